This design comes from an exercise in tuning for small area, a short achievable clock period and few clock cycles per item on the open sky130 flow, not from production work.
In this exercise RTL edits were held to simulation tests only and were not proved equivalent to the original.
Order is by start time. A run may have started before the one above it ended, and the first run may already hold edits.
Some runs may be left out. An edit can pass the tests and still lose a function that they never use.

--- design/flow/run.sh ---
#!/bin/bash
# synth_recipe.tcl (not shown) runs the flow's synth.tcl, then flattens the netlist and writes it again
# the make line also repeats each setting of config.mk as NAME=value (left out here)
make -C /OpenROAD-flow-scripts/flow DESIGN_CONFIG=/design/flow/config.mk WORK_HOME=/design/flow/orfs CLKGATE_MAP_FILE= SYNTH_SCRIPT=/design/flow/synth_recipe.tcl finish
--- design/flow/config.mk ---
export PLATFORM = sky130hd
export DESIGN_NAME = Crossbar_switching_fabric
export DESIGN_NICKNAME = Crossbar_switching_fabric
export VERILOG_FILES = /design/flow/design.v
export SDC_FILE = /design/flow/constraint.sdc
export NUM_CORES = 4
export LEC_CHECK = 0
export CAP_MARGIN = 20
export CORE_MARGIN = 2
export CORE_UTILIZATION = 40
export SLEW_MARGIN = 20
--- design/flow/constraint.sdc ---
create_clock -name core_clock -period 5.0 [get_ports {i_clk}]
set_input_delay 1.0000 -clock core_clock [delete_from_list [all_inputs] [get_ports {i_clk}]]
set_output_delay 1.0000 -clock core_clock [all_outputs]
set_load 0.01 [all_outputs]
--- design/flow/design.v ---
`timescale 1ns / 1ps
module cross_node_buffer (
    input             clk,
    input             rst_n,
    input      [31:0] din,
    input             wr_en,
    input             rd_en,       
    output     [31:0] head_dout,
    output            head_valid
);
reg  [31:0] d [0:15];
reg  [15:0] v;
wire [15:0] a;
assign a[0] = v[0];
genvar k;
generate
    for (k = 1; k < 16; k = k + 1) begin : g_all
        assign a[k] = a[k-1] & v[k];
    end
endgenerate
wire [14:0] mv;
generate
    for (k = 0; k < 15; k = k + 1) begin : g_mv
        assign mv[k] = v[k+1] & (rd_en | ~a[k]);
    end
endgenerate
wire [15:0] v_nx;
assign v_nx[0]  = (v[0] & ~rd_en) | mv[0];
assign v_nx[15] = (v[15] & ~mv[14]) | wr_en;
generate
    for (k = 1; k < 15; k = k + 1) begin : g_v
        assign v_nx[k] = (v[k] & ~mv[k-1]) | mv[k];
    end
endgenerate
always @(posedge clk or negedge rst_n) begin
    if (!rst_n) v <= 16'd0;
    else        v <= v_nx;
end
generate
    for (k = 0; k < 15; k = k + 1) begin : g_d
        always @(posedge clk) begin
            if (mv[k]) d[k] <= d[k+1];
        end
    end
endgenerate
always @(posedge clk) begin
    if (wr_en) d[15] <= din;
end
assign head_dout  = d[0];
assign head_valid = v[0];
endmodule
`timescale 1ns / 1ps
 `timescale 1ns / 1ps
module Crossbar_switching_fabric(
    input                                      i_clk,
    input                                      i_rst_n,
    input           [32-1:0]      i_cb_l1_din,
    input           [1:0]                      i_cb_l1_sel,
    input                                      i_cb_l1_wr_en,
    input           [32-1:0]      i_cb_l2_din,
    input           [1:0]                      i_cb_l2_sel,
    input                                      i_cb_l2_wr_en,
    input           [32-1:0]      i_cb_l3_din,
    input           [1:0]                      i_cb_l3_sel,
    input                                      i_cb_l3_wr_en,
    input           [32-1:0]      i_cb_l4_din,
    input           [1:0]                      i_cb_l4_sel,
    input                                      i_cb_l4_wr_en,
    output          [4:0]                      o_cb_c1_queue_sel,
    output          [32-1:0]      o_cb_c1_dout,
    output                                     o_cb_c1_dat_valid,
    output          [4:0]                      o_cb_c2_queue_sel,
    output          [32-1:0]      o_cb_c2_dout,
    output                                     o_cb_c2_dat_valid,
    output          [4:0]                      o_cb_c3_queue_sel,
    output          [32-1:0]      o_cb_c3_dout,
    output                                     o_cb_c3_dat_valid,
    output          [4:0]                      o_cb_c4_queue_sel,
    output          [32-1:0]      o_cb_c4_dout,
    output                                     o_cb_c4_dat_valid
    );
wire [32-1:0] lane_din [0:3];
wire [1:0]                 lane_sel [0:3];
wire [3:0]                 lane_wr;
assign lane_din[0] = i_cb_l1_din; assign lane_sel[0] = i_cb_l1_sel; assign lane_wr[0] = i_cb_l1_wr_en;
assign lane_din[1] = i_cb_l2_din; assign lane_sel[1] = i_cb_l2_sel; assign lane_wr[1] = i_cb_l2_wr_en;
assign lane_din[2] = i_cb_l3_din; assign lane_sel[2] = i_cb_l3_sel; assign lane_wr[2] = i_cb_l3_wr_en;
assign lane_din[3] = i_cb_l4_din; assign lane_sel[3] = i_cb_l4_sel; assign lane_wr[3] = i_cb_l4_wr_en;
wire [32-1:0] head_dout [0:15];
wire [15:0]                head_valid;
wire [15:0]                node_rd;
genvar l, c;
generate
    for (l = 0; l < 4; l = l + 1) begin : g_lane
        for (c = 0; c < 4; c = c + 1) begin : g_col
            cross_node_buffer u_node (
                .clk        (i_clk),
                .rst_n      (i_rst_n),
                .din        (lane_din[l]),
                .wr_en      (lane_wr[l] & (lane_sel[l] == c)),
                .rd_en      (node_rd[4*l+c]),
                .head_dout  (head_dout[4*l+c]),
                .head_valid (head_valid[4*l+c])
            );
        end
    end
endgenerate
reg [32-1:0] col_dout  [0:3];
reg [3:0]                 col_valid;
generate
    for (c = 0; c < 4; c = c + 1) begin : g_arb
        wire [3:0] req = {head_valid[12+c], head_valid[8+c], head_valid[4+c], head_valid[c]};
        reg  [3:0] last;    
        reg  [3:0] gnt;
        always @(*) begin
            case (last)
                4'b0001: gnt = req[1] ? 4'b0010 : req[2] ? 4'b0100 : req[3] ? 4'b1000 : req[0] ? 4'b0001 : 4'b0000;
                4'b0010: gnt = req[2] ? 4'b0100 : req[3] ? 4'b1000 : req[0] ? 4'b0001 : req[1] ? 4'b0010 : 4'b0000;
                4'b0100: gnt = req[3] ? 4'b1000 : req[0] ? 4'b0001 : req[1] ? 4'b0010 : req[2] ? 4'b0100 : 4'b0000;
                default: gnt = req[0] ? 4'b0001 : req[1] ? 4'b0010 : req[2] ? 4'b0100 : req[3] ? 4'b1000 : 4'b0000;
            endcase
        end
        assign node_rd[c]    = gnt[0];
        assign node_rd[4+c]  = gnt[1];
        assign node_rd[8+c]  = gnt[2];
        assign node_rd[12+c] = gnt[3];
        always @(posedge i_clk or negedge i_rst_n) begin
            if (!i_rst_n) begin
                last         <= 4'b1000;
                col_valid[c] <= 1'b0;
            end
            else begin
                if (|req) last <= gnt;
                col_valid[c] <= |req;
            end
        end
        always @(posedge i_clk) begin
            col_dout[c] <= ({32{gnt[0]}} & head_dout[c])
                         | ({32{gnt[1]}} & head_dout[4+c])
                         | ({32{gnt[2]}} & head_dout[8+c])
                         | ({32{gnt[3]}} & head_dout[12+c]);
        end
    end
endgenerate
assign o_cb_c1_dout = col_dout[0];
assign o_cb_c2_dout = col_dout[1];
assign o_cb_c3_dout = col_dout[2];
assign o_cb_c4_dout = col_dout[3];
assign o_cb_c1_queue_sel = {col_dout[0][6:4], col_dout[0][1:0]};
assign o_cb_c2_queue_sel = {col_dout[1][6:4], col_dout[1][1:0]};
assign o_cb_c3_queue_sel = {col_dout[2][6:4], col_dout[2][1:0]};
assign o_cb_c4_queue_sel = {col_dout[3][6:4], col_dout[3][1:0]};
assign o_cb_c1_dat_valid = col_valid[0];
assign o_cb_c2_dat_valid = col_valid[1];
assign o_cb_c3_dat_valid = col_valid[2];
assign o_cb_c4_dat_valid = col_valid[3];
endmodule
==> results of run 1 <==
==> per-layer routing <==
metal	vias to the layer above	track usage	wire length [um]
met5	-	0	51
met4	8	0.0470	18300
met3	848	0.0220	34300
met2	3520	0.229	233000
met1	49300	0.209	211000
li1	43600	-	-
==> worst max path at each step <==
stage / from / end / slack (ps)
5_1_grt: g_arb[2].last[0]$_DFFE_PN0P_ / g_lane[2].g_col[2].u_node.d[13][31]$_DFFE_PP_ / 1120
4_1_cts: g_arb[2].last[1]$_DFFE_PN0P_ / g_lane[2].g_col[2].u_node.d[13][30]$_DFFE_PP_ / 1370
2_1_floorplan: g_arb[3].last[2]$_DFFE_PN0P_ / g_lane[2].g_col[3].u_node.d[10][0]$_DFFE_PP_ / 460
3_5_place_dp: g_arb[2].last[0]$_DFFE_PN0P_ / g_lane[2].g_col[2].u_node.d[13][5]$_DFFE_PP_ / 1380
3_3_place_gp: g_arb[3].last[1]$_DFFE_PN0P_ / g_lane[3].g_col[3].u_node.d[9][25]$_DFFE_PP_ / 1390
6_report: g_arb[2].last[0]$_DFFE_PN0P_ / g_lane[2].g_col[2].u_node.d[13][30]$_DFFE_PP_ / 1330
==> repair_timing <==
action	in CTS	in global routing
endpoints found under the hold margin	54	0
endpoints found under the setup margin	0	0
setup buffers	0	0
hold buffers	1	0
==> registers in the layout, indices dropped and copies added, names as in the netlist <==
signal,cells
g_lane.g_col.u_node.v,256
g_arb.last,16
g_lane.g_col.u_node.d,8192
col_valid,4
col_dout,128
==> Yosys cell counts (15+ instances only) <==
| cell | n | area, um2 |
|---|---|---|
| a222oi_1 | 32 | 320 |
| edfxtp_1 | 8192 | 246000 |
| buf_4 | 21 | 158 |
| a31oi_1 | 42 | 263 |
| a41o_1 | 17 | 170 |
| a22o_1 | 34 | 298 |
| inv_1 | 132 | 495 |
| a21oi_1 | 15 | 75.1 |
| and3_1 | 70 | 438 |
| nor3_1 | 21 | 105 |
| a221o_1 | 33 | 330 |
| nor2_1 | 58 | 218 |
| dfxtp_1 | 128 | 2560 |
| and2_1 | 65 | 407 |
| o21bai_1 | 47 | 353 |
| o211ai_1 | 37 | 278 |
| a211o_1 | 32 | 280 |
| buf_2 | 36 | 180 |
| clkbuf_1 | 69 | 259 |
| o21ai_0 | 64 | 320 |
| a22oi_1 | 32 | 240 |
| a21o_1 | 80 | 601 |
| nand2_1 | 141 | 529 |
| or2_2 | 40 | 250 |
| o21a_1 | 48 | 360 |
| a31o_2 | 26 | 228 |
| a21boi_0 | 57 | 428 |
| nand3_1 | 54 | 270 |
| nand4_1 | 30 | 188 |
| nand2b_1 | 23 | 144 |
| a32o_1 | 32 | 320 |
| dfrtp_1 | 272 | 6810 |
| nor2b_1 | 48 | 300 |
==> stage by stage <==
stage	hold WS, ps	worst slack [ps]	util
floorplan	400	461	-
global placement	400	1390	0.426
detailed placement	405	1380	0.426
CTS	345	1370	0.465
global route	358	1120	0.466
finish	363	1330	0.466
==> kinds of logic after synthesis <==
| kind of cell | count (synthesis) | share of synthesized area |
|---|---|---|
| AND/OR/NAND/NOR | 621 | 0.0131 |
| flip-flops | 8596 | 0.962 |
| AO/OA/AOI/OAI | 680 | 0.0202 |
| buffers and inverters | 267 | 0.00441 |
| XOR/XNOR | 4 | 0.000132 |
| multiplexers | 2 | 0.0000754 |
==> area by class of cell <==
| class | instances | area (um2) |
|---|---|---|
| Fill cell | 53000 | 354000 |
| Clock inverter | 395 | 4540 |
| Sequential cell | 8596 | 255000 |
| Clock buffer | 1066 | 21300 |
| Antenna cell | 75 | 188 |
| Multi-Input combinational cell | 1307 | 10300 |
| Inverter | 132 | 495 |
| Tap cell | 8729 | 10900 |
| Timing Repair Buffer | 558 | 5400 |
==> flow_summary.toml, run 1 <==
[routing]
drc_errors = 0
wl_per_cell_um = 23.8
dr.pass1.iters = 19
drtAntennaViolNets = 0
totalWireLength_mm = 497
drt_iter0_markers = 11900
avgViaCountPerCell = 4.66
vias = 97200

[synthesis]
yosys_register_bits = 8596
netlist_area_um2 = 266000
ys_async_sr_fraction = 0.0321
ys.flop_type = "edfxtp_1"
synth_edf_count = 8192
syn_nets = 10300
ys_warn_count = 5
postSynthCellCount = 10200
avgSynthCellArea_um2 = 26.1
synth.distinct_cells = 87
yosysSeqAreaShare = 0.962

[die]
io_pins = 294
fp.dieH_um = 819
coreArea_um2 = 662000
dieArea_um2 = 670000
die_w_um = 819
start_util = 0.401
rows = 299

[clock_tree]
cts_tree = "built"
post_cts_resized = 0
clock-root-buffer = "clkbuf_16"
cts_buffer_depth = 4
cts-buffers-inserted = 786
clkTransAtPathRegs_ps = 60
cts.sinks = 8596
clk_latency_ps = 1110
ctsHtreeMaxLevel = 6

[setup_path]
worstPathMaxFanout = 32
cp_top_family = "compound AO/OA/AOI/OAI gates"
critical_path_cell_count = 6
cp.required_ps = 5620
worstReg2RegStart = "g_arb[2].last[0]$_DFFE_PN0P_"
cp_data_arrival_time_ps = 4290
critPathKind = "reg -> reg"
reg2reg_to = "g_lane[2].g_col[2].u_node.d[13][30]$_DFFE_PP_"
worstPathCellList = "nor4b_2, a221oi_1, nand4_1, buf_4, nor2_2, a41oi_4"
cpPeakStageDelay_ps = 730
critPathCaptureType = "register"
cp_slowest_cell = "a221oi_1"
ff2ff_path_depth = 6
path_buf_inv = 1
rrSetupSlack_ps = 1330
startpoint_type = "register"

[global_routing]
grt_max_degree = 67
grt_pass1_wl_mm = 695
grt_overflow = 0
antenna_found_initial = 121
grt_usage = 0.145
grt_pass1_vias = 94300

[timing]
post-route-period-util = 0.734
fmax_mhz = 272
maxSlewHeadroom = 0.236
worst_pin_slew_ps = 1140
min_period_ps = 3670
slew_viol_final = 0
finalClockSkew_ps = 102
hold_viol_final = 0
rsz0062_at_grt = "false"
setup_viol = 0
setup-tns-final_ps = 0

[job]
cap_violations = 0

[finish]
drive_gt1_frac = 0.138
mostFrequentLayoutCells = "edfxtp_1, clkbuf_16, clkdlybuf4s50_1"
area_growth_pct = 16.2
final_common_cell = "edfxtp_1"
stdcell_area_um2 = 309000
stdcell_count = 20900
nets = 11500

[place]
portBuffers = 293
placed_area_um2 = 282000
dp_cells = 19300
routabilityCongestion = 0.862
dp_hpwl_mm = 336

[min_path]
min_path_type = "reg -> reg"
hp-start = "g_lane[1].g_col[3].u_node.d[4][26]$_DFFE_PP_"
hold_depth = 0
hold_end = "g_lane[1].g_col[3].u_node.d[3][26]$_DFFE_PP_"

[run_status]
status = "finished clean"
Testbench counts, summed over its fixed seeds: cycles 4,458, items 16,384.
Power of run 1 is not shown: the default activity estimate is doubtful for this run.
==> inputs of run 2 (changes only) <==
--- a/design/flow/config.mk
+++ b/design/flow/config.mk
@@ -7,5 +7,7 @@
 export LEC_CHECK = 0
+export ABC_CLOCK_PERIOD_IN_PS = 2500
 export CAP_MARGIN = 20
 export CORE_MARGIN = 2
-export CORE_UTILIZATION = 40
+export CORE_UTILIZATION = 60
+export SETUP_SLACK_MARGIN = 2.5
 export SLEW_MARGIN = 20
==> run 2 against run 1 <==
  * Still clean on timing, DRC and antenna
  * Global-route usage up 9.2 points
  * Core utilization up 25 points
  * Critical path depth up 3
  * Final area up 2.9%
  * Final cell count down 10%
==> flow_summary.toml, run 2 <==
[die]
die_w_um = 669
coreArea_um2 = 441000
io_pins = 294
rows = 244
dieArea_um2 = 448000
fp.dieH_um = 669
start_util = 0.602

[routing]
drtAntennaViolNets = 0
drt_iter0_markers = 12800
wl_per_cell_um = 28.8
avgViaCountPerCell = 5.57
met1Wirelength_mm = 217
top_layer = "met5"
totalWireLength_mm = 538
wl_met3_mm = 39.6
vias = 104000
dr.pass1.iters = 10
routed-wl-met2_mm = 260
drc_errors = 0

[synthesis]
yosys-top-cells-count = "edfxtp_1, dfrtp_1, nand2_1"
synth_edf_count = 8192
synth.most_common_cell = "edfxtp_1"
avgSynthCellArea_um2 = 26.1
syn_nets = 10300
yosysTopAreaCellShare = 0.926
synth_top_area_cell = "edfxtp_1"
synth.distinct_cells = 87
ys_async_sr_fraction = 0.0321
synth.area.top_cells = "edfxtp_1, dfrtp_1, dfxtp_1"
ys_warn_count = 5
yosys_register_bits = 8596
netlist_area_um2 = 266000
ys.flop_type = "edfxtp_1"
yosysSeqAreaShare = 0.962
postSynthCellCount = 10200

[finish]
num-fill-cells = 24700
drive_gt1_frac = 0.225
mostFrequentLayoutCells = "edfxtp_1, clkbuf_16, buf_4"
nets = 12200
largest_reg_flops = 8192
area_growth_pct = 19.6
regMostFlops = "g_lane.g_col.u_node.d"
multi_input_area_um2 = 15500
final_common_cell = "edfxtp_1"
top_regs = "g_lane.g_col.u_node.d: 8192 flops, g_lane.g_col.u_node.v: 256 flops, col_dout: 128 flops"
final-seq-area_um2 = 256000

[clock_tree]
clk_latency_ps = 1060
cts_buffer_depth = 4
cts-buffers-inserted = 795
ctsHtreeMaxLevel = 6
cts.sinks = 8596
clkTransAtPathRegs_ps = 70
clock-root-buffer = "clkbuf_16"
cts_tree = "built"

[setup_path]
path_buf_inv = 4
critPathKind = "reg -> reg"
startpoint_type = "register"
worstPathMaxFanout = 8
cp_top_family = "compound AO/OA/AOI/OAI gates"
cp.required_ps = 5770
crit_path_frequent_cell = "buf_16"
critPathCaptureType = "register"
cp_slowest_cell = "or4b_4"
cp_data_arrival_time_ps = 3510
worstPathCellList = "or4b_4, a21o_1, a21oi_2, nor3b_4, buf_6, buf_16, buf_12, a31oi_4, buf_16"
cpPeakStageDelay_ps = 560

[timing]
rsz0062_at_grt = "true"
post-route-period-util = 0.549
setup-tns-final_ps = 0
maxSlewHeadroom = 0.215
min_period_ps = 2750
slew_viol_final = 0
setup_viol = 0
finalClockSkew_ps = 27.2
fmax_mhz = 364
worst_pin_slew_ps = 1170
hold_viol_final = 0

[min_path]
min_path_type = "reg -> reg"

[global_routing]
antenna_found_initial = 88
grt_pass1_wl_mm = 745
grt_max_degree = 68
grt_pass1_vias = 103000
grt_usage = 0.237
grt_overflow = 0

[place]
routabilityCongestion = 0.915
portBuffers = 293
dp_hpwl_mm = 324

[job]
cap_violations = 0

[run_status]
status = "finished clean"
==> run 2: cell count changes in the layout (fill, tap and decap cells not counted), moves of 42 or more <==
| cell | delta |
|---|---|
| clkdlybuf4s50_1 | -152 |
| buf_4 | +62 |
| clkbuf_16 | +52 |
| diode_2 | -49 |
| clkinv_2 | +43 |
| buf_12 | +233 |
| a21boi_4 | +82 |
| nor2b_4 | +56 |
| dfxtp_2 | +96 |
| buf_6 | +280 |
| a31oi_4 | +42 |
| o21a_4 | +74 |
| dfxtp_1 | -116 |
==> run 2: final cells by class <==
| type | instances | share of cell area |
|---|---|---|
| repair buffers | 1031 | 0.0405 |
| multi-input cells | 1522 | 0.0489 |
| inverters | 132 | 0.00157 |
| diodes | 26 | 0.000205 |
| clock buffers | 1072 | 0.0694 |
| flip-flops and latches | 8596 | 0.805 |
| well taps | 5904 | 0.0233 |
| clock inverters | 400 | 0.0112 |
==> run 2: timing repair <==
item,CTS,global route
gates resized for setup,1368,304
hold endpoints to repair,31,0
gates cloned,200,65
hold buffers,1,0
pin swaps,261,105
setup buffers,425,165
setup endpoints to repair,7296,5726
==> run 2: final timing paths <==
kind / startpoint / end / slack, ps / depth (start not counted)
worst max-delay path: g_arb[0].last[2]$_DFFE_PN0P_ / g_lane[3].g_col[0].u_node.d[6][16]$_DFFE_PP_ / 2250 / 9
worst min-delay path: g_lane[1].g_col[1].u_node.d[15][28]$_DFFE_PP_ / g_lane[1].g_col[1].u_node.d[14][28]$_DFFE_PP_ / 400 / 0
worst max register to register: g_arb[0].last[2]$_DFFE_PN0P_ / g_lane[3].g_col[0].u_node.d[6][16]$_DFFE_PP_ / 2250 / 9
worst min register to register: g_lane[1].g_col[1].u_node.d[15][28]$_DFFE_PP_ / g_lane[1].g_col[1].u_node.d[14][28]$_DFFE_PP_ / 400 / 0
max in group asynchronous: i_rst_n / g_lane[1].g_col[0].u_node.v[6]$_DFF_PN0_ / 3170 / 3
min in group asynchronous: i_rst_n / g_lane[0].g_col[2].u_node.v[11]$_DFF_PN0_ / 530 / 2
==> run 2: logic make-up (layout without fill, tap and decap cells) <==
| kind of cell | after synthesis | after routing | synth area share |
|---|---|---|---|
| AO/OA/AOI/OAI | 680 | 832 | 0.0202 |
| XOR/XNOR | 4 | 4 | 0.000132 |
| buffers and inverters | 267 | 2635 | 0.00441 |
| flip-flops | 8596 | 8596 | 0.962 |
| multiplexers | 2 | 2 | 0.0000754 |
| other | 0 | 26 | 0 |
| AND/OR/NAND/NOR | 621 | 684 | 0.0131 |
==> run 2: per-layer routing <==
layer  up-vias  track usage
met5         -            0
met4        18       0.0882
met3       986       0.0437
met2      4187        0.374
met1     53500        0.338
li1      45400            -
==> run 2: stage by stage <==
stage	instances	hold slack (ps)	instance area (um2)	util	worst slack, ps
floorplan	10200	400	268000	-	1860
global placement	16300	400	278000	0.630	1250
detailed placement	16300	405	278000	0.630	1190
CTS	18400	403	314000	0.711	2200
global route	18700	407	318000	0.720	2230
finish	18700	400	318000	0.720	2250
Power of run 2 is not shown: the default activity estimate is doubtful for this run.
==> inputs of run 3 (changes only) <==
--- a/design/flow/design.v
+++ b/design/flow/design.v
@@ -23,3 +23,3 @@
     for (k = 0; k < 15; k = k + 1) begin : g_mv
-        assign mv[k] = v[k+1] & (rd_en | ~a[k]);
+        assign mv[k] = rd_en ? v[k+1] : (v[k+1] & ~a[k]);
     end
@@ -34,5 +34,4 @@
 endgenerate
-always @(posedge clk or negedge rst_n) begin
-    if (!rst_n) v <= 16'd0;
-    else        v <= v_nx;
+always @(posedge clk) begin
+    v <= v_nx & {16{rst_n}};
 end
@@ -126,11 +125,9 @@
         assign node_rd[12+c] = gnt[3];
+        always @(posedge i_clk) begin
+            if (!i_rst_n)  last <= 4'b1000;
+            else if (|req) last <= gnt;
+        end
         always @(posedge i_clk or negedge i_rst_n) begin
-            if (!i_rst_n) begin
-                last         <= 4'b1000;
-                col_valid[c] <= 1'b0;
-            end
-            else begin
-                if (|req) last <= gnt;
-                col_valid[c] <= |req;
-            end
+            if (!i_rst_n) col_valid[c] <= 1'b0;
+            else          col_valid[c] <= |req;
         end
--- a/design/flow/config.mk
+++ b/design/flow/config.mk
@@ -7,3 +7,2 @@
 export LEC_CHECK = 0
-export ABC_CLOCK_PERIOD_IN_PS = 2500
 export CAP_MARGIN = 20
@@ -11,2 +10,4 @@
 export CORE_UTILIZATION = 60
+export CTS_CLUSTER_DIAMETER = 100
+export CTS_CLUSTER_SIZE = 30
 export SETUP_SLACK_MARGIN = 2.5
==> run 3 against run 2 <==
  * Final cell count is 4.5% lower
  * Die area down 0.27%
  * Hold slack improved by 6.8 ps
  * Clock-buffer cell count decreased by 512
  * Fmax rose by 0.31%
  * Sequential cell count unchanged
  * Worst setup slack better by 8.5 ps
  * Register-to-register slack about the same
  * Critical path depth grew 2
  * Non-clock buffer count down 156
==> flow_summary.toml, run 3 <==
[run_status]
status = "finished clean"

[place]
routabilityCongestion = 0.891
dp_hpwl_mm = 336
placed_area_um2 = 277000
portBuffers = 293
dp_cells = 16500

[die]
coreArea_um2 = 439000
dieArea_um2 = 447000
die_w_um = 668
rows = 243
fp.dieH_um = 668
start_util = 0.604
io_pins = 294

[clock_tree]
cts_tree = "built"
clock-root-buffer = "clkbuf_16"
ctsHtreeMaxLevel = 5
cts-buffers-inserted = 325
cts_buffer_depth = 4
clkTransAtPathRegs_ps = 110
clk_latency_ps = 980
cts.sinks = 8596

[synthesis]
yosys.area_share.xor_xnor = 0.000132
ys.flop_type = "edfxtp_1"
synth-simple-area-share = 0.0167
yosysSeqAreaShare = 0.960
ys_warn_count = 5
yosys-top-cells-count = "edfxtp_1, dfxtp_1, nand2_1"
avgSynthCellArea_um2 = 25.4
synth_edf_count = 8192
netlist_area_um2 = 265000
synth.most_common_cell = "edfxtp_1"
synth.distinct_cells = 82
synth.area.top_cells = "edfxtp_1, dfxtp_1, nand2_1"
synth_compound_area_frac = 0.0188
yosysTopAreaCellShare = 0.929
synth-adder-area-share = 0
syn_nets = 10600
synth_top_family_by_area = "compound AO/OA/AOI/OAI gates"
synth_top_area_cell = "edfxtp_1"
ys_async_sr_fraction = 0.000465
muxShareOfSynthArea = 0.0000803
postSynthCellCount = 10400
yosys_register_bits = 8596

[timing]
maxSlewHeadroom = 0.201
finalClockSkew_ps = 45.0
rsz0062_at_grt = "true"
worst_pin_slew_ps = 1200
hold_viol_final = 0
setup_viol = 0
setup-tns-final_ps = 0
slew_viol_final = 0
fmax_mhz = 365
post-route-period-util = 0.547
min_period_ps = 2740

[routing]
vias = 99600
totalWireLength_mm = 521
avgViaCountPerCell = 5.58
drtAntennaViolNets = 0
drt_iter0_markers = 12200
drc_errors = 0
wl_per_cell_um = 29.2
dr.pass1.iters = 9

[finish]
regMostFlops = "g_lane.g_col.u_node.d"
drive_gt1_frac = 0.158
stdcell_count = 17800
largest_reg_flops = 8192
final_util = 0.682
top_regs = "g_lane.g_col.u_node.d: 8192 flops, g_lane.g_col.u_node.v: 256 flops, col_dout: 128 flops"
final_common_cell = "edfxtp_1"
area_growth_pct = 13.0
nets = 11800
stdcell_area_um2 = 299000
mostFrequentLayoutCells = "edfxtp_1, clkbuf_16, nand2_1"
num-fill-cells = 26300

[setup_path]
worstPathMaxFanout = 8
cpPeakStageDelay_ps = 570
crit_path_frequent_cell = "buf_12"
cp.required_ps = 5710
startpoint_type = "register"
cp_slowest_cell = "or4b_4"
cp_data_arrival_time_ps = 3440
worstPathCellList = "or4b_4, o211a_4, o31ai_4, buf_12, buf_6, a21oi_4, buf_12, buf_12, buf_6, a31oi_4, clkbuf_16"
critPathKind = "reg -> reg"
critPathCaptureType = "register"

[global_routing]
grt_max_degree = 76
antenna_found_initial = 112
grt_pass1_vias = 97200
grt_usage = 0.233
grt_pass1_wl_mm = 723
grt_overflow = 0

[min_path]
min_path_type = "reg -> reg"

[job]
cap_violations = 0
-- run 3: layer usage --
metal	vias up	track usage	share of wire
met4	0	0.0888	0.044
li1	44100	-	-
met2	3434	0.386	0.50
met3	685	0.0291	0.065
met5	-	0	0
met1	51400	0.325	0.39
-- run 3: logic make-up after synthesis --
| logic type | after synthesis |
|---|---|
| muxes | 2 |
| buffers and inverters | 286 |
| AOI/OAI and AO/OA | 680 |
| xor gates and xnor gates | 4 |
| and+or+nand+nor | 874 |
| DFF | 8596 |
-- run 3: through the flow --
stage          hold WS (ps)  setup WS [ps]
6_report                407           2260
5_1_grt                 416           2230
4_1_cts                 406           2220
3_5_place_dp            405           1220
3_3_place_gp            400           1350
2_1_floorplan           400           2070
-- run 3: path summary, 6_finish.rpt --
| check | start | endpoint | slack [ps] | cells past startpoint |
|---|---|---|---|---|
| max in group asynchronous | i_rst_n | col_valid[1]$_DFF_PN0_ | 3470 | 3 |
| worst min-delay path | g_lane[2].g_col[0].u_node.d[15][7]$_DFFE_PP_ | g_lane[2].g_col[0].u_node.d[14][7]$_DFFE_PP_ | 410 | 0 |
| worst min register to register | g_lane[2].g_col[0].u_node.d[15][7]$_DFFE_PP_ | g_lane[2].g_col[0].u_node.d[14][7]$_DFFE_PP_ | 410 | 0 |
| min in group asynchronous | i_rst_n | col_valid[2]$_DFF_PN0_ | 620 | 2 |
| worst max register to register | g_arb[1].last[1]$_SDFFE_PN0P_ | g_lane[3].g_col[1].u_node.d[9][28]$_DFFE_PP_ | 2260 | 11 |
| worst max-delay path | g_arb[1].last[1]$_SDFFE_PN0P_ | g_lane[3].g_col[1].u_node.d[9][28]$_DFFE_PP_ | 2260 | 11 |
-- run 3: layout make-up --
cell class	instances	area (um2)	area share
well taps	5880	7360	0.0246
inverters	136	518	0.00173
flip-flops and latches	8596	255000	0.850
repair buffers	875	11400	0.0380
diodes	37	92.6	0.000309
clock buffers	560	9370	0.0313
multi-input cells	1754	15900	0.0531
clock inverters	11	129	0.000431
-- run 3: timing repair --
item                       4_1_cts  5_1_grt
setup endpoints to repair     7756     6009
pin swaps                      178       93
hold endpoints to repair         2        0
hold buffers                     1        0
gates cloned                   187       19
buffers inserted               322      163
gates resized for setup       1344      150
-- run 3: worst max-delay path, delay by kind of cell (launching register included) --
kind / cells / cell delay [ps]
buffers and inverters: 6 / 850
AO/OA/AOI/OAI: 4 / 660
AND/OR/NAND/NOR: 1 / 570
flip-flops: 1 / 380
Testbench counts for the RTL of run 3, summed over its fixed seeds: cycles 4,458, items 16,384.
Power of run 3 is not shown: the default activity estimate is doubtful for this run.
==> inputs of run 4 (changes only) <==
--- a/design/flow/design.v
+++ b/design/flow/design.v
@@ -8,3 +8,4 @@
     output     [31:0] head_dout,
-    output            head_valid
+    output            head_valid,
+    output            head_valid_nx    
 );
@@ -48,3 +49,4 @@
 assign head_dout  = d[0];
-assign head_valid = v[0];
+assign head_valid    = v[0];
+assign head_valid_nx = v_nx[0] & rst_n;
 endmodule
@@ -89,2 +91,3 @@
 wire [15:0]                head_valid;
+wire [15:0]                head_valid_nx;
 wire [15:0]                node_rd;
@@ -95,9 +98,10 @@
             cross_node_buffer u_node (
-                .clk        (i_clk),
-                .rst_n      (i_rst_n),
-                .din        (lane_din[l]),
-                .wr_en      (lane_wr[l] & (lane_sel[l] == c)),
-                .rd_en      (node_rd[4*l+c]),
-                .head_dout  (head_dout[4*l+c]),
-                .head_valid (head_valid[4*l+c])
+                .clk           (i_clk),
+                .rst_n         (i_rst_n),
+                .din           (lane_din[l]),
+                .wr_en         (lane_wr[l] & (lane_sel[l] == c)),
+                .rd_en         (node_rd[4*l+c]),
+                .head_dout     (head_dout[4*l+c]),
+                .head_valid    (head_valid[4*l+c]),
+                .head_valid_nx (head_valid_nx[4*l+c])
             );
@@ -110,5 +114,6 @@
     for (c = 0; c < 4; c = c + 1) begin : g_arb
-        wire [3:0] req = {head_valid[12+c], head_valid[8+c], head_valid[4+c], head_valid[c]};
+        wire [3:0] req = {head_valid_nx[12+c], head_valid_nx[8+c], head_valid_nx[4+c], head_valid_nx[c]};
         reg  [3:0] last;    
         reg  [3:0] gnt;
+        reg  [3:0] gnt_q;   
         always @(*) begin
@@ -121,9 +126,15 @@
         end
-        assign node_rd[c]    = gnt[0];
-        assign node_rd[4+c]  = gnt[1];
-        assign node_rd[8+c]  = gnt[2];
-        assign node_rd[12+c] = gnt[3];
+        assign node_rd[c]    = gnt_q[0];
+        assign node_rd[4+c]  = gnt_q[1];
+        assign node_rd[8+c]  = gnt_q[2];
+        assign node_rd[12+c] = gnt_q[3];
         always @(posedge i_clk) begin
-            if (!i_rst_n)  last <= 4'b1000;
-            else if (|req) last <= gnt;
+            if (!i_rst_n) begin
+                last  <= 4'b1000;
+                gnt_q <= 4'b0000;
+            end
+            else begin
+                if (|req) last <= gnt;
+                gnt_q <= gnt;
+            end
         end
@@ -131,9 +142,9 @@
             if (!i_rst_n) col_valid[c] <= 1'b0;
-            else          col_valid[c] <= |req;
+            else          col_valid[c] <= |gnt_q;
         end
         always @(posedge i_clk) begin
-            col_dout[c] <= ({32{gnt[0]}} & head_dout[c])
-                         | ({32{gnt[1]}} & head_dout[4+c])
-                         | ({32{gnt[2]}} & head_dout[8+c])
-                         | ({32{gnt[3]}} & head_dout[12+c]);
+            col_dout[c] <= ({32{gnt_q[0]}} & head_dout[c])
+                         | ({32{gnt_q[1]}} & head_dout[4+c])
+                         | ({32{gnt_q[2]}} & head_dout[8+c])
+                         | ({32{gnt_q[3]}} & head_dout[12+c]);
         end
==> run 4 against run 3 <==
  * Still clean
  * Critical path depth fell by 10
  * Die area is 0.32% lower
  * Synthesized cell count fell by 1.7%
  * Via count shrank 5.8%
  * Critical path type is now reg -> out
  * Critical endpoint is now o_cb_c1_dat_valid
  * Highest routed layer unchanged
==> flow_summary.toml, run 4 <==
[timing]
hold_viol_final = 0
worst_pin_slew_ps = 1130
finalClockSkew_ps = 42.1
slew_viol_final = 0
setup-tns-final_ps = 0
whs_ps = 399
min_period_ps = 2640
setup_viol = 0
fmax_mhz = 379
rsz0062_at_grt = "true"
maxSlewHeadroom = 0.249
post-route-period-util = 0.528

[die]
coreArea_um2 = 438000
start_util = 0.602
die_w_um = 667
fp.dieH_um = 667
dieArea_um2 = 445000
io_pins = 294
rows = 243

[synthesis]
postSynthCellCount = 10300
synth_edf_count = 8192
synth.most_common_cell = "edfxtp_1"
netlist_area_um2 = 264000
synth_top_area_cell = "edfxtp_1"
synth_top_family_by_area = "simple AND/OR/NAND/NOR gates"
ys_warn_count = 5
synth.area.top_cells = "edfxtp_1, dfxtp_1, a22oi_1"
avgSynthCellArea_um2 = 25.7
synth_compound_area_frac = 0.0162
yosysSeqAreaShare = 0.964
yosys-top-cells-count = "edfxtp_1, dfxtp_1, nor2_1"
ys_async_sr_fraction = 0.000464
muxShareOfSynthArea = 0
yosys_register_bits = 8612
synth-adder-area-share = 0
yosysTopAreaCellShare = 0.932
yosys.area_share.xor_xnor = 0
synth-simple-area-share = 0.0168
syn_nets = 10400
synth.distinct_cells = 74
ys.flop_type = "edfxtp_1"

[clock_tree]
clock-root-buffer = "clkbuf_16"
clkTransAtPathRegs_ps = 110
ctsHtreeMaxLevel = 5
cts_buffer_depth = 4
cts-buffers-inserted = 325
cts.sinks = 8612
cts_tree = "built"
clk_latency_ps = 990

[routing]
drtAntennaViolNets = 0
wl_per_cell_um = 26.7
dr.pass1.iters = 6
drt_iter0_markers = 11400
drc_errors = 0
avgViaCountPerCell = 5.44
totalWireLength_mm = 460
vias = 93800

[setup_path]
cp_data_arrival_time_ps = 1640
cp.required_ps = 4000
cp_top_family = "flip-flops"
cp_slowest_cell = "dfrtp_2"
cpPeakStageDelay_ps = 490
critPathKind = "reg -> out"
worstPathCellList = "buf_6"
startpoint_type = "register"
rrSetupSlack_ps = 2560
critPathCaptureType = "primary output"
path_buf_inv = 1
worstPathMaxFanout = 1

[global_routing]
grt_overflow = 0
grt_usage = 0.207
grt_pass1_vias = 91400
antenna_found_initial = 13
grt_max_degree = 84
grt_pass1_wl_mm = 654

[job]
cap_violations = 0

[run_status]
status = "finished clean"

[finish]
regMostFlops = "g_lane.g_col.u_node.d"
nets = 11200
final_util = 0.656
drive_gt1_frac = 0.107
top_regs = "g_lane.g_col.u_node.d: 8192 flops, g_lane.g_col.u_node.v: 256 flops, col_dout: 128 flops"
largest_reg_flops = 8192
area_growth_pct = 8.97
mostFrequentLayoutCells = "edfxtp_1, clkbuf_16, dfxtp_1"
final_common_cell = "edfxtp_1"

[place]
portBuffers = 293
dp_hpwl_mm = 310
routabilityCongestion = 0.893

[min_path]
min_path_type = "reg -> reg"
[run 4: changes by cell type in the layout (fill, tap and decap cells not counted), moves of 88 or more]
cell,before,now
a22oi_1,96,256
buf_12,269,26
nor2_1,40,263
nand2_1,296,208
inv_1,134,40
nand3_1,127,35
nor2b_4,175,19
[run 4: path summary, 6_finish.rpt]
check                                                                    from                                       endpoint  cells past startpoint
min in group asynchronous                                             i_rst_n                         col_valid[0]$_DFF_PN0_                      2
worst min-delay path            g_lane[1].g_col[3].u_node.d[15][28]$_DFFE_PP_  g_lane[1].g_col[3].u_node.d[14][28]$_DFFE_PP_                      0
worst max-delay path                                   col_valid[0]$_DFF_PN0_                              o_cb_c1_dat_valid                      1
worst max register to register                   g_arb[3].gnt_q[2]$_SDFF_PN0_  g_lane[2].g_col[3].u_node.d[11][15]$_DFFE_PP_                      9
worst min register to register  g_lane[1].g_col[3].u_node.d[15][28]$_DFFE_PP_  g_lane[1].g_col[3].u_node.d[14][28]$_DFFE_PP_                      0
max in group asynchronous                                             i_rst_n                         col_valid[2]$_DFF_PN0_                      2
[run 4: layout make-up]
cell class                      instances  area [um2]
Sequential cell                      8612      255000
Fill cell                           27300      150000
Multi-Input combinational cell       1505       10300
Clock buffer                          581        9430
Tap cell                             5880        7360
Timing Repair Buffer                  594        5590
Inverter                               42         165
Clock inverter                         12         130
Antenna cell                           10        25.0
[run 4: cells by family after synthesis]
kind of cell | count (synthesis)
buf+inv | 176
compound gates | 599
flops | 8612
simple gates | 881
[run 4: metal layers]
| layer | track usage | vias to the layer above | wire length [um] |
|---|---|---|---|
| met5 | 0 | - | 0 |
| met4 | 0.0593 | 0 | 14700 |
| met3 | 0.0245 | 600 | 25400 |
| met2 | 0.325 | 2778 | 219000 |
| met1 | 0.314 | 48200 | 201000 |
| li1 | - | 42300 | - |
[run 4: per-stage QoR]
step	area [um2]	setup WS, ps	std cells
2_1_floorplan	265000	1680	10300
3_3_place_gp	276000	1760	16500
3_5_place_dp	276000	1710	16500
4_1_cts	287000	2220	17200
5_1_grt	288000	2280	17200
6_report	288000	2360	17200
[run 4: what timing repair did]
item                                    in CTS  in global routing
buffers inserted                            36                 18
endpoints found under the setup margin    2704               2054
gates cloned                                23                  3
pin swaps                                   28                 15
resized for setup                          883                 81
hold buffers                                 1                  0
hold endpoints to repair                     2                  0
Testbench counts for the RTL of run 4, summed over its fixed seeds: cycles 4,458, items 16,384.
Power of run 4 is not shown: the default activity estimate is doubtful for this run.
==> inputs of run 5 (changes only) <==
--- a/design/flow/design.v
+++ b/design/flow/design.v
@@ -1,3 +1,5 @@
 `timescale 1ns / 1ps
-module cross_node_buffer (
+module cross_node_buffer #(
+    parameter ENTRY = 3
+) (
     input             clk,
@@ -6,3 +8,3 @@
     input             wr_en,
-    input             rd_en,       
+    input             rd_en,           
     output     [31:0] head_dout,
@@ -27,8 +29,15 @@
 endgenerate
+wire wr_lo = wr_en & ~(|v[15:ENTRY+1]) & (~v[ENTRY] | mv[ENTRY-1]);
+wire wr_hi = wr_en & ~wr_lo;
 wire [15:0] v_nx;
 assign v_nx[0]  = (v[0] & ~rd_en) | mv[0];
-assign v_nx[15] = (v[15] & ~mv[14]) | wr_en;
+assign v_nx[15] = (v[15] & ~mv[14]) | wr_hi;
 generate
     for (k = 1; k < 15; k = k + 1) begin : g_v
-        assign v_nx[k] = (v[k] & ~mv[k-1]) | mv[k];
+        if (k == ENTRY) begin : g_e
+            assign v_nx[k] = (v[k] & ~mv[k-1]) | mv[k] | wr_lo;
+        end
+        else begin : g_n
+            assign v_nx[k] = (v[k] & ~mv[k-1]) | mv[k];
+        end
     end
@@ -40,4 +49,12 @@
     for (k = 0; k < 15; k = k + 1) begin : g_d
-        always @(posedge clk) begin
-            if (mv[k]) d[k] <= d[k+1];
+        if (k == ENTRY) begin : g_e
+            always @(posedge clk) begin
+                if (wr_lo)      d[k] <= din;
+                else if (mv[k]) d[k] <= d[k+1];
+            end
+        end
+        else begin : g_n
+            always @(posedge clk) begin
+                if (mv[k]) d[k] <= d[k+1];
+            end
         end
@@ -46,5 +63,5 @@
 always @(posedge clk) begin
-    if (wr_en) d[15] <= din;
+    if (wr_hi) d[15] <= din;
 end
-assign head_dout  = d[0];
+assign head_dout     = d[0];
 assign head_valid    = v[0];
==> run 5 against run 4 <==
  * Sequential share of layout area shrank 2.7 points
  * Die area is 2.7% higher
  * Critical path type unchanged
  * Still clean on timing, DRC and antenna
  * Register-to-register slack worse by 60 ps
  * Sequential cell count is the same
  * Global-route usage is 3.9 points higher
  * Non-clock buffer count up 145
==> flow_summary.toml, run 5 <==
[clock_tree]
clkTransAtPathRegs_ps = 110
cts_tree = "built"
cts.sinks = 8612
ctsHtreeMaxLevel = 5
cts-buffers-inserted = 325
clock-root-buffer = "clkbuf_16"
clk_latency_ps = 1000
cts_buffer_depth = 4

[synthesis]
synth_top_area_cell = "edfxtp_1"
avgSynthCellArea_um2 = 24.7
synth.distinct_cells = 80
synth.area.top_cells = "edfxtp_1, dfxtp_1, mux2_2"
yosys.area_share.xor_xnor = 0.000129
synth_edf_count = 8192
synth_top_family_by_area = "multiplexers"
muxShareOfSynthArea = 0.0221
syn_nets = 11100
yosysSeqAreaShare = 0.939
netlist_area_um2 = 271000
synth-adder-area-share = 0
ys_warn_count = 5
yosys-top-cells-count = "edfxtp_1, mux2_2, dfxtp_1"
yosysTopAreaCellShare = 0.907
postSynthCellCount = 11000
ys_async_sr_fraction = 0.000464
yosys_register_bits = 8612
ys.flop_type = "edfxtp_1"
synth_compound_area_frac = 0.0153
synth-simple-area-share = 0.0191
synth.most_common_cell = "edfxtp_1"

[timing]
fmax_mhz = 373
slew_viol_final = 0
setup-tns-final_ps = 0
min_period_ps = 2680
maxSlewHeadroom = 0.125
finalClockSkew_ps = 45.4
rsz0062_at_grt = "true"
post-route-period-util = 0.537
worst_pin_slew_ps = 1310
setup_viol = 0
hold_viol_final = 0

[setup_path]
critical_path_cell_count = 1
worstReg2RegStart = "g_arb[3].gnt_q[3]$_SDFF_PN0_"
critPathKind = "reg -> out"
cp_slowest_cell = "dfrtp_2"
cp_top_family = "flip-flops"
worstPathCellList = "buf_6"
startpoint_type = "register"
cp_data_arrival_time_ps = 1680
cp.required_ps = 4000
path_buf_inv = 1
worstPathMaxFanout = 1
ff2ff_path_depth = 6
cpPeakStageDelay_ps = 510
reg2reg_to = "g_arb[3].last[2]$_SDFFE_PN0P_"
critPathCaptureType = "primary output"
rrSetupSlack_ps = 2500

[die]
io_pins = 294
fp.dieH_um = 676
start_util = 0.603
dieArea_um2 = 457000
rows = 246
die_w_um = 676
coreArea_um2 = 449000

[routing]
vias = 103000
drt_iter0_markers = 13700
drc_errors = 0
avgViaCountPerCell = 5.68
totalWireLength_mm = 563
drtAntennaViolNets = 0
wl_per_cell_um = 30.9
dr.pass1.iters = 6

[global_routing]
grt_pass1_wl_mm = 762
grt_overflow = 0
antenna_found_initial = 108
grt_max_degree = 60
grt_pass1_vias = 98000
grt_usage = 0.246

[finish]
mostFrequentLayoutCells = "edfxtp_1, mux2_2, buf_4"
nets = 12000
top_regs = "g_lane.g_col.u_node.d: 8192 flops, g_lane.g_col.u_node.v: 256 flops, col_dout: 128 flops"
regMostFlops = "g_lane.g_col.u_node.d"
num-fill-cells = 28400
final_common_cell = "edfxtp_1"
largest_reg_flops = 8192
area_growth_pct = 9.46
drive_gt1_frac = 0.161

[place]
routabilityCongestion = 0.968
portBuffers = 293
dp_hpwl_mm = 376

[min_path]
hp-start = "g_lane[3].g_col[2].u_node.d[6][23]$_DFFE_PP_"
min_path_type = "reg -> reg"
hold_depth = 0
hold_end = "g_lane[3].g_col[2].u_node.d[5][23]$_DFFE_PP_"

[job]
cap_violations = 0

[run_status]
status = "finished clean"
run 5: timing repair:
action / 4_1_cts / 5_1_grt
cloned: 26 / 11
hold endpoints to repair: 1 / 0
hold buffers: 1 / 0
gates resized for setup: 929 / 86
pin swaps: 28 / 16
setup endpoints to repair: 4351 / 2099
buffers inserted: 44 / 23
run 5: routing by layer:
layer  GRT usage  wire length [um]  vias up
met3      0.0438             45500      886
met5           0                73        -
met4      0.0972             25300       12
met2       0.401            276000     4173
met1       0.336            216000    53000
li1            -                 -    45400
run 5: worst max-delay path by stage:
stage / from / endpoint / slack, ps
4_1_cts: col_valid[1]$_DFF_PN0_ / o_cb_c2_dat_valid / 2240
3_5_place_dp: i_cb_l2_sel[1] / g_lane[1].g_col[2].u_node.d[3][24]$_DFFE_PP_ / 870
5_1_grt: col_valid[1]$_DFF_PN0_ / o_cb_c2_dat_valid / 2280
2_1_floorplan: i_cb_l3_wr_en / g_lane[2].g_col[0].u_node.d[15][0]$_DFFE_PP_ / 2230
6_report: col_valid[1]$_DFF_PN0_ / o_cb_c2_dat_valid / 2320
3_3_place_gp: i_cb_l2_sel[1] / g_lane[1].g_col[2].u_node.d[3][25]$_DFFE_PP_ / 840
run 5: final cells by class:
cell class / instances / area (um2) / share of cell area
inverter: 58 / 234 / 0.000788
clock buffer: 593 / 9530 / 0.0321
tap: 5952 / 7450 / 0.0251
sequential: 8612 / 255000 / 0.858
multi-input combinational: 2136 / 17800 / 0.0599
antenna: 115 / 288 / 0.000970
timing repair buffer: 739 / 6790 / 0.0229
clock inverter: 9 / 92.6 / 0.000312
run 5: logic make-up (layout without fill, tap and decap cells):
family                    Yosys count  after routing
and+or+nand+nor                   988           1010
AOI/OAI and AO/OA                 596            610
xor gates and xnor gates            4              4
muxes                             512            512
buffers and inverters             245           1399
other                               0            115
DFF                              8612           8612
run 5: stage by stage:
stage / setup WS (ps) / hold slack (ps) / std cells / instance area [um2] / utilization
floorplan: 2230 / 400 / 11000 / 272000 / -
global placement: 836 / 400 / 17300 / 284000 / 0.632
detailed placement: 870 / 405 / 17400 / 284000 / 0.633
CTS: 2240 / 403 / 18000 / 295000 / 0.657
global route: 2280 / 406 / 18100 / 297000 / 0.660
finish: 2320 / 399 / 18200 / 297000 / 0.660
Testbench counts for the RTL of run 5, summed over its fixed seeds: cycles 4,369, items 16,384.
Power of run 5 is not shown: the default activity estimate is doubtful for this run.
==> inputs of run 6 (changes only) <==
--- a/design/flow/design.v
+++ b/design/flow/design.v
@@ -1,5 +1,40 @@
 `timescale 1ns / 1ps
-module cross_node_buffer #(
-    parameter ENTRY = 3
-) (
+module cross_node_buffer (
+    input             clk,
+    input             rst_n,
+    input      [31:0] din,
+    input             wr_en,
+    input             rd_en,           
+    output     [31:0] head0_dout,      
+    output     [31:0] head1_dout,      
+    output            head_valid_nx,   
+    output            sel_nx           
+);
+reg wsel;    
+reg rsel;    
+wire [1:0] hv_nx;
+fall_chain u_chain0 (
+    .clk (clk), .rst_n (rst_n),
+    .din (din), .wr_en (wr_en & ~wsel), .rd_en (rd_en & ~rsel),
+    .head_dout (head0_dout), .head_valid_nx (hv_nx[0])
+);
+fall_chain u_chain1 (
+    .clk (clk), .rst_n (rst_n),
+    .din (din), .wr_en (wr_en & wsel), .rd_en (rd_en & rsel),
+    .head_dout (head1_dout), .head_valid_nx (hv_nx[1])
+);
+assign sel_nx        = rsel ^ rd_en;
+assign head_valid_nx = sel_nx ? hv_nx[1] : hv_nx[0];
+always @(posedge clk) begin
+    if (!rst_n) begin
+        wsel <= 1'b0;
+        rsel <= 1'b0;
+    end
+    else begin
+        wsel <= wsel ^ wr_en;
+        rsel <= rsel ^ rd_en;
+    end
+end
+endmodule
+module fall_chain (
     input             clk,
@@ -10,8 +45,7 @@
     output     [31:0] head_dout,
-    output            head_valid,
-    output            head_valid_nx    
-);
-reg  [31:0] d [0:15];
-reg  [15:0] v;
-wire [15:0] a;
+    output            head_valid_nx
+);
+reg  [31:0] d [0:7];
+reg  [7:0]  v;
+wire [7:0] a;
 assign a[0] = v[0];
@@ -19,3 +53,3 @@
 generate
-    for (k = 1; k < 16; k = k + 1) begin : g_all
+    for (k = 1; k < 8; k = k + 1) begin : g_all
         assign a[k] = a[k-1] & v[k];
@@ -23,5 +57,5 @@
 endgenerate
-wire [14:0] mv;
-generate
-    for (k = 0; k < 15; k = k + 1) begin : g_mv
+wire [6:0] mv;
+generate
+    for (k = 0; k < 7; k = k + 1) begin : g_mv
         assign mv[k] = rd_en ? v[k+1] : (v[k+1] & ~a[k]);
@@ -29,15 +63,8 @@
 endgenerate
-wire wr_lo = wr_en & ~(|v[15:ENTRY+1]) & (~v[ENTRY] | mv[ENTRY-1]);
-wire wr_hi = wr_en & ~wr_lo;
-wire [15:0] v_nx;
-assign v_nx[0]  = (v[0] & ~rd_en) | mv[0];
-assign v_nx[15] = (v[15] & ~mv[14]) | wr_hi;
-generate
-    for (k = 1; k < 15; k = k + 1) begin : g_v
-        if (k == ENTRY) begin : g_e
-            assign v_nx[k] = (v[k] & ~mv[k-1]) | mv[k] | wr_lo;
-        end
-        else begin : g_n
-            assign v_nx[k] = (v[k] & ~mv[k-1]) | mv[k];
-        end
+wire [7:0] v_nx;
+assign v_nx[0] = (v[0] & ~rd_en) | mv[0];
+assign v_nx[7] = (v[7] & ~mv[6]) | wr_en;
+generate
+    for (k = 1; k < 7; k = k + 1) begin : g_v
+        assign v_nx[k] = (v[k] & ~mv[k-1]) | mv[k];
     end
@@ -45,16 +72,8 @@
 always @(posedge clk) begin
-    v <= v_nx & {16{rst_n}};
+    v <= v_nx & {8{rst_n}};
 end
 generate
-    for (k = 0; k < 15; k = k + 1) begin : g_d
-        if (k == ENTRY) begin : g_e
-            always @(posedge clk) begin
-                if (wr_lo)      d[k] <= din;
-                else if (mv[k]) d[k] <= d[k+1];
-            end
-        end
-        else begin : g_n
-            always @(posedge clk) begin
-                if (mv[k]) d[k] <= d[k+1];
-            end
+    for (k = 0; k < 7; k = k + 1) begin : g_d
+        always @(posedge clk) begin
+            if (mv[k]) d[k] <= d[k+1];
         end
@@ -63,6 +82,5 @@
 always @(posedge clk) begin
-    if (wr_hi) d[15] <= din;
+    if (wr_en) d[7] <= din;
 end
 assign head_dout     = d[0];
-assign head_valid    = v[0];
 assign head_valid_nx = v_nx[0] & rst_n;
@@ -106,5 +124,6 @@
 assign lane_din[3] = i_cb_l4_din; assign lane_sel[3] = i_cb_l4_sel; assign lane_wr[3] = i_cb_l4_wr_en;
-wire [32-1:0] head_dout [0:15];
-wire [15:0]                head_valid;
+wire [32-1:0] head0_dout [0:15];
+wire [32-1:0] head1_dout [0:15];
 wire [15:0]                head_valid_nx;
+wire [15:0]                head_sel_nx;
 wire [15:0]                node_rd;
@@ -120,5 +139,6 @@
                 .rd_en         (node_rd[4*l+c]),
-                .head_dout     (head_dout[4*l+c]),
-                .head_valid    (head_valid[4*l+c]),
-                .head_valid_nx (head_valid_nx[4*l+c])
+                .head0_dout    (head0_dout[4*l+c]),
+                .head1_dout    (head1_dout[4*l+c]),
+                .head_valid_nx (head_valid_nx[4*l+c]),
+                .sel_nx        (head_sel_nx[4*l+c])
             );
@@ -135,2 +155,4 @@
         reg  [3:0] gnt_q;   
+        reg  [7:0] src_q;   
+        wire [3:0] hsel = {head_sel_nx[12+c], head_sel_nx[8+c], head_sel_nx[4+c], head_sel_nx[c]};
         always @(*) begin
@@ -151,2 +173,3 @@
                 gnt_q <= 4'b0000;
+                src_q <= 8'd0;
             end
@@ -155,2 +178,3 @@
                 gnt_q <= gnt;
+                src_q <= {gnt & hsel, gnt & ~hsel};
             end
@@ -162,6 +186,10 @@
         always @(posedge i_clk) begin
-            col_dout[c] <= ({32{gnt_q[0]}} & head_dout[c])
-                         | ({32{gnt_q[1]}} & head_dout[4+c])
-                         | ({32{gnt_q[2]}} & head_dout[8+c])
-                         | ({32{gnt_q[3]}} & head_dout[12+c]);
+            col_dout[c] <= ({32{src_q[0]}} & head0_dout[c])
+                         | ({32{src_q[1]}} & head0_dout[4+c])
+                         | ({32{src_q[2]}} & head0_dout[8+c])
+                         | ({32{src_q[3]}} & head0_dout[12+c])
+                         | ({32{src_q[4]}} & head1_dout[c])
+                         | ({32{src_q[5]}} & head1_dout[4+c])
+                         | ({32{src_q[6]}} & head1_dout[8+c])
+                         | ({32{src_q[7]}} & head1_dout[12+c]);
         end
==> run 6 against run 5 <==
  * Critical endpoint is now o_cb_c4_dat_valid
  * The layout now fails its checks (antenna violations)
  * Global-route usage increased by 2.9 points
  * First-iteration DRC count increased by 26%
  * Non-clock buffer count decreased by 132
  * Sequential share of layout area increased by 1.8 points
==> flow_summary.toml, run 6 <==
[run_status]
status = "finished with violations"
so.violations = "antenna violations"

[global_routing]
antenna_found_initial = 156
grt_usage = 0.274
grt_pass1_vias = 98600
grt_max_degree = 73
grt_pass1_wl_mm = 827
grt_overflow = 0

[timing]
fmax_mhz = 382
slew_viol_final = 0
post-route-period-util = 0.524
worst_pin_slew_ps = 1200
setup_viol = 0
rsz0062_at_grt = "true"
maxSlewHeadroom = 0.201
finalClockSkew_ps = 48.1
hold_viol_final = 0
setup-tns-final_ps = 0
min_period_ps = 2620

[synthesis]
synth.distinct_cells = 67
avgSynthCellArea_um2 = 25.0
yosysTopAreaCellShare = 0.917
synth.most_common_cell = "edfxtp_1"
yosys-top-cells-count = "edfxtp_1, a22oi_1, dfxtp_1"
postSynthCellCount = 10700
syn_nets = 11000
ys.flop_type = "edfxtp_1"
synth_top_area_cell = "edfxtp_1"
ys_warn_count = 6
synth.area.top_cells = "edfxtp_1, dfxtp_1, a22oi_1"
yosys_register_bits = 8676
yosysSeqAreaShare = 0.953
ys_async_sr_fraction = 0.000461
synth_edf_count = 8192
netlist_area_um2 = 268000

[finish]
area_growth_pct = 8.82
nets = 11700
multi_input_area_um2 = 13100
top_regs = "g_lane.g_col.u_node.u_chain0.d: 4096 flops, g_lane.g_col.u_node.u_chain1.d: 4096 flops"
final-seq-area_um2 = 256000
mostFrequentLayoutCells = "edfxtp_1, a22oi_1, nor2_1"
final_common_cell = "edfxtp_1"
num-fill-cells = 28500
drive_gt1_frac = 0.109

[job]
cap_violations = 0

[setup_path]
cp_data_arrival_time_ps = 1620
path_buf_inv = 1
worstPathMaxFanout = 1
cpPeakStageDelay_ps = 480
critPathKind = "reg -> out"
critPathCaptureType = "primary output"
cp.required_ps = 4000
startpoint_type = "register"
cp_slowest_cell = "dfrtp_2"
cp_top_family = "flip-flops"
worstReg2RegStart = "g_arb[3].gnt_q[0]$_SDFF_PN0_"
worstPathCellList = "buf_6"
crit_start = "col_valid[3]$_DFF_PN0_"

[min_path]
min_path_type = "in -> async"

[place]
dp_hpwl_mm = 404
portBuffers = 293
routabilityCongestion = 0.958

[routing]
drtAntennaViolNets = 6
wl_per_cell_um = 34.2
avgViaCountPerCell = 5.89
drt_iter0_markers = 17300
totalWireLength_mm = 619
vias = 106000
drc_errors = 0
dr.pass1.iters = 14

[clock_tree]
clkTransAtPathRegs_ps = 110
cts_tree = "built"
cts_buffer_depth = 4
clock-root-buffer = "clkbuf_16"
cts-buffers-inserted = 328
ctsHtreeMaxLevel = 5
clk_latency_ps = 1000
cts.sinks = 8676

[die]
fp.dieH_um = 673
dieArea_um2 = 453000
die_w_um = 673
coreArea_um2 = 445000
io_pins = 294
start_util = 0.602
rows = 245
[run 6: cell types whose count changed in the layout (fill, tap and decap cells not counted), sizes merged, moves of 43 or more]
cell           change
a22oi            +254
buf               -68
clkdlybuf4s50     -54
dfxtp             +64
diode            +242
ha                +64
mux2             -512
nand2            -178
nand4            +110
nor2             +182
nor4              -43
o21a              -50
[run 6: what timing repair did]
item / CTS / global route
pin swaps: 2 / 6
hold buffers: 1 / 0
endpoints found under the setup margin: 635 / 551
hold endpoints to repair: 1 / 0
gates cloned: 3 / 4
gates resized for setup: 783 / 33
setup buffers: 3 / 15
[run 6: final timing paths]
check | endpoint | slack, ps | depth (start not counted)
hold reg to reg | g_lane[3].g_col[1].u_node.u_chain1.d[0][5]$_DFFE_PP_ | 390 | 0
setup / recovery | o_cb_c4_dat_valid | 2380 | 1
setup reg to reg | g_lane[0].g_col[3].u_node.u_chain1.d[6][9]$_DFFE_PP_ | 2540 | 5
hold / removal | col_valid[1]$_DFF_PN0_ | 140 | 1
max in group asynchronous | col_valid[0]$_DFF_PN0_ | 3940 | 2
min in group core_clock | g_lane[0].g_col[3].u_node.u_chain1.d[7][26]$_DFFE_PP_ | 370 | 1
[run 6: metrics by stage]
stage	std cells	setup WS [ps]	hold WS (ps)	utilization	cell area [um2]
final	18100	2380	142	0.656	292000
after global routing	17800	2320	51.3	0.654	291000
after CTS	17700	2270	30.8	0.653	291000
after detailed placement	17100	1180	405	0.631	281000
after global placement	17100	815	400	0.630	281000
after floorplan	10700	2050	400	-	269000
[run 6: layer usage]
layer | GRT usage | part of all wire
met5 | 0.00223 | 0.00029
met4 | 0.129 | 0.051
met3 | 0.0515 | 0.10
met2 | 0.416 | 0.46
met1 | 0.394 | 0.38
[run 6: cell type report]
class,instances,share of cell area
sequential,8676,0.876
multi-input combinational,1872,0.0448
clock buffer,578,0.0322
tap,5928,0.0254
timing repair buffer,607,0.0172
antenna,357,0.00306
inverter,53,0.000707
clock inverter,15,0.000630
[run 6: logic make-up after synthesis]
kind of cell	after synthesis	synth area share
compound gates	774	0.0209
xor+xnor	7	0.000228
fa+ha+maj	64	0.00298
buf+inv	206	0.00319
flops	8676	0.953
simple gates	1020	0.0199
Testbench counts for the RTL of run 6, summed over its fixed seeds: cycles 4,382, items 16,384.
Power of run 6 is not shown: the default activity estimate is doubtful for this run.
==> inputs of run 7 (changes only) <==
==> design/flow/design.v: back to that of run 4 <==
--- a/design/flow/config.mk
+++ b/design/flow/config.mk
@@ -12,3 +12,3 @@
 export CTS_CLUSTER_SIZE = 30
-export SETUP_SLACK_MARGIN = 2.5
+export SETUP_SLACK_MARGIN = 2.3
 export SLEW_MARGIN = 20
==> run 7 against run 6 <==
  * Critical path type unchanged
  * Die area down 1.6%
  * Non-clock buffer count shrank 27
  * Hold slack improved by 77 ps
  * Core utilization shrank 0.14 points
  * Now clean on timing, DRC and antenna
  * Final area fell by 1.8%
==> flow_summary.toml, run 7 <==
[die]
die_w_um = 667
dieArea_um2 = 445000
fp.dieH_um = 667
start_util = 0.602
rows = 243
coreArea_um2 = 438000
io_pins = 294

[setup_path]
path_buf_inv = 1
cp_top_family = "flip-flops"
cp.required_ps = 4000
worstReg2RegStart = "g_arb[2].gnt_q[3]$_SDFF_PN0_"
ff2ff_path_depth = 6
critPathCaptureType = "primary output"
cp_slowest_cell = "dfrtp_2"
startpoint_type = "register"
rrSetupSlack_ps = 2400
critPathKind = "reg -> out"
cpPeakStageDelay_ps = 470
worstPathMaxFanout = 1
worstPathCellList = "buf_6"
reg2reg_to = "g_lane[3].g_col[2].u_node.d[14][5]$_DFFE_PP_"
cp_data_arrival_time_ps = 1600

[timing]
setup-tns-final_ps = 0
slew_viol_final = 0
hold_viol_final = 0
maxSlewHeadroom = 0.279
finalClockSkew_ps = 39.2
rsz0062_at_grt = "true"
worst_pin_slew_ps = 1080
fmax_mhz = 384
min_period_ps = 2600
setup_slack_ps = 2400
setup_viol = 0
post-route-period-util = 0.521

[synthesis]
synth_top_area_cell = "edfxtp_1"
netlist_area_um2 = 264000
yosys-top-cells-count = "edfxtp_1, dfxtp_1, nor2_1"
ys_warn_count = 5
avgSynthCellArea_um2 = 25.7
synth.distinct_cells = 74
yosys_register_bits = 8612
synth_edf_count = 8192
synth.most_common_cell = "edfxtp_1"
postSynthCellCount = 10300
syn_nets = 10400
yosysSeqAreaShare = 0.964
ys_async_sr_fraction = 0.000464
ys.flop_type = "edfxtp_1"
synth.area.top_cells = "edfxtp_1, dfxtp_1, a22oi_1"
yosysTopAreaCellShare = 0.932

[clock_tree]
clock-root-buffer = "clkbuf_16"
cts_tree = "built"
ctsHtreeMaxLevel = 5
cts_buffer_depth = 4
cts-buffers-inserted = 326
cts.sinks = 8612
clkTransAtPathRegs_ps = 110
clk_latency_ps = 980

[finish]
regMostFlops = "g_lane.g_col.u_node.d"
top_regs = "g_lane.g_col.u_node.d: 8192 flops, g_lane.g_col.u_node.v: 256 flops, col_dout: 128 flops"
mostFrequentLayoutCells = "edfxtp_1, dfxtp_1, clkbuf_16"
area_growth_pct = 8.60
drive_gt1_frac = 0.0825
largest_reg_flops = 8192
final_common_cell = "edfxtp_1"
nets = 11200

[run_status]
status = "finished clean"

[place]
routabilityCongestion = 0.915
dp_hpwl_mm = 312
pre_cts_ws_ps = 1540
portBuffers = 293

[global_routing]
antenna_found_initial = 47
grt_usage = 0.206
grt_pass1_vias = 91200
grt_pass1_wl_mm = 648
grt_max_degree = 66
grt_overflow = 0

[routing]
wl_per_cell_um = 26.7
totalWireLength_mm = 459
dr.pass1.iters = 7
drt_iter0_markers = 11500
avgViaCountPerCell = 5.48
drc_errors = 0
drtAntennaViolNets = 0
vias = 94200

[job]
cap_violations = 0

[min_path]
min_path_type = "in -> async"
==> run 7: cell count changes after synthesis, moves of 64 or more <==
cell     before  now
ha_1         64    0
nor2_1      463  278
nor2b_1     189  123
nand2_1      22  208
dfxtp_1     480  416
nand4_1     135   23
a22oi_1     512  256
==> run 7: worst max path at each step <==
| stage | from | end | slack (ps) | cells past startpoint |
|---|---|---|---|---|
| CTS | col_valid[3]$_DFF_PN0_ | o_cb_c4_dat_valid | 2240 | 1 |
| global placement | g_arb[1].gnt_q[0]$_SDFF_PN0_ | g_lane[0].g_col[1].u_node.d[13][4]$_DFFE_PP_ | 1190 | 5 |
| floorplan | g_arb[1].gnt_q[0]$_SDFF_PN0_ | g_lane[0].g_col[1].u_node.d[3][0]$_DFFE_PP_ | 1470 | 3 |
| detailed placement | g_arb[1].gnt_q[0]$_SDFF_PN0_ | g_lane[0].g_col[1].u_node.d[10][27]$_DFFE_PP_ | 1540 | 5 |
| finish | col_valid[3]$_DFF_PN0_ | o_cb_c4_dat_valid | 2400 | 1 |
| global route | col_valid[3]$_DFF_PN0_ | o_cb_c4_dat_valid | 2300 | 1 |
==> run 7: area by class of cell <==
class	count	area, um2
diodes	12	30.0
clock buffers	583	9550
clock inverters	12	134
fillers	27600	151000
inverters	42	165
multi-input cells	1491	9870
flip-flops and latches	8612	254000
well taps	5880	7360
repair buffers	580	5110
==> run 7: per-stage QoR <==
stage	utilization	hold WS (ps)	instances	cell area (um2)
after floorplan	-	400	10300	264000
after global placement	0.631	400	16600	276000
after detailed placement	0.631	405	16600	276000
after CTS	0.654	11.4	17200	286000
after global routing	0.654	138	17200	287000
final	0.654	219	17200	287000
==> run 7: per-layer routing <==
| metal | track usage | vias to the layer above | wire length, um |
|---|---|---|---|
| met3 | 0.0275 | 569 | 28900 |
| met2 | 0.334 | 2899 | 225000 |
| li1 | - | 42200 | - |
| met5 | 0 | - | 217 |
| met1 | 0.304 | 48600 | 193000 |
| met4 | 0.0527 | 2 | 12500 |
==> run 7: cell families (layout without fill, tap and decap cells) <==
group / Yosys count / count (layout) / share of synthesized area
AO/OA/AOI/OAI: 599 / 610 / 0.0162
buffers and inverters: 176 / 1217 / 0.00307
flip-flops: 8612 / 8612 / 0.964
other: 0 / 12 / 0
AND/OR/NAND/NOR: 881 / 881 / 0.0168
==> run 7: timing repair <==
item                                    CTS  global route
setup buffers                            14            11
pin swaps                                17             7
hold buffers                              0             1
setup endpoints to repair              2375          1226
gates resized for setup                 235            25
gates cloned                             10             1
endpoints found under the hold margin     0             1
Testbench counts for the RTL of run 7, summed over its fixed seeds: cycles 4,458, items 16,384.
Power of run 7 is not shown: the default activity estimate is doubtful for this run.
==> inputs of run 8 (changes only) <==
--- a/design/flow/config.mk
+++ b/design/flow/config.mk
@@ -7,2 +7,3 @@
 export LEC_CHECK = 0
+export ABC_AREA = 1
 export CAP_MARGIN = 20
@@ -12,3 +13,3 @@
 export CTS_CLUSTER_SIZE = 30
-export SETUP_SLACK_MARGIN = 2.3
+export SETUP_SLACK_MARGIN = 2.4
 export SLEW_MARGIN = 20
==> run 8 against run 7 <==
  * Core utilization increased by 0.48 points
  * Clock-buffer cell count down 14
  * Synthesized area is essentially flat
  * Largest cell class unchanged
  * Hold slack improved by 160 ps
  * Die area barely moved
  * Worst setup slack better by 27 ps
  * Critical path depth did not move
==> flow_summary.toml, run 8 <==
[timing]
rsz0062_at_grt = "true"
hold_viol_final = 0
post-route-period-util = 0.515
setup_viol = 0
fmax_mhz = 388
setup-tns-final_ps = 0
min_period_ps = 2580
slew_viol_final = 0
worst_pin_slew_ps = 1060
maxSlewHeadroom = 0.296
finalClockSkew_ps = 43.7

[setup_path]
rrSetupSlack_ps = 2430
worstReg2RegStart = "g_arb[3].gnt_q[1]$_SDFF_PN0_"
cp_slowest_cell = "dfrtp_1"
path_buf_inv = 1
reg2reg_to = "g_lane[1].g_col[3].u_node.d[12][13]$_DFFE_PP_"
critPathKind = "reg -> out"
worstPathCellList = "buf_2"
worstPathMaxFanout = 1
cp_data_arrival_time_ps = 1580
cp.required_ps = 4000
cp_top_family = "flip-flops"
crit_start = "col_valid[2]$_DFF_PN0_"
cpPeakStageDelay_ps = 450
ff2ff_path_depth = 13
critPathCaptureType = "primary output"
startpoint_type = "register"

[synthesis]
synth.most_common_cell = "edfxtp_1"
yosys_register_bits = 8612
synth.distinct_cells = 35
yosys-top-cells-count = "edfxtp_1, nand2_1, inv_1"
yosysSeqAreaShare = 0.963
avgSynthCellArea_um2 = 24.5
synth.area.top_cells = "edfxtp_1, dfxtp_1, nand2_1"
netlist_area_um2 = 264000
ys_warn_count = 5
postSynthCellCount = 10800
synth_edf_count = 8192
syn_nets = 10900
yosysTopAreaCellShare = 0.931
synth_top_area_cell = "edfxtp_1"
ys.flop_type = "edfxtp_1"
ys_async_sr_fraction = 0.000464

[finish]
multi_input_area_um2 = 8580
top_regs = "g_lane.g_col.u_node.d: 8192 flops, g_lane.g_col.u_node.v: 256 flops, col_dout: 128 flops"
stdcell_area_um2 = 289000
final_common_cell = "edfxtp_1"
largest_reg_flops = 8192
num-fill-cells = 27500
nets = 11900
final_util = 0.659
final-seq-area_um2 = 255000
mostFrequentLayoutCells = "edfxtp_1, nand2_1, clkbuf_16"
area_growth_pct = 9.29
regMostFlops = "g_lane.g_col.u_node.d"
drive_gt1_frac = 0.121

[global_routing]
grt_pass1_vias = 93700
grt_usage = 0.219
antenna_found_initial = 69
grt_max_degree = 80
grt_overflow = 0
grt_pass1_wl_mm = 686

[die]
io_pins = 294
die_w_um = 668
fp.dieH_um = 668
rows = 243
coreArea_um2 = 438000
dieArea_um2 = 446000
start_util = 0.603

[routing]
totalWireLength_mm = 489
met1Wirelength_mm = 208
drtAntennaViolNets = 0
drt_iter0_markers = 12100
drc_errors = 0
dr.pass1.iters = 6
top_layer = "met5"
avgViaCountPerCell = 5.42
wl_met3_mm = 33.4
vias = 96900
routed-wl-met2_mm = 235
wl_per_cell_um = 27.3

[clock_tree]
clock-root-buffer = "clkbuf_16"
ctsHtreeMaxLevel = 5
cts.sinks = 8612
cts-buffers-inserted = 326
clkTransAtPathRegs_ps = 110
cts_buffer_depth = 4
cts_tree = "built"
clk_latency_ps = 980

[run_status]
status = "finished clean"

[job]
cap_violations = 0

[place]
routabilityCongestion = 0.949
dp_hpwl_mm = 338
portBuffers = 293
placed_area_um2 = 276000

[min_path]
min_path_type = "in -> async"
## run 8: changes by cell type after synthesis, sizes merged, moves of 47 or more
cell    before  now
and2        64    0
a21oi       87  269
nand4       23  194
and3        47    0
inv         42  455
nand2      210  756
a21boi      78    1
nor2b      127    0
a22oi      256    0
## run 8: layout make-up
type,instances,area share
inverter,458,0.00686
timing repair inverter,52,0.00135
sequential,8612,0.882
clock inverter,12,0.000537
timing repair buffer,697,0.0219
tap,5880,0.0255
multi-input combinational,1585,0.0297
antenna,15,0.000130
clock buffer,569,0.0324
## run 8: routing by layer
| metal | GRT usage | vias up |
|---|---|---|
| met5 | 0 | - |
| met2 | 0.348 | 3258 |
| li1 | - | 43200 |
| met3 | 0.0290 | 549 |
| met4 | 0.0525 | 4 |
| met1 | 0.333 | 49900 |
## run 8: how the worst max path moves through the flow
stage	to	slack (ps)	cells past startpoint
after floorplan	g_lane[3].g_col[1].u_node.d[13][0]$_DFFE_PP_	1960	11
after global placement	g_lane[1].g_col[3].u_node.d[14][5]$_DFFE_PP_	1440	10
final	o_cb_c3_dat_valid	2420	1
after CTS	g_lane[3].g_col[3].u_node.d[13][5]$_DFFE_PP_	2210	11
after detailed placement	g_lane[1].g_col[2].u_node.d[14][21]$_DFFE_PP_	1350	10
after global routing	g_lane[2].g_col[0].u_node.d[13][0]$_DFFE_PP_	2350	15
## run 8: metrics by stage
step / cells / hold slack (ps) / setup WS [ps]
2_1_floorplan: 10800 / 400 / 1960
3_3_place_gp: 17000 / 400 / 1440
3_5_place_dp: 17000 / 405 / 1350
4_1_cts: 17800 / 286 / 2210
5_1_grt: 17900 / 314 / 2350
6_report: 17900 / 384 / 2420
## run 8: repair_timing
| action | 4_1_cts | 5_1_grt |
|---|---|---|
| pin swaps | 39 | 51 |
| endpoints found under the setup margin | 4185 | 2278 |
| hold buffers | 1 | 0 |
| resized for setup | 899 | 71 |
| cloned | 50 | 7 |
| hold endpoints to repair | 2 | 0 |
| setup buffers | 186 | 44 |
## run 8: logic make-up (layout without fill, tap and decap cells)
kind of cell / after synthesis / count (layout) / synth area share
compound gates: 320 / 322 / 0.00642
flops: 8612 / 8612 / 0.963
other cells: 0 / 15 / 0
buf+inv: 572 / 1788 / 0.00856
simple gates: 1263 / 1263 / 0.0220
Power of run 8 is not shown: the default activity estimate is doubtful for this run.
==> inputs of run 9 (changes only) <==
--- a/design/flow/config.mk
+++ b/design/flow/config.mk
@@ -7,9 +7,8 @@
 export LEC_CHECK = 0
-export ABC_AREA = 1
 export CAP_MARGIN = 20
 export CORE_MARGIN = 2
-export CORE_UTILIZATION = 60
+export CORE_UTILIZATION = 50
 export CTS_CLUSTER_DIAMETER = 100
 export CTS_CLUSTER_SIZE = 30
-export SETUP_SLACK_MARGIN = 2.4
+export SETUP_SLACK_MARGIN = 2.5
 export SLEW_MARGIN = 20
==> run 9 against run 8 <==
  * Clock skew rose by 21 ps
  * Die area rose by 20%
  * First-iteration DRC count is 7.2% lower
  * Final cell count grew 2.4%
==> flow_summary.toml, run 9 <==
[run_status]
status = "finished clean"

[setup_path]
cp_top_family = "flip-flops"
cpPeakStageDelay_ps = 460
critPathKind = "reg -> out"
worstReg2RegStart = "g_arb[0].gnt_q[3]$_SDFF_PN0_"
reg2reg_to = "g_lane[3].g_col[0].u_node.d[12][26]$_DFFE_PP_"
worstPathCellList = "buf_6"
path_buf_inv = 1
cp_slowest_cell = "dfrtp_2"
ff2ff_path_depth = 7
critPathCaptureType = "primary output"
cp_data_arrival_time_ps = 1580
worstPathMaxFanout = 1
cp.required_ps = 4000
rrSetupSlack_ps = 2560
startpoint_type = "register"
crit_start = "col_valid[3]$_DFF_PN0_"

[min_path]
hp-start = "g_lane[1].g_col[0].u_node.d[2][31]$_DFFE_PP_"
hold_end = "g_lane[1].g_col[0].u_node.d[1][31]$_DFFE_PP_"
min_path_type = "reg -> reg"
hold_depth = 0

[timing]
slew_viol_final = 0
hold_viol_final = 0
post-route-period-util = 0.516
setup-tns-final_ps = 0
whs_ps = 398
min_period_ps = 2580
finalClockSkew_ps = 64.3
setup_viol = 0
maxSlewHeadroom = 0.297
rsz0062_at_grt = "true"
fmax_mhz = 388
worst_pin_slew_ps = 1050

[die]
io_pins = 294
dieArea_um2 = 534000
coreArea_um2 = 525000
start_util = 0.503
rows = 266
die_w_um = 731
fp.dieH_um = 731

[synthesis]
synth.distinct_cells = 74
synth_top_area_cell = "edfxtp_1"
yosys-top-cells-count = "edfxtp_1, dfxtp_1, nor2_1"
syn_nets = 10400
avgSynthCellArea_um2 = 25.7
yosysTopAreaCellShare = 0.932
synth.most_common_cell = "edfxtp_1"
netlist_area_um2 = 264000
ys_warn_count = 5
ys_async_sr_fraction = 0.000464
synth_edf_count = 8192
ys.flop_type = "edfxtp_1"
yosys_register_bits = 8612
postSynthCellCount = 10300
synth.area.top_cells = "edfxtp_1, dfxtp_1, a22oi_1"
yosysSeqAreaShare = 0.964

[place]
portBuffers = 293
routabilityCongestion = 0.911
placed_area_um2 = 278000
dp_hpwl_mm = 316

[finish]
stdcell_area_um2 = 289000
num-fill-cells = 38000
top_regs = "g_lane.g_col.u_node.d: 8192 flops, g_lane.g_col.u_node.v: 256 flops, col_dout: 128 flops"
regMostFlops = "g_lane.g_col.u_node.d"
mostFrequentLayoutCells = "edfxtp_1, clkbuf_16, dfxtp_1"
final_common_cell = "edfxtp_1"
area_growth_pct = 9.45
drive_gt1_frac = 0.108
largest_reg_flops = 8192
nets = 11200

[global_routing]
grt_max_degree = 56
grt_overflow = 0
grt_pass1_vias = 91600
antenna_found_initial = 61
grt_usage = 0.172
grt_pass1_wl_mm = 654

[routing]
wl_per_cell_um = 25.3
drc_errors = 0
avgViaCountPerCell = 5.11
vias = 93600
drt_iter0_markers = 11300
drtAntennaViolNets = 0
totalWireLength_mm = 463
dr.pass1.iters = 6

[job]
cap_violations = 0

[clock_tree]
ctsHtreeMaxLevel = 5
cts_buffer_depth = 4
clkTransAtPathRegs_ps = 110
clock-root-buffer = "clkbuf_16"
clk_latency_ps = 1020
cts.sinks = 8612
cts-buffers-inserted = 330
cts_tree = "built"
==> run 9: cell count changes in the layout (fill, tap and decap cells not counted), sizes merged, moves of 125 or more <==
cell / delta
a21oi: -183
inv: -344
nand4: -171
nand2: -546
a22oi: +256
nor2b: +132
buf: -125
==> run 9: final cells by class <==
type	count	area (um2)	area share
flip-flops and latches	8612	255000	0.881
multi-input cells	1502	10200	0.0354
clock buffers	561	9290	0.0322
well taps	6968	8720	0.0302
repair buffers	569	5260	0.0182
clock inverters	35	584	0.00202
inverters	42	165	0.000572
diodes	17	42.5	0.000147
==> run 9: cells by family (layout without fill, tap and decap cells) <==
kind of cell,after synthesis,count (layout),synth area share
AO/OA/AOI/OAI,599,614,0.0162
buffers and inverters,176,1207,0.00307
flip-flops,8612,8612,0.964
AND/OR/NAND/NOR,881,888,0.0168
other,0,17,0
==> run 9: worst max path at each step <==
stage / slack [ps] / cells after the start / to
floorplan: 1680 / 6 / g_lane[0].g_col[1].u_node.d[12][0]$_DFFE_PP_
global placement: 1230 / 7 / g_arb[1].last[1]$_SDFFE_PN0P_
detailed placement: 1370 / 7 / g_arb[1].last[1]$_SDFFE_PN0P_
CTS: 2260 / 1 / o_cb_c4_dat_valid
global route: 2310 / 1 / o_cb_c4_dat_valid
finish: 2420 / 1 / o_cb_c4_dat_valid
==> run 9: repair_timing <==
| action | CTS | global route |
|---|---|---|
| buffers inserted | 16 | 22 |
| pin swaps | 23 | 12 |
| hold buffers | 1 | 0 |
| gates resized for setup | 850 | 100 |
| hold endpoints to repair | 2 | 0 |
| setup endpoints to repair | 3424 | 2112 |
| cloned | 21 | 1 |
==> run 9: layer usage <==
| metal | share of wire | GRT usage |
|---|---|---|
| met5 | 0.000026 | 0 |
| met4 | 0.031 | 0.0487 |
| met3 | 0.058 | 0.0236 |
| met2 | 0.48 | 0.278 |
| met1 | 0.43 | 0.249 |
==> run 9: per-stage QoR <==
| step | util | setup slack (ps) | cells |
|---|---|---|---|
| 2_1_floorplan | - | 1680 | 10300 |
| 3_3_place_gp | 0.529 | 1230 | 17600 |
| 3_5_place_dp | 0.529 | 1370 | 17600 |
| 4_1_cts | 0.549 | 2260 | 18300 |
| 5_1_grt | 0.550 | 2310 | 18300 |
| 6_report | 0.550 | 2420 | 18300 |
Power of run 9 is not shown: the default activity estimate is doubtful for this run.
==> inputs of run 10 (changes only) <==
--- a/design/flow/config.mk
+++ b/design/flow/config.mk
@@ -9,3 +9,3 @@
 export CORE_MARGIN = 2
-export CORE_UTILIZATION = 50
+export CORE_UTILIZATION = 45
 export CTS_CLUSTER_DIAMETER = 100
==> run 10 against run 9 <==
  * Final area up 0.38%
  * Critical path depth unchanged
  * Routed wire length down 0.34%
  * Synthesized area unchanged
  * Via count down 0.57%
  * Register-to-register slack worse by 20 ps
  * Synthesized cell count unchanged
  * Critical path type unchanged
  * Core utilization down 5.4 points
  * Sequential share of layout area down 0.33 points
  * Still clean
  * Sequential cell count unchanged
  * Worst setup slack worse by 110 ps
  * Highest routed layer unchanged
==> flow_summary.toml, run 10 <==
[setup_path]
critPathCaptureType = "primary output"
critPathKind = "reg -> out"
worstPathMaxFanout = 1
startpoint_type = "register"
cp_top_family = "flip-flops"
worstPathCellList = "buf_6"
crit_start = "col_valid[0]$_DFF_PN0_"
cpPeakStageDelay_ps = 510
worstReg2RegStart = "g_arb[1].gnt_q[2]$_SDFF_PN0_"
cp_slowest_cell = "dfrtp_2"
cp.required_ps = 4000
path_buf_inv = 1
cp_data_arrival_time_ps = 1690
rrSetupSlack_ps = 2540

[synthesis]
avgSynthCellArea_um2 = 25.7
ys_async_sr_fraction = 0.000464
synth_top_area_cell = "edfxtp_1"
synth_edf_count = 8192
yosysSeqAreaShare = 0.964
ys.flop_type = "edfxtp_1"
yosys_register_bits = 8612
synth.area.top_cells = "edfxtp_1, dfxtp_1, a22oi_1"
synth.distinct_cells = 74
yosysTopAreaCellShare = 0.932
ys_warn_count = 5
postSynthCellCount = 10300
syn_nets = 10400
yosys-top-cells-count = "edfxtp_1, dfxtp_1, nor2_1"
netlist_area_um2 = 264000
synth.most_common_cell = "edfxtp_1"

[clock_tree]
cts_buffer_depth = 4
cts_tree = "built"
clk_latency_ps = 1060
clock-root-buffer = "clkbuf_16"
cts-buffers-inserted = 330
clkTransAtPathRegs_ps = 110
ctsHtreeMaxLevel = 5
cts.sinks = 8612

[die]
start_util = 0.451
die_w_um = 770
fp.dieH_um = 770
dieArea_um2 = 593000
coreArea_um2 = 585000
rows = 281
io_pins = 294

[timing]
slew_viol_final = 0
hold_viol_final = 0
finalClockSkew_ps = 85.0
maxSlewHeadroom = 0.260
min_period_ps = 2690
setup-tns-final_ps = 0
post-route-period-util = 0.537
fmax_mhz = 372
setup_viol = 0
worst_pin_slew_ps = 1110
whs_ps = 382
rsz0062_at_grt = "true"

[finish]
num-fill-cells = 45200
drive_gt1_frac = 0.107
regMostFlops = "g_lane.g_col.u_node.d"
stdcell_count = 19100
top_regs = "g_lane.g_col.u_node.d: 8192 flops, g_lane.g_col.u_node.v: 256 flops, col_dout: 128 flops"
largest_reg_flops = 8192
final_common_cell = "edfxtp_1"
stdcell_area_um2 = 290000
mostFrequentLayoutCells = "edfxtp_1, clkbuf_16, dfxtp_1"
nets = 11200
area_growth_pct = 9.86

[routing]
wl_per_cell_um = 24.1
vias = 93100
drc_errors = 0
drt_iter0_markers = 10900
drtAntennaViolNets = 0
totalWireLength_mm = 461
avgViaCountPerCell = 4.87
dr.pass1.iters = 12

[global_routing]
grt_usage = 0.153
grt_pass1_wl_mm = 655
grtUsageMet2 = 0.249
grt_overflow = 0
grt.busiest_layer = "met2"
grt_pass1_vias = 91500
met3_usage = 0.0233
grt_max_degree = 79
antenna_found_initial = 53
grtUsageMet1 = 0.215

[job]
cap_violations = 0

[run_status]
status = "finished clean"

[place]
routabilityCongestion = 0.944
portBuffers = 293
dp_hpwl_mm = 320
placed_area_um2 = 279000
dp_cells = 18400

[min_path]
min_path_type = "reg -> reg"
hp-start = "g_lane[3].g_col[3].u_node.d[7][7]$_DFFE_PP_"
run 10: final cells by class:
class	count	area (um2)	share of cell area
Tap cell	7782	9740	0.0336
Inverter	42	165	0.000570
Clock inverter	34	583	0.00201
Antenna cell	19	47.5	0.000164
Timing Repair Buffer	559	5250	0.0181
Sequential cell	8612	255000	0.878
Multi-Input combinational cell	1505	10300	0.0357
Clock buffer	571	9270	0.0320
run 10: final timing paths:
path,cells after the start,to
setup / recovery,1,o_cb_c1_dat_valid
hold / removal,0,g_lane[3].g_col[3].u_node.d[6][7]$_DFFE_PP_
setup reg to reg,6,g_lane[2].g_col[1].u_node.d[8][10]$_DFFE_PP_
hold reg to reg,0,g_lane[3].g_col[3].u_node.d[6][7]$_DFFE_PP_
max in group asynchronous,2,col_valid[3]$_DFF_PN0_
min in group asynchronous,2,col_valid[2]$_DFF_PN0_
run 10: what timing repair did:
| action | in CTS | in global routing |
|---|---|---|
| gates cloned | 24 | 1 |
| hold buffers | 0 | 0 |
| setup endpoints to repair | 4063 | 1599 |
| gates resized for setup | 898 | 63 |
| buffers inserted | 21 | 21 |
| pin swaps | 28 | 15 |
run 10: kinds of logic after synthesis:
logic type / after synthesis / share of synthesized area
DFF: 8612 / 0.964
AOI/OAI and AO/OA: 599 / 0.0162
and+or+nand+nor: 881 / 0.0168
buffers and inverters: 176 / 0.00307
run 10: metrics by stage:
stage	util	worst slack [ps]
global placement	0.476	1440
floorplan	-	1680
detailed placement	0.476	1290
finish	0.496	2310
global route	0.496	2210
CTS	0.495	2170
run 10: metal layers:
metal  wire length [um]  share of wire
met1             194000           0.42
met2             223000           0.48
met3              28600          0.062
met4              16400          0.036
met5                 55        0.00012
Power of run 10 is not shown: the default activity estimate is doubtful for this run.
==> inputs of run 11 (changes only) <==
--- a/design/flow/config.mk
+++ b/design/flow/config.mk
@@ -9,3 +9,3 @@
 export CORE_MARGIN = 2
-export CORE_UTILIZATION = 45
+export CORE_UTILIZATION = 55
 export CTS_CLUSTER_DIAMETER = 100
==> run 11 against run 10 <==
  * Sequential share of layout area is 0.55 points higher
  * Synthesized area is the same
  * Non-clock buffer count up 25
  * Register-to-register slack is essentially flat
  * Final cell count decreased by 7.1%
  * Highest routed layer unchanged
==> flow_summary.toml, run 11 <==
[setup_path]
cpPeakStageDelay_ps = 450
cp.required_ps = 4000
worstPathMaxFanout = 1
cp_top_family = "flip-flops"
cp_data_arrival_time_ps = 1560
path_buf_inv = 1
worstPathCellList = "buf_6"
critPathKind = "reg -> out"
critPathCaptureType = "primary output"
startpoint_type = "register"
cp_slowest_cell = "dfrtp_2"

[timing]
slew_viol_final = 0
maxSlewHeadroom = 0.194
min_period_ps = 2560
hold_viol_final = 0
rsz0062_at_grt = "true"
post-route-period-util = 0.513
setup-tns-final_ps = 0
setup_viol = 0
worst_pin_slew_ps = 1210
finalClockSkew_ps = 50.1
fmax_mhz = 390

[clock_tree]
cts-buffers-inserted = 327
cts_buffer_depth = 4
clkTransAtPathRegs_ps = 110
clk_latency_ps = 1000
clock-root-buffer = "clkbuf_16"
cts_tree = "built"
cts.sinks = 8612
ctsHtreeMaxLevel = 5

[synthesis]
avgSynthCellArea_um2 = 25.7
netlist_area_um2 = 264000
synth_edf_count = 8192
synth.area.top_cells = "edfxtp_1, dfxtp_1, a22oi_1"
postSynthCellCount = 10300
synth.most_common_cell = "edfxtp_1"
yosys_register_bits = 8612
synth_top_area_cell = "edfxtp_1"
syn_nets = 10400
ys_async_sr_fraction = 0.000464
synth.distinct_cells = 74
ys.flop_type = "edfxtp_1"
yosysTopAreaCellShare = 0.932
yosysSeqAreaShare = 0.964
yosys-top-cells-count = "edfxtp_1, dfxtp_1, nor2_1"
ys_warn_count = 5

[finish]
regMostFlops = "g_lane.g_col.u_node.d"
final_common_cell = "edfxtp_1"
nets = 11200
drive_gt1_frac = 0.108
mostFrequentLayoutCells = "edfxtp_1, clkbuf_16, dfxtp_1"
area_growth_pct = 9.17
largest_reg_flops = 8192
top_regs = "g_lane.g_col.u_node.d: 8192 flops, g_lane.g_col.u_node.v: 256 flops, col_dout: 128 flops"

[routing]
drc_errors = 0
totalWireLength_mm = 463
drtAntennaViolNets = 0
drt_iter0_markers = 11400
avgViaCountPerCell = 5.28
vias = 93800
dr.pass1.iters = 7
wl_per_cell_um = 26.1

[die]
start_util = 0.552
rows = 254
coreArea_um2 = 478000
io_pins = 294
fp.dieH_um = 697
dieArea_um2 = 485000
die_w_um = 697

[run_status]
status = "finished clean"

[job]
cap_violations = 0

[global_routing]
grt_max_degree = 101
grt_overflow = 0
antenna_found_initial = 41
grt_pass1_wl_mm = 656
grt_pass1_vias = 91700
grt_usage = 0.190

[min_path]
min_path_type = "in -> async"

[place]
portBuffers = 293
dp_hpwl_mm = 316
routabilityCongestion = 0.913
[run 11: final cells by class]
class	count	area [um2]
antenna	18	45.0
inverter	42	165
sequential	8612	255000
clock buffer	581	9380
fill	32200	190000
timing repair buffer	584	5440
tap	6400	8010
multi-input combinational	1504	10300
clock inverter	20	241
[run 11: per-layer routing]
metal,part of all wire,track usage,vias up
met1,0.42,0.278,48100
met3,0.065,0.0290,547
li1,-,-,42300
met2,0.49,0.308,2942
met4,0.025,0.0455,6
met5,0.000086,0,-
[run 11: timing repair]
item | in CTS | in global routing
cloned | 24 | 0
setup buffers | 50 | 11
hold endpoints to repair | 2 | 0
hold buffers | 1 | 0
resized for setup | 870 | 69
pin swaps | 34 | 7
setup endpoints to repair | 3990 | 1494
[run 11: worst reg2reg max path, cell delays in order (launching register included)]
cell and delay (ps):
dfxtp_1 340, buf_12 170, nand4b_1 190, buf_4 190, nor3_4 240, buf_6 200
and3_1 200, buf_4 190, and3_1 210, nor2b_2 60, buf_12 170
[run 11: logic make-up (layout without fill, tap and decap cells)]
group | Yosys count | count (layout) | synth area share
AOI/OAI and AO/OA | 599 | 616 | 0.0162
buffers and inverters | 176 | 1227 | 0.00307
DFF | 8612 | 8612 | 0.964
other | 0 | 18 | 0
and+or+nand+nor | 881 | 888 | 0.0168
[run 11: stage by stage]
stage	instance area (um2)	hold slack, ps	util	worst slack, ps	std cells
finish	288000	197	0.602	2440	17800
global placement	277000	401	0.579	1330	17100
global route	288000	93.9	0.602	2330	17700
CTS	288000	63.3	0.601	2280	17700
detailed placement	277000	405	0.579	1430	17100
floorplan	265000	400	-	1680	10300
[run 11: final timing paths]
kind                                                              start                                       endpoint  slack (ps)  cells past startpoint
max in group asynchronous                                       i_rst_n                         col_valid[1]$_DFF_PN0_        3870                      2
min                                                             i_rst_n                         col_valid[0]$_DFF_PN0_         200                      1
min in group core_clock    g_lane[2].g_col[3].u_node.d[1][19]$_DFFE_PP_   g_lane[2].g_col[3].u_node.d[0][19]$_DFFE_PP_         400                      0
max                                              col_valid[0]$_DFF_PN0_                              o_cb_c1_dat_valid        2440                      1
min reg2reg                g_lane[2].g_col[3].u_node.d[1][19]$_DFFE_PP_   g_lane[2].g_col[3].u_node.d[0][19]$_DFFE_PP_         400                      0
max reg2reg                                g_arb[2].gnt_q[3]$_SDFF_PN0_  g_lane[3].g_col[2].u_node.d[14][12]$_DFFE_PP_        2530                     10
Power of run 11 is not shown: the default activity estimate is doubtful for this run.

==> separate check: timing with driven ports <==
The flow's constraints put no driver on any port. The routed layouts listed below were extracted and timed again, unchanged, in two steps. Step 1 (the two cells are an assumption about what drives the block):
set clk [get_ports {i_clk}]
set_driving_cell -lib_cell sky130_fd_sc_hd__clkbuf_16 $clk
set_driving_cell -lib_cell sky130_fd_sc_hd__buf_2 [delete_from_list [all_inputs] $clk]
Step 2 also shifts input and output timing later by t, the mid clock arrival at the registers, as if the neighbouring blocks saw the same clock. a / b / c = ideal ports / drivers / drivers and shift; a / b = the first two.
run	t (ns)	setup WS [ns]	hold slack, ns	worst setup path at the end	worst slew at a driven data input, ns
run 1	1.182	1.328 / 1.328 / 1.328	0.363 / 0.363 / 0.363	register to register	0.19
run 2	1.164	2.255 / 2.190 / 1.926	0.400 / 0.400 / 0.400	input to register	0.14
run 3	1.075	2.263 / 2.235 / 1.519	0.407 / 0.407 / 0.407	input to register	0.12
run 4	1.087	2.359 / 2.244 / 1.755	0.399 / 0.399 / 0.399	input to register	0.10
run 5	1.094	2.315 / 2.199 / 1.447	0.399 / 0.399 / 0.399	input to register	0.10
run 6	1.105	2.382 / 2.257 / 1.579	0.142 / 0.047 / 0.392	input to register	0.06
run 7	1.074	2.396 / 2.288 / 1.632	0.219 / 0.147 / 0.406	input to register	0.18
run 8	1.077	2.423 / 2.307 / 1.736	0.384 / 0.297 / 0.395	input to register	0.04
run 9	1.105	2.421 / 2.294 / 1.669	0.398 / 0.398 / 0.398	input to register	0.22
run 10	1.129	2.313 / 2.184 / 1.776	0.382 / 0.303 / 0.382	input to register	0.20
run 11	1.099	2.436 / 2.312 / 1.661	0.197 / 0.108 / 0.398	input to register	0.15
For run 5, which loses most, drivers alone change the setup slack by -0.116 ns; drivers and shift together by -0.868 ns.
